Context: an optimization exercise on an open-source flow, tuned for small area, a short achievable clock period and few clock cycles. The choices shown serve that exercise and are no tape-out recipe. At most, simulation tests tie the RTL to the original design; equivalence was not proved. The runs stand in the order in which they began. Some may have run side by side, so a run need not build on the results above it, and the first need not be the original design. The series may have gaps, and a smaller design here may also do less where the tests do not look. Function not checked in runs 3 to 5: the RTL went through the layout flow alone. Power and IR drop assume default switching activity.

<file path="flow/constraint.sdc">
create_clock -name core_clock -period 10.0 [get_ports {Clock}]
set_input_delay 2.0000 -clock core_clock [delete_from_list [all_inputs] [get_ports {Clock}]]
set_output_delay 2.0000 -clock core_clock [all_outputs]
set_load 0.01 [all_outputs]
</file>
<file path="flow/run.sh">
#!/bin/bash
# synth_recipe.tcl (not shown) runs the flow's synth.tcl, then flattens the netlist and writes it again
# the make line also repeats each setting of config.mk as NAME=value (left out here)
make -C /OpenROAD-flow-scripts/flow DESIGN_CONFIG=/design/flow/config.mk WORK_HOME=/design/flow/orfs CLKGATE_MAP_FILE= SYNTH_SCRIPT=/design/flow/synth_recipe.tcl finish
</file>
<file path="flow/design.v">
`timescale 1ns / 1ps
module add32(a, b, c);
input [31:0] a, b;
output [31:0] c;
assign c=a+b;
endmodule
`timescale 1ns / 1ps
module mux32_2_1(a0,a1,s,y
    );
	 input [31:0] a0,a1;
	 input s;
	 output [31:0] y;
	 reg [31:0] y;
	 always @ (*)
		begin
			case(s)
				1'b0: y=a0;
				1'b1: y=a1;
				default: y=32'hxxxxxxxx; 
			endcase
		end
endmodule
`timescale 1ns / 1ps
module mux32_4_1(a0,a1,a2,a3,s,y
    );
	 input [31:0] a0,a1,a2,a3;
	 input [1:0] s;
	 output [31:0] y;
	 reg [31:0] y;
	 always @ (*)
		begin
			case(s)
				2'b00: y=a0;
				2'b01: y=a1;
				2'b10: y=a2;
				2'b11: y=a3;
				default: y=2'bx; 
			endcase
		end
endmodule
`timescale 1ns / 1ps
module mux5_2_1(a0,a1,s,y
    );
	 input [4:0] a0,a1;
	 input s;
	 output [4:0] y;
	 reg [4:0] y;
	 always @ (*)
		begin
			case(s)
				1'b0: y=a0;
				1'b1: y=a1;
				default: y=1'bx; 
			endcase
		end
endmodule
`timescale 1ns / 1ps
module dff32(d,clk,clrn,q,write_en
    );
	 input [31:0] d;
	 input clk,clrn,write_en;
	 output [31:0] q;
    reg [31:0] q;
    always @ (negedge clrn or posedge clk)
	 if(clrn==0)
	     begin
		      q<=0;
		  end
    else if(write_en)
        begin		      
		      q<=d;
		  end	 
endmodule
`timescale 1ns / 1ps
module program_counter(
    clk,
    clrn,
    write_en,
    npc,
    pc
    );
	 input clk, clrn,write_en;
	 input [31:0] npc;		
	 output [31:0] pc;		
 	 dff32 program_counter(npc,clk,clrn,pc,write_en);   
endmodule
`timescale 1ns / 1ps
module instruction_fetch(pcsource,pc,bpc,jpc,pc4,npc
    );
	 input [1:0] pcsource;
	 input [31:0] pc, bpc, jpc;
	 output [31:0] pc4, npc;		 
	 add32 pc_plus4(pc,32'h4,pc4);
	 mux32_4_1 next_pc(pc4,bpc,jpc,32'h0,pcsource,npc);
endmodule
`timescale 1ns / 1ps
module instruction_register(if_pc4,if_inst,clk,clrn,id_pc4,id_inst,write_en,flush
                           );
input [31:0] if_pc4, if_inst;
input write_en, flush;
input clk, clrn;
output [31:0] id_pc4,id_inst;
reg [31:0] id_pc4,id_inst;
always @(posedge clk or negedge clrn)
    if(clrn == 0) begin
        id_pc4 <= 32'b0;
        id_inst <= 32'b0;
    end
    else if(flush)
    begin
        id_pc4 <= if_pc4;
        id_inst <= 32'b0;
    end
    else if(write_en)
    begin
        id_pc4 <= if_pc4;
        id_inst <= if_inst;
    end
endmodule
`timescale 1ns / 1ps
module Control_Unit(func,
                    op,wreg,sld,wmem,aluop,regrt,aluimm,
                    sext,pcsource,shift,wz,bne,rs_used,rt_used
                   );
input [5:0] func,op;		 
output wreg;  
output sld;  
output wmem;  
output regrt;  
output aluimm;
output sext;
output shift;
output wz;		 
output bne;		 
output rs_used, rt_used;	 
output [2:0] aluop;		 
output [1:0] pcsource;		 
reg [2:0] aluop;
wire i_add,i_and,i_or,i_xor,i_sll,i_srl;            
wire i_addi,i_andi,i_ori,i_xori;
wire i_lw,i_sw;		
wire i_beq,i_bne;		 
wire i_j;		 
and(i_add,~op[5],~op[4],~op[3],~op[2],~op[1],~op[0],~func[5],~func[4],~func[3],~func[2],~func[1],func[0]);		 
and(i_and,~op[5],~op[4],~op[3],~op[2],~op[1],op[0],~func[5],~func[4],~func[3],~func[2],~func[1],func[0]);		 
and(i_or,~op[5],~op[4],~op[3],~op[2],~op[1],op[0],~func[5],~func[4],~func[3],~func[2],func[1],~func[0]);		 
and(i_xor,~op[5],~op[4],~op[3],~op[2],~op[1],op[0],~func[5],~func[4],~func[3],func[2],~func[1],~func[0]);		 
and(i_srl,~op[5],~op[4],~op[3],~op[2],op[1],~op[0],~func[5],~func[4],~func[3],~func[2],func[1],~func[0]);		 
and(i_sll,~op[5],~op[4],~op[3],~op[2],op[1],~op[0],~func[5],~func[4],~func[3],~func[2],func[1],func[0]);		 
and(i_addi,~op[5],~op[4],~op[3],op[2],~op[1],op[0]);		 
and(i_andi,~op[5],~op[4],op[3],~op[2],~op[1],op[0]);		 
and(i_ori,~op[5],~op[4],op[3],~op[2],op[1],~op[0]);		 
and(i_xori,~op[5],~op[4],op[3],op[2],~op[1],~op[0]);		 
and(i_lw,~op[5],~op[4],op[3],op[2],~op[1],op[0]);		 
and(i_sw,~op[5],~op[4],op[3],op[2],op[1],~op[0]);		 
and(i_beq,~op[5],~op[4],op[3],op[2],op[1],op[0]);		 
and(i_bne,~op[5],op[4],~op[3],~op[2],~op[1],~op[0]);		 
and(i_j,~op[5],op[4],~op[3],~op[2],op[1],~op[0]);		 
assign wreg=i_add|i_and|i_or|i_xor|i_sll|i_srl|i_addi|i_andi|i_ori|i_xori|i_lw;		
assign regrt=i_addi|i_andi|i_ori|i_xori|i_lw;     
assign sld=i_lw;   
assign shift=i_sll|i_srl; 
assign aluimm=i_addi|i_andi|i_ori|i_xori|i_lw|i_sw; 
assign sext=i_addi|i_lw|i_sw|i_beq|i_bne; 
assign wmem=i_sw; 
assign wz=i_beq|i_bne;
assign bne=i_bne;
assign rs_used=i_add|i_and|i_or|i_xor|i_addi|i_andi|i_ori|i_xori|i_lw|i_sw|i_beq|i_bne;
assign rt_used=i_add|i_and|i_or|i_xor|i_sll|i_srl|i_sw|i_beq|i_bne;
assign pcsource={i_j,1'b0};
always @(*)
    if (i_and|i_andi) aluop=3'b001;
    else if (i_or|i_ori) aluop=3'b010;
    else if (i_xor|i_xori) aluop=3'b011;
    else if (i_srl) aluop=3'b100;
    else if (i_sll) aluop=3'b101;
    else if (i_beq|i_bne) aluop=3'b110;
    else aluop=3'b000;
endmodule
`timescale 1ns / 1ps
module Regfile(rna,rnb,d,wn,we,clk,clrn,qa,qb
    );
	 input [4:0] rna,rnb,wn;
    input [31:0] d;
	 input we,clk,clrn;
	 output [31:0] qa,qb;
	 reg [31:0] register [1:31];
	 assign qa=(rna==0)?0:((we&&(wn==rna))?d:register[rna]);
	 assign qb=(rnb==0)?0:((we&&(wn==rnb))?d:register[rnb]);
	 always @(posedge clk or negedge clrn)
	     if(clrn==0)
		  begin:init
		  integer i;
		  for(i=1;i<32;i=i+1)
		      register[i]<=0;
			register[5'h01]<=32'h00000001;
			register[5'h02]<=32'h00000002;
			register[5'h03]<=32'h00000003;
			register[5'h04]<=32'h00000004;
			register[5'h05]<=32'h00000005;
			register[5'h06]<=32'h00000006;
			register[5'h07]<=32'h00000007;
			register[5'h08]<=32'h00000008;		  
		  end
		  else if((wn!=0)&&we)
		     register[wn]<=d;
endmodule
`timescale 1ns / 1ps
module ForwardDecoder(
	input [3:0] depen,
	input shift,
	output [1:0] EXE_A_CTRL,
	output [1:0] EXE_B_CTRL
	 );
	 assign EXE_A_CTRL[1] = ~shift & (depen[3] | depen[1]);
	 assign EXE_A_CTRL[0] = shift | (~depen[3] & depen[1]);
	 assign EXE_B_CTRL[1] = depen[2] | depen[0];
	 assign EXE_B_CTRL[0] = ~depen[2] & depen[0];
endmodule
`timescale 1ns / 1ps
module instruction_decode(
				clk,
				clrn,
				pc4,
				inst,
              	wb_data_in,
				wb_wreg,
                wb_rn,
                depen,
				bpc,
				jpc,
				pcsource,
				sld,
				wmem,
				aluop,
				b_ctrl,
				a,
				b,
				imm,
				a_ctrl,
				id_wreg,
				id_rd,
				id_wz,
				id_bne,
				aluimm,
				rs,
				rt,
				rs_used,
				rt_used
    );
	 input [31:0] pc4,inst,wb_data_in;
	 input clk,clrn;
	 input wb_wreg;		 
	 input [4:0] wb_rn;		 
	 input [3:0] depen;
	 output [31:0] bpc,jpc,a,b,imm;		 
	 output [2:0] aluop;		 
	 output [1:0] pcsource;		
	 output [4:0] id_rd;
	 output sld,wmem,id_wreg;
	 output [1:0] a_ctrl,b_ctrl;
	 output id_wz, id_bne, aluimm;
	 output [4:0] rs,rt;
	 output rs_used, rt_used;
	 wire shift;
	 wire [5:0] op,func;
	 wire [4:0] rd;
	 wire [31:0] qa,qb,br_offset;
	 wire [15:0] ext16;
	 wire regrt,sext,e;
	 assign func=inst[25:20];  
	 assign op=inst[31:26];
	 assign rs=inst[9:5];
	 assign rt=inst[4:0];
	 assign rd=inst[14:10];
	 Control_Unit cu(
	 .func(func),
	 .op(op),
	 .wreg(id_wreg),
	 .sld(sld),
	 .wmem(wmem),
	 .aluop(aluop),
	 .regrt(regrt),
	 .aluimm(aluimm),
	 .sext(sext),
	 .pcsource(pcsource),
	 .shift(shift),
	 .wz(id_wz),
	 .bne(id_bne),
	 .rs_used(rs_used),
	 .rt_used(rt_used)
	 );
	 Regfile rf (rs,rt,wb_data_in,wb_rn,wb_wreg,clk,clrn,qa,qb);
	 mux5_2_1 des_reg_num (rd,rt,regrt,id_rd);
	ForwardDecoder	 forward_decoder(
	.depen(depen),
	.shift(shift),
	.EXE_A_CTRL(a_ctrl),
	.EXE_B_CTRL(b_ctrl)
	);
	 assign a=qa;
	 assign b=qb;
	 assign e=sext&inst[25];
	 assign ext16={16{e}};
	 assign imm={ext16,inst[25:10]};		 
	 assign br_offset={imm[29:0],2'b00};
	 add32 br_addr (pc4,br_offset,bpc);		 
	 assign jpc={pc4[31:28],inst[25:0],2'b00};		 
endmodule
`timescale 1ns / 1ps
module DataHazardDepen(
           input [4:0] ID_rs1,
           input [4:0] ID_rs2,
           input ID_rs1ISReg,
           input ID_rs2ISReg,
           input [4:0]EXE_rd,
           input EXE_wreg,
           input EXE_sld,
           input[4:0] MEM_rd,
           input MEM_Wreg,
           output [3:0] DEPEN,
           output LOAD_DEPEN
       );
wire EXE_ADEPEN,EXE_BDEPEN;
wire MEM_ADEPEN,MEM_BDEPEN;
wire LOAD_A_DEPEN,LOAD_B_DEPEN;
wire EXE_w, MEM_w;
assign EXE_w = EXE_wreg && (EXE_rd != 5'b0);
assign MEM_w = MEM_Wreg && (MEM_rd != 5'b0);
assign LOAD_A_DEPEN = (ID_rs1 == EXE_rd) && EXE_w && EXE_sld && ID_rs1ISReg;
assign LOAD_B_DEPEN = (ID_rs2 == EXE_rd) && EXE_w && EXE_sld && ID_rs2ISReg;
assign EXE_ADEPEN = (ID_rs1 == EXE_rd) && EXE_w && ID_rs1ISReg;
assign EXE_BDEPEN = (ID_rs2 == EXE_rd) && EXE_w && ID_rs2ISReg;
assign MEM_ADEPEN = (ID_rs1 == MEM_rd) && MEM_w && ID_rs1ISReg;
assign MEM_BDEPEN = (ID_rs2 == MEM_rd) && MEM_w && ID_rs2ISReg;
assign DEPEN =  {EXE_ADEPEN ,EXE_BDEPEN , MEM_ADEPEN ,MEM_BDEPEN};
assign LOAD_DEPEN = ~(LOAD_A_DEPEN || LOAD_B_DEPEN);
endmodule
`timescale 1ns / 1ps
module id_exe_register(clk,clrn,
		id_aluop,
		id_a,
		id_b,
		id_imm,
		id_rd,
		id_a_ctrl,
		id_b_ctrl,
		id_wz,
		id_bne,
		id_aluimm,
		id_bpc,
		id_wreg,
		id_m2reg,
		id_wmem,
		write_en,
		flush,
		exe_aluop,
		exe_a,
		exe_b,
		exe_imm,
		exe_rd,
		exe_a_ctrl,
		exe_b_ctrl,
		exe_wz,
		exe_bne,
		exe_aluimm,
		exe_bpc,
		exe_wreg,
		exe_m2reg,
		exe_wmem
    );
	 input [31:0] id_a,id_b,id_imm,id_bpc;
	 input [4:0] id_rd;
	 input [2:0] id_aluop;
	 input id_wreg,id_m2reg,id_wmem,id_wz,id_bne,id_aluimm;
	 input [1:0] id_b_ctrl,id_a_ctrl;
	 input clk,clrn,write_en,flush;
	 output [31:0] exe_a,exe_b,exe_imm,exe_bpc;
	 reg [31:0] exe_a,exe_b,exe_imm,exe_bpc;
	 output [4:0] exe_rd;
	 reg  [4:0] exe_rd;
	 output [2:0] exe_aluop;
	 reg [2:0] exe_aluop;
	 output exe_wreg,exe_m2reg,exe_wmem,exe_wz,exe_bne,exe_aluimm;
	reg exe_wreg,exe_m2reg,exe_wmem,exe_wz,exe_bne,exe_aluimm;
	output [1:0] exe_b_ctrl,exe_a_ctrl;
	reg [1:0] exe_b_ctrl,exe_a_ctrl;
		always @(posedge clk or negedge clrn)
		if(clrn == 0)
			begin
				exe_aluop <= 3'b0;
				exe_a <= 32'b0;
				exe_b <= 32'b0;
				exe_imm <= 32'b0;
				exe_bpc <= 32'b0;
				exe_rd <= 5'b0;
				exe_a_ctrl<= 2'b0;
				exe_b_ctrl<= 2'b0;
				exe_bne <= 0;
				exe_aluimm <= 0;
				exe_wz<= 0;
				exe_wreg <= 0;
				exe_m2reg<= 0;
				exe_wmem <= 0;
			end
		else
			begin
				exe_aluop <= id_aluop;
				exe_a <= id_a;
				exe_b <= id_b;
				exe_imm <= id_imm;
				exe_bpc <= id_bpc;
				exe_rd <= id_rd;
				exe_a_ctrl<= id_a_ctrl;
				exe_b_ctrl<= id_b_ctrl;
				exe_bne <= id_bne;
				exe_aluimm <= id_aluimm;
				if(write_en && !flush)
				begin
					exe_wz<=id_wz;
                    exe_wreg <= id_wreg;
                    exe_m2reg<= id_m2reg;
                    exe_wmem <= id_wmem;
				end
				else
				begin
					exe_wz<=0;
                    exe_wreg <= 0;
                    exe_m2reg<= 0;
                    exe_wmem <= 0;
				end
			end
			endmodule
`timescale 1ns / 1ps
module alu(alua,alub,aluop,alu_output,z
    );
	 input [31:0] alua,alub;
	 input [2:0] aluop;
	 output [31:0] alu_output;
	 output z;
    assign alu_output = (aluop == 3'b000) ? alua + alub :
	               (aluop == 3'b001) ? alua & alub :
	               (aluop == 3'b010) ? alua | alub :
	               (aluop == 3'b011) ? alua ^ alub :
	               (aluop == 3'b100) ? alub >> alua :
	               (aluop == 3'b101) ? alub << alua :
	               (aluop == 3'b110) ? alua - alub :					
	    				32'hxxxxxxxx;	
	 assign z = ~|alu_output;
	 always@(alua or alub)
	 begin
	 end
endmodule
`timescale 1ns / 1ps
module execute(
	aluop,
	exe_a,
	exe_b,
	imm,
	aluimm,
	exe_data_forward,  
	mem_data_forward,  
	a_ctrl,
	b_ctrl,
	exe_output,
	store_data,
	zero_flag
    );
	 input [31:0] exe_a,exe_b,imm;
	 input [2:0] aluop;
	 input aluimm;
	 input [1:0]b_ctrl,a_ctrl;
	 input [31:0] exe_data_forward,mem_data_forward;
	 output [31:0] exe_output;		 
	 output [31:0] store_data;
	 output zero_flag;
	 wire [31:0] alu_in_a,alu_in_b,shift_num;
	 assign shift_num={27'b0,imm[9:5]};
	 mux32_4_1 alu_ina (exe_a,shift_num,exe_data_forward,mem_data_forward,  a_ctrl,alu_in_a);
	 mux32_4_1 fwd_b (exe_b,exe_b,exe_data_forward,mem_data_forward,  b_ctrl,store_data);
	 mux32_2_1 alu_inb (store_data,imm,aluimm,alu_in_b);
 	 alu al_unit (alu_in_a,alu_in_b,aluop,exe_output,zero_flag);
endmodule
`timescale 1ns / 1ps
module exe_mem_register(clk,clrn,
                        exe_wreg,exe_m2reg,exe_wmem,exe_alu,exe_b,exe_rn,
                        mem_wreg,mem_m2reg,mem_wmem,mem_alu,mem_b,mem_rn
                       );
input [31:0] exe_alu,exe_b;		
input [4:0] exe_rn;
input exe_wreg,exe_m2reg,exe_wmem;
input clk,clrn;
output  [31:0] mem_alu,mem_b;
reg  [31:0] mem_alu,mem_b;
output [4:0] mem_rn;
reg  [4:0] mem_rn;
output mem_wreg,mem_m2reg,mem_wmem;		 
reg mem_wreg,mem_m2reg,mem_wmem;
always @(posedge clk or negedge clrn)
    if(clrn == 0) begin
        mem_alu <=32'b0;
        mem_b <=32'b0;
        mem_rn <= 5'b0;
        mem_wreg <= 0;
        mem_m2reg <=0;
        mem_wmem <=0;
    end
    else begin
        mem_alu <=exe_alu;
        mem_b <=exe_b;
        mem_rn <=exe_rn;
        mem_wreg <=exe_wreg;
        mem_m2reg <=exe_m2reg;
        mem_wmem <=exe_wmem;
    end
endmodule
`timescale 1ns / 1ps
module mem_wb_register(
				mem_wreg,
				mem_m2reg,
				mem_mo,
				mem_alu,
				mem_rn,
				clk,clrn,
                 wb_wreg,
				 wb_m2reg,
				 wb_mo,
				 wb_alu,
				 wb_rn
    );
	 input [31:0] mem_alu,mem_mo;
	 input [4:0] mem_rn;
	 input mem_wreg,mem_m2reg;
	 input clk,clrn;
	 output [31:0] wb_alu,wb_mo;
	 reg [31:0] wb_alu,wb_mo;
	 output [4:0] wb_rn;
	 reg [4:0] wb_rn;
	 output wb_wreg,wb_m2reg;
		reg wb_wreg,wb_m2reg;
	 always @(posedge clk or negedge clrn)
		if(clrn == 0)
			begin
			wb_alu <= 32'b0;
				wb_mo <= 32'b0;
				wb_rn <= 4'b0;
				wb_wreg<= 0;
				wb_m2reg <= 0;
			end
		else
			begin
				wb_alu <= mem_alu;
				wb_mo <= mem_mo;
				wb_rn <= mem_rn;
				wb_wreg<= mem_wreg;
				wb_m2reg <= mem_m2reg;
			end
endmodule
`timescale 1ns / 1ps
module write_back(resut_alu,mem_output,sld,wb_data_output
    );
	 input [31:0] resut_alu;
	 input [31:0] mem_output;
	 input sld;
	 output [31:0] wb_data_output;
	 mux32_2_1 wb_stage (resut_alu, mem_output, sld, wb_data_output);
endmodule
`timescale 1ns / 1ps
module PPCPU(Clock, reset, PC, inst, dmem_we, dmem_addr, dmem_wdata, dmem_rdata,
    rf_we, rf_wn, rf_wd
    );
	 input Clock, reset;
	 output [31:0] PC;		 
	 input [31:0] inst;		 
	 output dmem_we;		 
	 output [4:0] dmem_addr;	 
	 output [31:0] dmem_wdata;	 
	 input [31:0] dmem_rdata;	 
	 output rf_we;			 
	 output [4:0] rf_wn;
	 output [31:0] rf_wd;
	 wire [31:0] ID_Inst;
	 wire [31:0] EXE_Alu, MEM_Alu, WB_Alu;
	 wire [3:0] DEPEN;
	 wire LOAD_DEPEN;
	 wire [31:0]new_pc;
	 wire [1:0] id_pcsource, pcsource;
	 wire [31:0] branch_pc, jump_pc4, if_pc4, id_pc4, exe_bpc; 
	 wire [31:0] wb_data;
	 wire id_m2reg, exe_m2reg, mem_m2reg, wb_m2reg;
	 wire id_wmem, exe_wmem, mem_wmem;
	 wire [2:0] id_aluc, exe_aluop;
	 wire[1:0] id_b_ctrl, exe_b_ctrl;
	 wire [31:0] id_a, exe_a;
	 wire [31:0] id_b, exe_b, mem_b, exe_sd;
	 wire [31:0] id_imm, exe_imm;
	 wire[1:0] id_a_ctrl, exe_a_ctrl;
	 wire exe_z;
 	 wire id_wz, exe_wz, id_bne, exe_bne, id_aluimm, exe_aluimm;
	 wire id_wreg, exe_wreg, mem_wreg, wb_wreg;
	 wire [4:0] id_rn, exe_rn, mem_rn, wb_rn;
	 wire [4:0] id_rs, id_rt;
	 wire id_rs_used, id_rt_used;
	 wire [31:0] wb_mo;
	 wire exe_taken, id_jump, pc_we;
	 assign exe_taken = exe_wz & (exe_bne ^ exe_z);
	 assign id_jump = id_pcsource[1];
	 assign pcsource = exe_taken ? 2'b01 : (id_jump ? 2'b10 : 2'b00);
	 assign pc_we = LOAD_DEPEN | exe_taken;
	 program_counter PCR (
	 .clk(Clock),
      .clrn(reset),
      .npc(new_pc),
      .pc(PC),
      .write_en(pc_we)
	 );
	 instruction_fetch IF_STAGE (
	    .pcsource(pcsource),
	    .pc(PC),
	    .jpc(jump_pc4),
	    .bpc(exe_bpc),
	    .pc4(if_pc4),
	    .npc(new_pc)
	 );
	 instruction_register IR(
	 .if_pc4(if_pc4),
	 .if_inst(inst),
	 .clk(Clock),
	 .clrn(reset),
	 .id_inst(ID_Inst),
	 .id_pc4(id_pc4),
	 .write_en(LOAD_DEPEN),
	 .flush(exe_taken | id_jump)
	 );
	 instruction_decode ID_STAGE (
	  .clk(Clock),
	  .clrn(reset),
	  .pc4(id_pc4),
	  .inst(ID_Inst),
	  .wb_data_in(wb_data),
	  .wb_wreg(wb_wreg),
	  .wb_rn(wb_rn),
       .depen(DEPEN),
	  .bpc(branch_pc),
	  .jpc(jump_pc4),
	  .pcsource(id_pcsource),
       .sld(id_m2reg),
       .wmem(id_wmem),
       .aluop(id_aluc),
       .b_ctrl(id_b_ctrl),
       .a(id_a),
       .b(id_b),
       .imm(id_imm),
       .a_ctrl(id_a_ctrl),
	   .id_wz(id_wz),
	   .id_bne(id_bne),
	   .aluimm(id_aluimm),
       .id_rd(id_rn),
       .id_wreg(id_wreg),
       .rs(id_rs),
       .rt(id_rt),
       .rs_used(id_rs_used),
       .rt_used(id_rt_used)
       );
	  DataHazardDepen hazaed (
	 		.ID_rs1(id_rs),
	 		.ID_rs2(id_rt),
	 		.ID_rs1ISReg(id_rs_used),
	 		.ID_rs2ISReg(id_rt_used),
	 		.EXE_rd(exe_rn),
	 		.EXE_wreg(exe_wreg),
	 		.EXE_sld(exe_m2reg),
	 		.MEM_rd(mem_rn),
	  		.MEM_Wreg(mem_wreg),
	 		.DEPEN(DEPEN),
	 		.LOAD_DEPEN(LOAD_DEPEN)
	 );
	 id_exe_register ID_EXE (
		 	.clk(Clock), .clrn(reset),
            .id_aluop (id_aluc),
            .id_a(id_a),
            .id_b(id_b),
            .id_imm(id_imm),
            .id_rd(id_rn),
            .id_a_ctrl(id_a_ctrl),
            .id_b_ctrl(id_b_ctrl),
            .id_wz(id_wz),
            .id_bne(id_bne),
            .id_aluimm(id_aluimm),
            .id_bpc(branch_pc),
            .id_wreg(id_wreg),
            .id_m2reg(id_m2reg),
            .id_wmem(id_wmem),
            .write_en(LOAD_DEPEN),
            .flush(exe_taken),
             .exe_aluop(exe_aluop),
             .exe_a(exe_a),
             .exe_b(exe_b),
             .exe_imm(exe_imm),
             .exe_rd(exe_rn),
             .exe_a_ctrl(exe_a_ctrl),
             .exe_b_ctrl(exe_b_ctrl),
             .exe_wz(exe_wz),
             .exe_bne(exe_bne),
             .exe_aluimm(exe_aluimm),
             .exe_bpc(exe_bpc),
             .exe_wreg(exe_wreg),
             .exe_m2reg(exe_m2reg),
             .exe_wmem(exe_wmem)
             );
	 execute EXE_STAGE (
		 .aluop(exe_aluop),
		 .exe_a(exe_a),
		 .exe_b(exe_b),
		 .imm(exe_imm),
		 .aluimm(exe_aluimm),
		 .exe_data_forward(MEM_Alu),
		 .mem_data_forward(wb_data),
		 .a_ctrl(exe_a_ctrl),
		 .b_ctrl(exe_b_ctrl),
		 .exe_output(EXE_Alu),
		 .store_data(exe_sd),
		 .zero_flag(exe_z));
	 exe_mem_register EXE_MEM (
		.clk(Clock),
	 	.clrn(reset), 
		.exe_wreg(exe_wreg),
		.exe_m2reg(exe_m2reg),
		.exe_wmem(exe_wmem),
		.exe_alu(EXE_Alu),
		.exe_b(exe_sd),
		.exe_rn(exe_rn), 
		.mem_wreg(mem_wreg),
		.mem_m2reg(mem_m2reg),
		.mem_wmem(mem_wmem),
		.mem_alu(MEM_Alu),
		.mem_b(mem_b),
		.mem_rn(mem_rn));
	 assign dmem_we = mem_wmem;
	 assign dmem_addr = MEM_Alu[4:0];
	 assign dmem_wdata = mem_b;
	 mem_wb_register MEM_WB (
		mem_wreg,
		mem_m2reg, 
		dmem_rdata,
		MEM_Alu,
		mem_rn,
		Clock,
		reset,
		wb_wreg,
		wb_m2reg,
		wb_mo,
		WB_Alu, 
		wb_rn);
	 write_back WB_STAGE (
		 .resut_alu(WB_Alu),
		 .mem_output(wb_mo),
		 .sld(wb_m2reg),
		 .wb_data_output(wb_data)
		 );
	 assign rf_we = wb_wreg;
	 assign rf_wn = wb_rn;
	 assign rf_wd = wb_data;
endmodule
</file>
<file path="flow/config.mk">
export PLATFORM = sky130hd
export DESIGN_NAME = PPCPU
export DESIGN_NICKNAME = PPCPU
export VERILOG_FILES = /design/flow/design.v
export SDC_FILE = /design/flow/constraint.sdc
export NUM_CORES = 4
export LEC_CHECK = 0
export CAP_MARGIN = 20
export CELL_PAD_IN_SITES_DETAIL_PLACEMENT = 1
export CELL_PAD_IN_SITES_GLOBAL_PLACEMENT = 2
export CORE_MARGIN = 2
export CORE_UTILIZATION = 35
export SLEW_MARGIN = 20
</file>
==> results.json, run 1 <==
{
  "status": "timing/DRC/antenna clean",
  "synth_cells": 8162,
  "clk_pin_slew_ns": 0.06,
  "rsz0062_at_grt": "false",
  "ys_types": 93,
  "finalCritPeriodShare_pct": 89.6,
  "worst_pin_slew_ns": 1.35,
  "cap_violations": 0,
  "wl_per_cell_um": 40.8,
  "cp.arrival_ns": 9.66,
  "cts_buffers": 166,
  "cts_tree": "built",
  "dpl.hpwl_um": 286000,
  "cp_top_family": "compound AO/OA/AOI/OAI gates",
  "netSwitchingPower_w": 0.00646,
  "maxSlewHeadroom_pct": 9.47,
  "cp_num_buf_inv": 4,
  "grt_max_degree": 173,
  "grt_usage_pct": 41.4,
  "comb_power_share_pct": 24.3,
  "slew_viol_final": 0,
  "ys_warn_count": 12,
  "via_per_inst": 6.75,
  "drtPass1Iterations": 7,
  "dp.cells": 10677,
  "final_cells": 10982,
  "num_rows": 167,
  "cts_max_level": 4,
  "portBuffers": 173,
  "crit_type": "register to register",
  "largest_reg_flops": 992,
  "final_cell_mix": "1338 x dfrtp_1, 857 x nor2_1, 822 x a21oi_1",
  "grt_overflow": 0,
  "crit_path_max_incr_delay_ns": 0.87,
  "die-area_um2": 213000,
  "power.density_nw_per_um2": 210,
  "required_ns": 10.71,
  "ys_async_sr_fraction_pct": 100,
  "setup_viol": 0,
  "fin_nets": 8252,
  "leakagePower_nw": 35.8,
  "p_sw_share_pct": 36.3,
  "grt_pass1_wl_um": 614000,
  "drt-total-wl_um": 448000,
  "die-height_um": 461,
  "ys_ff_latch": 1362,
  "critPathCaptureType": "register",
  "irDropWorstVdd_v": 0.000191,
  "cts_sinks": 1362,
  "crit_slowest_cell": "dfrtp_4",
  "syn_avg_cell_area_um2": 8.96,
  "synth_area_um2": 73100,
  "initialDrtViolationCount": 9897,
  "ioPinCount": 174,
  "grt_pass1_vias": 72629,
  "root_buffer": "clkbuf_16",
  "clk_latency_ns": 0.86,
  "globalplace.congestion": 0.978,
  "p_seq_share_pct": 39.3,
  "clock_power_share_pct": 36.4,
  "cp_max_fo": 36,
  "start_kind": "register",
  "drive_gt1_share_pct": 10.7,
  "yosysSeqAreaShare_pct": 46.6,
  "cp_cell_sequence": "mux2i_4, buf_4, inv_1, mux4_2, inv_1, ha_1, o31a_1, o41a_1, o211ai_1, a311oi_2, or3b_2, a211oi_1, o311ai_0, nor4_1, a311oi_1, o22ai_1, nand2b_1, nor3_2, o21bai_4, buf_4, mux2_1",
  "ctsResizeCount": 0,
  "hold_class": "register to register",
  "ys.flop_type": "dfrtp_1",
  "clockBufferDepth": 3,
  "layout_min_cycle_time_ns": 8.96,
  "initial_core_util_pct": 35.3,
  "antenna_found_initial": 17,
  "largest_register": "ID_STAGE.rf.register",
  "synth_edf_count": 0,
  "ctsHoldBuffers": 0,
  "die_w_um": 461,
  "finalSetupTns_ns": 0,
  "postCtsSetupRepairBufs": 0,
  "skew_ns": 0.0499,
  "drc_errors": 0,
  "final_common_cell": "dfrtp_1",
  "syn2layout_area_growth_pct": 15.8,
  "internal_power_w": 0.0113,
  "core_um2": 207000,
  "max_freq_mhz": 112,
  "vias": 74093,
  "hold_viol": 0,
  "ant_nets": 0
}
## path summary, 6_finish.rpt
path,to,cells past startpoint,slack [ns],from
min in group asynchronous,EXE_MEM.mem_alu[20],1,1.06,reset
max in group asynchronous,IR.id_inst[5],3,6.41,reset
min,MEM_WB.wb_m2reg,0,0.35,EXE_MEM.mem_m2reg
min reg2reg,MEM_WB.wb_m2reg,0,0.35,EXE_MEM.mem_m2reg
max reg2reg,PCR.program_counter.q[23],21,1.04,MEM_WB.wb_m2reg
max,PCR.program_counter.q[23],21,1.04,MEM_WB.wb_m2reg
## per-stage QoR
stage / instance area (µm²) / power (W) / hold slack (ns) / util [%] / setup WS, ns
after global placement: 78900 / 0.0112 / 0.340 / 38.0 / 1.29
after CTS: 84700 / 0.0177 / 0.351 / 40.8 / 1.24
final: 84700 / 0.0178 / 0.349 / 40.9 / 1.04
after detailed placement: 78900 / 0.0113 / 0.340 / 38.1 / 1.28
after floorplan: 73100 / 0.00904 / 0.331 / - / 2.44
after global routing: 84700 / 0.0184 / 0.368 / 40.9 / 0.769
## per-layer routing
metal | wire (µm) | up-vias | global-route usage [%]
li1 | - | 29927 | -
met1 | 190000 | 38697 | 57.4
met2 | 185000 | 4380 | 59.1
met3 | 46200 | 1081 | 10.9
met4 | 26200 | 8 | 20.5
met5 | 345 | - | 0.873
## synth_stat cells, types with 22 or more instances
library cell  instances  area [µm²]
nand4_1             150         938
nand3_1             186         931
a221oi_1            288        2520
dfrtp_1            1349       33800
a222oi_1             64         641
a22o_1              219        1920
a31oi_1              28         175
xnor2_1              84         736
xor2_1               46         403
or2_2                40         250
nand2b_1             33         206
mux2_2               50         563
a32oi_1              29         254
ha_1                126        1580
a211oi_1             37         278
o211ai_1             47         353
buf_1                56         210
nor3_1              125         626
clkbuf_1            667        2500
mux2_1               29         327
o31ai_1              50         375
o22ai_1             105         657
nor4_1               34         213
nor3b_1              34         255
nor2_1              931        3490
a22oi_1             442        3320
nor2b_1              22         138
a21oi_1             822        4110
mux2i_1              96         961
or4_1                36         270
inv_1               159         597
nand2_1             742        2790
o21ai_0             681        3410
nand4b_1             28         245
## logic make-up after synthesis
kind of cell	count (synthesis)	share of synthesized area, %
simple gates	2436	14.9
flops	1362	46.6
xor+xnor	130	1.56
compound gates	2995	26.9
fa+ha+maj	130	2.25
buf+inv	921	4.88
mux	188	2.90
## layout make-up
class | count | area, µm²
Antenna cell | 7 | 17.5
Clock buffer | 232 | 4700
Clock inverter | 66 | 1020
Fill cell | 23476 | 123000
Inverter | 167 | 627
Multi-Input combinational cell | 5879 | 36500
Sequential cell | 1362 | 34100
Tap cell | 2788 | 3490
Timing Repair Buffer | 481 | 4180
## power by group through the flow
stage	clock network, W	logic, W	registers [W]
2_1_floorplan	0	0.00235	0.00668
3_3_place_gp	0	0.00413	0.00707
3_5_place_dp	0	0.00419	0.00707
4_1_cts	0.00653	0.00421	0.00698
5_1_grt	0.00674	0.00457	0.00707
6_report	0.00647	0.00432	0.00700
Testbench counts, summed over its fixed seeds: cycles 34,662.
==> run 2: changes to the inputs <==
==> flow/design.v (replaced) <==
`timescale 1ns / 1ps
module PPCPU(Clock, reset, PC, inst, dmem_we, dmem_addr, dmem_wdata, dmem_rdata,
    rf_we, rf_wn, rf_wd
    );
	input Clock, reset;
	output [31:0] PC;		 
	input [31:0] inst;		 
	output dmem_we;			 
	output [4:0] dmem_addr;		 
	output [31:0] dmem_wdata;	 
	input [31:0] dmem_rdata;	 
	output rf_we;			 
	output [4:0] rf_wn;
	output [31:0] rf_wd;
	reg [7:0] pc;			 
	reg d_v;			 
	reg [31:0] d_inst;
	reg [7:0] d_alt;		 
	reg d_pt;			 
	reg e_wreg, e_store, e_beq, e_bne;	 
	reg e_load, e_pt;
	reg [31:0] e_a, e_b;
	reg [4:0] e_k5, e_rd;
	reg [7:0] e_alt;
	reg e_add, e_and, e_or, e_xor, e_srl, e_sll, e_pass;
	reg e_fa_r, e_fa_m, e_fa_w, e_fb_r, e_fb_m, e_fb_w;
	reg m_wreg, m_store, m_load;	 
	reg [31:0] m_res;
	reg [4:0] m_addr, m_rd;
	reg w_we;			 
	reg [31:0] w_wd;
	reg [4:0] w_rd;
	reg [31:0] rf [1:31];		 
	reg [31:1] rv;			 
	wire [5:0] f_op = inst[31:26];
	wire f_j  = (f_op == 6'b010010);
	wire f_bt = ((f_op == 6'b001111) | (f_op == 6'b010000)) & inst[25];
	wire [7:0] pc1 = pc + 8'd1;
	wire [7:0] f_btgt = pc1 + inst[17:10];
	wire f_rtype = (f_op == 6'b000000) | (f_op == 6'b000001);
	wire f_shift = (f_op == 6'b000010);
	wire f_itype = (f_op == 6'b000101) | (f_op == 6'b001001) | (f_op == 6'b001010) |
	               (f_op == 6'b001100) | (f_op == 6'b001101);
	wire f_msb   = (f_op == 6'b001110) | (f_op == 6'b001111) | (f_op == 6'b010000);
	wire f_urs = f_rtype | f_itype | f_msb;
	wire f_urt = f_rtype | f_shift | f_msb;
	wire d_load = d_v & (d_inst[31:26] == 6'b001101) & (d_inst[4:0] != 5'd0);
	wire f_stall = d_load & ((f_urs & (inst[9:5] == d_inst[4:0])) |
	                         (f_urt & (inst[4:0] == d_inst[4:0])));
	wire ex_redirect;
	always @(posedge Clock or negedge reset)
		if (!reset) begin
			pc <= 8'd0;
			d_v <= 1'b0;
		end else begin
			if (ex_redirect) pc <= e_alt;
			else if (!f_stall) pc <= f_j ? inst[7:0] : (f_bt ? f_btgt : pc1);
			d_v <= ~ex_redirect & ~f_stall & ~f_j;
		end
	always @(posedge Clock) begin
		d_inst <= inst;
		d_alt <= f_bt ? pc1 : f_btgt;
		d_pt <= f_bt;
	end
	assign PC = {22'b0, pc, 2'b00};
	wire [5:0] op = d_inst[31:26];
	wire [5:0] func = d_inst[25:20];
	wire [4:0] rs = d_inst[9:5];
	wire [4:0] rt = d_inst[4:0];
	wire [4:0] rd = d_inst[14:10];
	wire i_add  = (op == 6'b000000) & (func == 6'b000001);
	wire i_and  = (op == 6'b000001) & (func == 6'b000001);
	wire i_or   = (op == 6'b000001) & (func == 6'b000010);
	wire i_xor  = (op == 6'b000001) & (func == 6'b000100);
	wire i_srl  = (op == 6'b000010) & (func == 6'b000010);
	wire i_sll  = (op == 6'b000010) & (func == 6'b000011);
	wire i_addi = (op == 6'b000101);
	wire i_andi = (op == 6'b001001);
	wire i_ori  = (op == 6'b001010);
	wire i_xori = (op == 6'b001100);
	wire i_lw   = (op == 6'b001101);
	wire i_sw   = (op == 6'b001110);
	wire i_beq  = (op == 6'b001111);
	wire i_bne  = (op == 6'b010000);
	wire r_type = i_add | i_and | i_or | i_xor | i_srl | i_sll;
	wire i_alui = i_addi | i_andi | i_ori | i_xori;
	wire [4:0] dest = r_type ? rd : rt;
	wire wreg = (r_type | i_alui | i_lw) & (dest != 5'd0);
	wire use_rs = i_add | i_and | i_or | i_xor | i_alui | i_lw | i_sw | i_beq | i_bne;
	wire use_rt = r_type | i_sw | i_beq | i_bne;	 
	wire [31:0] immv = {{16{i_addi & d_inst[25]}}, d_inst[25:10]};
	wire [31:0] qa, qb;
	rf_read RA (.a(rs), .rv(rv), .rf_flat(rf_flat), .we(w_we), .wn(w_rd), .wd(w_wd), .q(qa));
	rf_read RB (.a(rt), .rv(rv), .rf_flat(rf_flat), .we(w_we), .wn(w_rd), .wd(w_wd), .q(qb));
	wire fa_m = use_rs & e_wreg & (rs == e_rd);
	wire fa_w = use_rs & m_wreg & (rs == m_rd) & ~fa_m;
	wire fb_m = use_rt & e_wreg & (rt == e_rd);
	wire fb_w = use_rt & m_wreg & (rt == m_rd) & ~fb_m;
	wire d_ok = d_v & ~ex_redirect;
	always @(posedge Clock or negedge reset)
		if (!reset) begin
			e_wreg <= 1'b0;
			e_store <= 1'b0;
			e_beq <= 1'b0;
			e_bne <= 1'b0;
		end else begin
			e_wreg <= d_ok & wreg;
			e_store <= d_ok & i_sw;
			e_beq <= d_ok & i_beq;
			e_bne <= d_ok & i_bne;
		end
	always @(posedge Clock) begin
		e_load <= i_lw;
		e_pt <= d_pt;
		e_a <= qa;
		e_b <= i_alui ? immv : qb;
		e_k5 <= (i_srl | i_sll) ? d_inst[19:15] : d_inst[14:10];
		e_rd <= dest;
		e_alt <= d_alt;
		e_add <= i_add | i_addi;
		e_and <= i_and | i_andi;
		e_or <= i_or | i_ori;
		e_xor <= i_xor | i_xori;
		e_srl <= i_srl;
		e_sll <= i_sll;
		e_pass <= i_sw;
		e_fa_r <= ~fa_m & ~fa_w;
		e_fa_m <= fa_m;
		e_fa_w <= fa_w;
		e_fb_r <= ~fb_m & ~fb_w;
		e_fb_m <= fb_m;
		e_fb_w <= fb_w;
	end
	wire [31:0] A = ({32{e_fa_r}} & e_a) | ({32{e_fa_m}} & m_res) | ({32{e_fa_w}} & w_wd);
	wire [31:0] B = ({32{e_fb_r}} & e_b) | ({32{e_fb_m}} & m_res) | ({32{e_fb_w}} & w_wd);
	wire [31:0] sum = A + B;
	wire [31:0] shr = B >> e_k5;
	wire [31:0] shl = B << e_k5;
	wire [31:0] res = ({32{e_add}} & sum) | ({32{e_and}} & (A & B)) |
	                  ({32{e_or}} & (A | B)) | ({32{e_xor}} & (A ^ B)) |
	                  ({32{e_srl}} & shr) | ({32{e_sll}} & shl) | ({32{e_pass}} & B);
	wire eq = (A == B);
	wire taken = (e_beq & eq) | (e_bne & ~eq);
	assign ex_redirect = (e_beq | e_bne) & (taken ^ e_pt);
	wire [4:0] addr = A[4:0] + e_k5;
	always @(posedge Clock or negedge reset)
		if (!reset) begin
			m_wreg <= 1'b0;
			m_store <= 1'b0;
		end else begin
			m_wreg <= e_wreg;
			m_store <= e_store;
		end
	always @(posedge Clock) begin
		m_load <= e_load;
		m_res <= res;
		m_addr <= addr;
		m_rd <= e_rd;
	end
	assign dmem_we = m_store;
	assign dmem_addr = m_addr;
	assign dmem_wdata = m_res;
	always @(posedge Clock or negedge reset)
		if (!reset) w_we <= 1'b0;
		else w_we <= m_wreg;
	always @(posedge Clock) begin
		w_wd <= m_load ? dmem_rdata : m_res;
		w_rd <= m_rd;
	end
	assign rf_we = w_we;
	assign rf_wn = w_rd;
	assign rf_wd = w_wd;
	wire [32*32-1:0] rf_flat;
	assign rf_flat[31:0] = 32'b0;
	genvar g;
	generate
		for (g = 1; g < 32; g = g + 1) begin : regs
			assign rf_flat[32*g+31:32*g] = rf[g];
			always @(posedge Clock)
				if (w_we && w_rd == g) rf[g] <= w_wd;
		end
	endgenerate
	always @(posedge Clock or negedge reset)
		if (!reset) rv <= 31'b0;
		else if (w_we) rv[w_rd] <= 1'b1;
endmodule
module rf_read(a, rv, rf_flat, we, wn, wd, q);
	input [4:0] a;
	input [31:1] rv;
	input [32*32-1:0] rf_flat;
	input we;
	input [4:0] wn;
	input [31:0] wd;
	output [31:0] q;
	reg [31:0] sel;
	reg v;
	integer i;
	always @(*) begin
		sel = 32'b0;
		v = 1'b0;
		for (i = 1; i < 32; i = i + 1)
			if (a == i) begin
				sel = rf_flat[32*i +: 32];
				v = rv[i];
			end
	end
	wire [31:0] init = (a != 5'd0 && a <= 5'd8) ? {27'b0, a} : 32'b0;
	wire wt = we && (wn == a) && (a != 5'd0);
	assign q = wt ? wd : (v ? sel : init);
endmodule
==> results.json, run 2 <==
{
  "status": "timing/DRC/antenna clean",
  "max_freq_mhz": 182,
  "r2r-start": "d_inst[3]",
  "cts_max_level": 4,
  "crit_type": "register to register",
  "start_kind": "register",
  "synth_common_cells": "992 x edfxtp_1, 529 x nand2_1, 410 x nor2_1",
  "synth_area_um2": 63200,
  "ctsHoldBuffers": 0,
  "rr_endpoint": "e_b[1]",
  "vias": 59633,
  "hold_viol": 0,
  "final_common_cell": "edfxtp_1",
  "crit_path_max_incr_delay_ns": 1.06,
  "crit_slowest_cell": "a2111oi_0",
  "antenna_found_initial": 41,
  "cp.arrival_ns": 6.23,
  "grt_pass1_wl_um": 532000,
  "cp_max_fo": 32,
  "dpl.hpwl_um": 284000,
  "synth_edf_count": 992,
  "layout_min_cycle_time_ns": 5.49,
  "finalSetupTns_ns": 0,
  "wl_per_cell_um": 48.1,
  "die-area_um2": 184000,
  "via_per_inst": 7.08,
  "yosysMostFrequentCell": "edfxtp_1",
  "clockBufferDepth": 3,
  "grt_usage_pct": 42.6,
  "grt_max_degree": 74,
  "core_um2": 179000,
  "syn2layout_area_growth_pct": 16.4,
  "die-height_um": 429,
  "irDropWorstVdd_v": 0.000135,
  "drive_gt1_share_pct": 14.0,
  "leakagePower_nw": 24.6,
  "critPathCaptureType": "register",
  "clk_latency_ns": 0.83,
  "largest_register": "rf",
  "fin_nets": 6077,
  "portBuffers": 149,
  "drtPass1Iterations": 7,
  "drc_errors": 0,
  "ys_warn_count": 3,
  "synth_top_area_cell": "edfxtp_1",
  "setup_viol": 0,
  "drt-total-wl_um": 405000,
  "grt_overflow": 0,
  "num_rows": 155,
  "worst_pin_slew_ns": 1.27,
  "ys_types": 111,
  "final_cell_mix": "992 x edfxtp_1, 529 x nand2_1, 381 x a22oi_1",
  "ys.flop_type": "edfxtp_1",
  "globalplace.congestion": 0.976,
  "yosysSeqAreaShare_pct": 55.9,
  "postCtsSetupRepairBufs": 0,
  "ctsResizeCount": 0,
  "required_ns": 10.75,
  "synth_top_area_share_pct": 47.2,
  "maxSlewHeadroom_pct": 14.8,
  "hold_end": "e_alt[0]",
  "initialDrtViolationCount": 10799,
  "power.density_nw_per_um2": 186,
  "syn_avg_cell_area_um2": 11.0,
  "ys_async_sr_fraction_pct": 3.74,
  "min_path_cells": 0,
  "rsz0062_at_grt": "false",
  "root_buffer": "clkbuf_16",
  "ys_ff_latch": 1257,
  "clk_pin_slew_ns": 0.06,
  "cp_cell_sequence": "buf_4, or3b_1, buf_4, nor2_2, buf_4, a22oi_1, nand3_1, o221ai_1, a2111oi_0, a211oi_1, nor3_1",
  "slew_viol_final": 0,
  "cts_tree": "built",
  "r2r_cells": 11,
  "grt_pass1_vias": 57115,
  "initial_core_util_pct": 35.3,
  "synthTopCellsByArea": "edfxtp_1 47%, dfxtp_1 6.9%, a22oi_1 4.5%, nand2_1 3.1%, o21ai_0 3.0%",
  "synth_cells": 5725,
  "ant_nets": 0,
  "ioPinCount": 174,
  "skew_ns": 0.0334,
  "die_w_um": 429,
  "hp-start": "d_alt[0]",
  "cap_violations": 0,
  "cts_buffers": 152,
  "finalCritPeriodShare_pct": 54.9,
  "path_common_cell": "buf_4",
  "r2r_slack_ns": 4.51,
  "hold_class": "register to register",
  "cts_sinks": 1257,
  "holdWs_ns": 0.324,
  "largest_reg_flops": 992
}
==> run 2: cell count changes after synthesis, moves of 93 or more <==
cell,before,now
a21oi_1,822,349
a221oi_1,288,119
a22o_1,219,41
buf_2,11,129
clkbuf_1,667,192
dfrtp_1,1349,47
dfxtp_1,0,218
edfxtp_1,0,992
nand2_1,742,529
nand4_1,150,57
nor2_1,931,410
o21ai_0,681,380
==> run 2: worst max path at each step <==
stage,startpoint,to,slack (ns),depth (start not counted)
floorplan,inst[10],pc[6],5.95,10
global placement,w_wd[3],pc[7],4.83,12
detailed placement,w_wd[10],pc[7],4.87,11
CTS,w_wd[10],pc[7],4.85,11
global route,e_fb_r,m_res[24],4.54,14
finish,d_inst[3],e_b[1],4.51,11
==> run 2: cell families (layout without fill, tap and decap cells) <==
logic type | count (synthesis) | count (layout) | share of synthesized area [%]
mux | 219 | 219 | 3.78
buf+inv | 536 | 834 | 3.96
other cells | 1 | 40 | 0.00594
simple gates | 1503 | 1503 | 11.1
xor+xnor | 81 | 81 | 1.12
flops | 1257 | 1257 | 55.9
compound gates | 2036 | 2036 | 22.2
fa+ha+maj | 92 | 92 | 1.85
==> run 2: layout make-up <==
type / instances / area [µm²]
diodes: 16 / 40.0
clock buffers: 184 / 4050
clock inverters: 96 / 968
fillers: 19153 / 105000
inverters: 109 / 409
multi-input cells: 3955 / 25900
flip-flops and latches: 1257 / 35400
well taps: 2355 / 2950
repair buffers: 445 / 3750
==> run 2: stage by stage <==
stage	area [µm²]	util, %	std cells	total power [W]	setup WS, ns
after floorplan	63200	-	5748	0.00695	5.95
after global placement	68400	38.2	8116	0.00793	4.83
after detailed placement	68400	38.3	8117	0.00793	4.87
after CTS	73400	41.1	8397	0.0136	4.85
after global routing	73500	41.1	8402	0.0139	4.54
final	73500	41.1	8417	0.0136	4.51
==> run 2: power breakdown <==
| group | switching (W) | leakage, nW | internal (W) | total (W) |
|---|---|---|---|---|
| logic | 0.00137 | 11.4 | 0.000617 | 0.00199 |
| clock network | 0.00248 | 2.45 | 0.00327 | 0.00575 |
| registers | 0.000162 | 10.8 | 0.00575 | 0.00591 |
| total | 0.00401 | 24.6 | 0.00963 | 0.0136 |
==> run 2: critical path: cells and delay by family (launching register included) <==
kind	cells	cell delay (ns)
DFF	1	0.68
buffers and inverters	3	1.36
and+or+nand+nor	4	1.58
AOI/OAI and AO/OA	4	1.63
==> run 2: metal layers <==
metal / wire (µm) / GRT usage (%) / up-vias / part of all wire (%)
met4: 25200 / 22.7 / 12 / 6.2
li1: - / - / 22887 / -
met3: 50400 / 12.3 / 986 / 12
met2: 167000 / 60.5 / 4810 / 41
met5: 80 / 0 / - / 0.020
met1: 163000 / 58.3 / 30938 / 40
Testbench counts for the RTL of run 2, summed over its fixed seeds: cycles 33,338.
==> run 3: changes to the inputs <==
--- a/flow/design.v
+++ b/flow/design.v
@@ -134,14 +134,18 @@
 	wire [31:0] A = ({32{e_fa_r}} & e_a) | ({32{e_fa_m}} & m_res) | ({32{e_fa_w}} & w_wd);
 	wire [31:0] B = ({32{e_fb_r}} & e_b) | ({32{e_fb_m}} & m_res) | ({32{e_fb_w}} & w_wd);
-	wire [31:0] sum = A + B;
-	wire [31:0] shr = B >> e_k5;
-	wire [31:0] shl = B << e_k5;
+	wire [31:0] sum;
+	add32 ADD (.a(A), .b(B), .s(sum));
+	wire [31:0] sh = (e_sll ? rev32(B) : B) >> e_k5;
 	wire [31:0] res = ({32{e_add}} & sum) | ({32{e_and}} & (A & B)) |
 	                  ({32{e_or}} & (A | B)) | ({32{e_xor}} & (A ^ B)) |
-	                  ({32{e_srl}} & shr) | ({32{e_sll}} & shl) | ({32{e_pass}} & B);
+	                  ({32{e_srl}} & sh) | ({32{e_sll}} & rev32(sh)) | ({32{e_pass}} & B);
 	wire eq = (A == B);
 	wire taken = (e_beq & eq) | (e_bne & ~eq);
 	assign ex_redirect = (e_beq | e_bne) & (taken ^ e_pt);
 	wire [4:0] addr = A[4:0] + e_k5;
+	function [31:0] rev32(input [31:0] x);
+		integer i;
+		for (i = 0; i < 32; i = i + 1) rev32[i] = x[31 - i];
+	endfunction
 	always @(posedge Clock or negedge reset)
 		if (!reset) begin
@@ -173,10 +177,15 @@
 	wire [32*32-1:0] rf_flat;
 	assign rf_flat[31:0] = 32'b0;
-	genvar g;
+	wire [31:0] wsel = 32'b1 << w_rd;
+	genvar g, b;
 	generate
 		for (g = 1; g < 32; g = g + 1) begin : regs
+			wire we_g = w_we & wsel[g];
+			wire [31:0] nxt;
+			for (b = 0; b < 32; b = b + 1) begin : bits
+				c_ao22 h (.a1(we_g), .a2(w_wd[b]), .b1(~we_g), .b2(rf[g][b]), .x(nxt[b]));
+			end
 			assign rf_flat[32*g+31:32*g] = rf[g];
-			always @(posedge Clock)
-				if (w_we && w_rd == g) rf[g] <= w_wd;
+			always @(posedge Clock) rf[g] <= nxt;
 		end
 	endgenerate
@@ -193,18 +202,60 @@
 	input [31:0] wd;
 	output [31:0] q;
-	reg [31:0] sel;
-	reg v;
-	integer i;
+	wire wt = we && (wn == a) && (a != 5'd0);
+	wire [31:0] dec = 32'b1 << a;
+	wire [31:1] s = dec[31:1] & rv & {31{~wt}};	 
+	wire [8:1] z = dec[8:1] & ~rv[8:1] & {8{~wt}};	 
+	wire [3:0] init = {z[8], z[4] | z[5] | z[6] | z[7],
+	                   z[2] | z[3] | z[6] | z[7], z[1] | z[3] | z[5] | z[7]};
+	genvar b, k;
+	generate
+		for (b = 0; b < 32; b = b + 1) begin : bits
+			wire [10:0] y;
+			for (k = 0; k < 10; k = k + 1) begin : t
+				c_a222oi c (.a1(s[3*k+1]), .a2(rf_flat[32*(3*k+1)+b]),
+				            .b1(s[3*k+2]), .b2(rf_flat[32*(3*k+2)+b]),
+				            .c1(s[3*k+3]), .c2(rf_flat[32*(3*k+3)+b]), .y(y[k]));
+			end
+			c_a22oi c10 (.a1(s[31]), .a2(rf_flat[32*31+b]), .b1(wt), .b2(wd[b]), .y(y[10]));
+			if (b < 4) begin : lo
+				assign q[b] = ~(&y) | init[b];
+			end else begin : hi
+				assign q[b] = ~(&y);
+			end
+		end
+	endgenerate
+endmodule
+module add32(a, b, s);
+	input [31:0] a, b;
+	output [31:0] s;
+	wire [31:0] g0 = a & b, p0 = a ^ b;
+	reg [31:0] g, p;
+	integer l, i, j;
 	always @(*) begin
-		sel = 32'b0;
-		v = 1'b0;
-		for (i = 1; i < 32; i = i + 1)
-			if (a == i) begin
-				sel = rf_flat[32*i +: 32];
-				v = rv[i];
-			end
-	end
-	wire [31:0] init = (a != 5'd0 && a <= 5'd8) ? {27'b0, a} : 32'b0;
-	wire wt = we && (wn == a) && (a != 5'd0);
-	assign q = wt ? wd : (v ? sel : init);
-endmodule
+		g = g0;
+		p = p0;
+		for (l = 0; l < 5; l = l + 1)
+			for (i = 0; i < 32; i = i + 1)
+				if ((i >> l) & 1) begin
+					j = ((i >> l) << l) - 1;
+					g[i] = g[i] | (p[i] & g[j]);
+					p[i] = p[i] & p[j];
+				end
+	end
+	assign s = p0 ^ {g[30:0], 1'b0};
+endmodule
+module c_a222oi(a1, a2, b1, b2, c1, c2, y);
+	input a1, a2, b1, b2, c1, c2;
+	output y;
+	assign y = ~((a1 & a2) | (b1 & b2) | (c1 & c2));
+endmodule
+module c_a22oi(a1, a2, b1, b2, y);
+	input a1, a2, b1, b2;
+	output y;
+	assign y = ~((a1 & a2) | (b1 & b2));
+endmodule
+module c_ao22(a1, a2, b1, b2, x);
+	input a1, a2, b1, b2;
+	output x;
+	assign x = (a1 & a2) | (b1 & b2);
+endmodule
--- a/flow/config.mk
+++ b/flow/config.mk
@@ -6,4 +6,5 @@
 export NUM_CORES = 4
 export LEC_CHECK = 0
+export ABC_CLOCK_PERIOD_IN_PS = 3000
 export CAP_MARGIN = 20
 export CELL_PAD_IN_SITES_DETAIL_PLACEMENT = 1
@@ -11,3 +12,5 @@
 export CORE_MARGIN = 2
 export CORE_UTILIZATION = 35
+export SETUP_SLACK_MARGIN = 5
 export SLEW_MARGIN = 20
+export SYNTH_HIERARCHICAL = 1
==> results.json, run 3 <==
{
  "required_ns": 10.68,
  "clk_latency_ns": 0.81,
  "syn2layout_area_growth_pct": 19.5,
  "ys_async_sr_fraction_pct": 3.74,
  "synthTopCellsByArea": "dfxtp_1 44%, a22o_1 16%, a222oi_1 13%, ha_1 2.7%, nand4_1 2.3%",
  "multiInputGateArea_um2": 28500,
  "ioPinCount": 174,
  "hold_viol": 0,
  "leakagePower_nw": 25.5,
  "skew_ns": 0.0313,
  "worst_pin_slew_ns": 1.19,
  "irDropWorstVdd_v": 0.000193,
  "initialDrtViolationCount": 9858,
  "cp_max_fo": 32,
  "final_common_cell": "dfxtp_1",
  "synth_edf_count": 0,
  "initial_core_util_pct": 35.2,
  "power.density_nw_per_um2": 178,
  "drt-total-wl_um": 303000,
  "cts_buffers": 150,
  "synth_cells": 4853,
  "hold_class": "register to register",
  "ctsHoldBuffers": 0,
  "drive_gt1_share_pct": 14.6,
  "maxSlewHeadroom_pct": 20.5,
  "ys_ff_latch": 1257,
  "ys.flop_type": "dfxtp_1",
  "num_rows": 145,
  "grt_usage_pct": 36.6,
  "core_um2": 156000,
  "cts_tree": "built",
  "yosysSeqAreaShare_pct": 46.3,
  "crit_type": "register to register",
  "synth_top_area_share_pct": 44.2,
  "clk_pin_slew_ns": 0.06,
  "ys_types": 99,
  "critPathCaptureType": "register",
  "root_buffer": "clkbuf_16",
  "portBuffers": 149,
  "power.total_w": 0.0116,
  "largest_reg_flops": 992,
  "die-area_um2": 160000,
  "fin_nets": 5473,
  "cts_max_level": 4,
  "start_kind": "register",
  "cap_violations": 0,
  "grt_overflow": 0,
  "synth_top_area_cell": "dfxtp_1",
  "setup_viol": 0,
  "drtPass1Iterations": 11,
  "antenna_found_initial": 18,
  "final_cell_mix": "1170 x dfxtp_1, 997 x a22o_1, 704 x a222oi_1",
  "max_freq_mhz": 201,
  "hp-start": "d_alt[4]",
  "via_per_inst": 7.12,
  "slew_viol_final": 0,
  "synth_area_um2": 54800,
  "dpl.hpwl_um": 198000,
  "register_area_um2": 25500,
  "syn_avg_cell_area_um2": 11.3,
  "grt_pass1_vias": 50340,
  "rsz0062_at_grt": "true",
  "status": "timing/DRC/antenna clean",
  "clockBufferDepth": 3,
  "grt_pass1_wl_um": 418000,
  "grt_max_degree": 64,
  "dp.cells": 7174,
  "cts_sinks": 1257,
  "ys_warn_count": 10,
  "finalSetupTns_ns": 0,
  "r2r-start": "d_inst[0]",
  "layout_min_cycle_time_ns": 4.97,
  "fillers": 16695,
  "ant_nets": 0,
  "finalCritPeriodShare_pct": 49.7,
  "wl_per_cell_um": 40.6,
  "vias": 53150,
  "synth_common_cells": "1210 x dfxtp_1, 997 x a22o_1, 704 x a222oi_1",
  "drc_errors": 0,
  "startpoint": "d_inst[0]",
  "die-height_um": 400,
  "final_cells": 7462,
  "die_w_um": 400,
  "globalplace.congestion": 0.952,
  "cp.arrival_ns": 5.64,
  "yosysMostFrequentCell": "dfxtp_1",
  "largest_register": "rf"
}
[run 3: critical path, stage by stage (launching register included)]
cell,delay [ns]
dfxtp_2,0.62
nor3_2,0.16
a221oi_1,0.28
and3_4,0.61
buf_6,0.48
nor3_2,0.11
buf_4,0.33
a222oi_1,0.66
nand4_1,0.37
nor3_1,0.51
o41ai_1,0.25
mux2_2,0.31
[run 3: logic make-up after synthesis]
| logic type | after synthesis | share of synthesized area [%] |
|---|---|---|
| AO/OA/AOI/OAI | 2136 | 35.1 |
| XOR/XNOR | 88 | 1.41 |
| adder cells (fa/ha/maj) | 126 | 2.97 |
| buffers and inverters | 284 | 2.50 |
| flip-flops | 1257 | 46.3 |
| multiplexers | 205 | 4.48 |
| other | 1 | 0.00684 |
| AND/OR/NAND/NOR | 756 | 7.19 |
[run 3: path summary, 6_finish.rpt]
check | end | slack [ns] | cells past startpoint
max | e_b[2] | 5.03 | 11
min | e_alt[4] | 0.33 | 0
max reg2reg | e_b[2] | 5.03 | 11
min reg2reg | e_alt[4] | 0.33 | 0
max in group asynchronous | rv[16] | 8.14 | 2
min in group asynchronous | pc[3] | 1.33 | 2
[run 3: metal layers]
layer	up-vias	part of all wire (%)	global-route usage [%]
met4	2	4.7	15.6
met5	-	0.0043	0
met1	27453	42	50.9
li1	21929	-	-
met2	3259	42	53.4
met3	507	11	9.39
[run 3: power breakdown]
| group | switching [W] | internal [W] |
|---|---|---|
| Clock | 0.00234 | 0.00340 |
| Combinational | 0.000389 | 0.000299 |
| Sequential | 0.000102 | 0.00511 |
[run 3: layout make-up]
type	count	area share, %
diodes	5	0.0191
clock buffers	226	6.86
clock inverters	43	0.915
inverters	144	0.825
multi-input cells	3335	43.5
flip-flops and latches	1257	38.9
well taps	2058	3.93
repair buffers	394	5.08
[run 3: per-stage QoR]
stage                     utilization, %  cell area (µm²)  setup slack, ns  hold WS [ns]
after floorplan                        -            54900             5.89         0.310
after global placement              38.7            60300             4.72         0.310
after detailed placement            38.7            60300             4.65         0.316
after CTS                           42.0            65400             5.00         0.330
after global routing                42.0            65500             4.88         0.335
final                               42.0            65500             5.03         0.328
[run 3: modules after synthesis, one instance, submodules excluded]
module | cell area [µm²] | copies in the design | flops+latches
PPCPU | 34900 | 1 | 1257
add32 | 1450 | 1 | 0
c_a222oi | 10.0 | 640 | 0
c_a22oi | 12.5 | 64 | 0
c_ao22 | 8.76 | 992 | 0
rf_read | 1310 | 2 | 0
[run 3: timing repair]
action	in CTS	in global routing
pin swaps	3	9
setup buffers	3	11
gates resized for setup	2	11
endpoints found under the setup margin	21	51
hold endpoints to repair	0	0
==> run 4: changes to the inputs <==
==> flow/flow/run.sh (new file) <==
#!/bin/bash
set -euo pipefail
bash standard.sh SETUP_SLACK_MARGIN=6.5 finish > standard_make.log 2>&1
==> flow/standard.sh (new file) <==
#!/bin/bash
# synth_recipe.tcl (not shown) runs the flow's synth.tcl, then flattens the netlist and writes it again
# the make line also repeats each setting of config.mk as NAME=value (left out here)
make -C /OpenROAD-flow-scripts/flow DESIGN_CONFIG=/design/flow/config.mk WORK_HOME=/design/flow/orfs CLKGATE_MAP_FILE= SYNTH_SCRIPT=/design/flow/synth_recipe.tcl "${@:-finish}"
--- a/flow/config.mk
+++ b/flow/config.mk
@@ -12,5 +12,4 @@
 export CORE_MARGIN = 2
 export CORE_UTILIZATION = 35
-export SETUP_SLACK_MARGIN = 5
 export SLEW_MARGIN = 20
 export SYNTH_HIERARCHICAL = 1
removed: flow/run.sh
==> results.json, run 4 <==
{
  "status": "timing/DRC/antenna clean",
  "grt_max_degree": 64,
  "final_cell_mix": "1127 x dfxtp_1, 996 x a22o_1, 704 x a222oi_1",
  "irDropWorstVdd_v": 0.000179,
  "synth_top_area_share_pct": 44.2,
  "clockBufferDepth": 3,
  "synth_cells": 4853,
  "drc_errors": 0,
  "yosysSeqAreaShare_pct": 46.3,
  "cp_max_fo": 7,
  "fin_nets": 5781,
  "synthAdderAreaFrac_pct": 2.97,
  "drtPass1Iterations": 11,
  "num_rows": 145,
  "clk_pin_slew_ns": 0.06,
  "synth_common_cells": "1210 x dfxtp_1, 997 x a22o_1, 704 x a222oi_1",
  "globalplace.congestion": 0.941,
  "met2_usage_pct": 55.9,
  "wl_per_cell_um": 42.0,
  "grt_pass1_wl_um": 437000,
  "multiInputGateArea_um2": 30200,
  "fillers": 16355,
  "vias": 55422,
  "critPathCaptureType": "register",
  "dp.cells": 7161,
  "largest_register": "rf",
  "slew_viol_final": 0,
  "synth_top_family_by_area": "compound AO/OA/AOI/OAI gates",
  "syn_avg_cell_area_um2": 11.3,
  "setup_viol": 0,
  "dpl.hpwl_um": 194000,
  "syn2layout_area_growth_pct": 29.7,
  "finalCritPeriodShare_pct": 42.0,
  "ys_warn_count": 10,
  "grt_busiest_layer": "met2",
  "holdWs_ns": 0.324,
  "grt_util_met1_pct": 52.4,
  "power.density_nw_per_um2": 162,
  "p_seq_share_pct": 44.9,
  "grt_overflow": 0,
  "rsz0062_at_grt": "true",
  "ioPinCount": 174,
  "final_common_cell": "dfxtp_1",
  "antenna_found_initial": 21,
  "crit_type": "register to register",
  "portBuffers": 149,
  "finalSetupTns_ns": 0,
  "yosysMostFrequentCell": "dfxtp_1",
  "ys_async_sr_fraction_pct": 3.74,
  "root_buffer": "clkbuf_16",
  "clk_latency_ns": 0.81,
  "via_per_inst": 7.13,
  "netSwitchingPower_w": 0.00293,
  "die_w_um": 400,
  "required_ns": 10.67,
  "die-height_um": 400,
  "ctsHoldBuffers": 0,
  "internal_power_w": 0.00861,
  "comb_power_share_pct": 7.4,
  "core_um2": 156000,
  "grt_usage_pct": 38.7,
  "drive_gt1_share_pct": 24.7,
  "ys_types": 99,
  "register_area_um2": 25600,
  "ys_ff_latch": 1257,
  "worst_pin_slew_ns": 1.33,
  "yosys.area_share.simple_pct": 7.19,
  "maxSlewHeadroom_pct": 11.6,
  "hold_viol": 0,
  "cp.arrival_ns": 4.86,
  "synth_edf_count": 0,
  "initial_core_util_pct": 35.2,
  "synth_compound_area_share_pct": 35.1,
  "cts_buffers": 148,
  "synth_area_um2": 54800,
  "clock_power_share_pct": 47.7,
  "ys.flop_type": "dfxtp_1",
  "met3_usage_pct": 12.2,
  "die-area_um2": 160000,
  "cts_max_level": 4,
  "layout_min_cycle_time_ns": 4.20,
  "skew_ns": 0.0346,
  "cts_tree": "built",
  "p_sw_share_pct": 25.4,
  "cap_violations": 0,
  "leakagePower_nw": 27.8,
  "max_freq_mhz": 238,
  "synth.area.mux_share_pct": 4.48,
  "grt_pass1_vias": 52162,
  "drt-total-wl_um": 327000,
  "yosys.area_share.xor_xnor_pct": 1.41,
  "largest_reg_flops": 992,
  "hold_class": "register to register",
  "cts_sinks": 1257,
  "final_cells": 7771,
  "start_kind": "register",
  "synth_top_area_cell": "dfxtp_1",
  "ant_nets": 0,
  "synthTopCellsByArea": "dfxtp_1 44%, a22o_1 16%, a222oi_1 13%, ha_1 2.7%, nand4_1 2.3%",
  "initialDrtViolationCount": 10349
}
[run 4: metal layers]
layer	up-vias	part of all wire, %
li1	22568	-
met1	28755	41
met2	3539	42
met3	552	12
met4	8	4.9
met5	-	0.017
[run 4: worst paths after layout]
check                      depth (start not counted)  slack [ns]       end    from
setup / recovery                                  18        5.80  m_res[9]  e_fb_r
setup reg to reg                                  18        5.80  m_res[9]  e_fb_r
min in group asynchronous                          2        1.33     rv[1]   reset
hold / removal                                     0        0.32    m_load  e_load
max in group asynchronous                          2        8.14     pc[5]   reset
hold reg to reg                                    0        0.32    m_load  e_load
[run 4: per-stage QoR]
step,worst slack (ns),power [W],instance area (µm²),util (%)
detailed placement,4.81,0.00601,60400,38.8
finish,5.80,0.0115,71100,45.6
floorplan,6.19,0.00574,55200,-
CTS,5.95,0.0116,69300,44.4
global placement,4.87,0.00601,60400,38.8
global route,5.75,0.0119,71100,45.6
[run 4: critical path: stages, from the launching register on]
cell	delay, ns
dfxtp_4	0.39
buf_12	0.16
a222oi_1	0.34
buf_4	0.20
inv_4	0.04
ha_4	0.15
fa_2	0.39
a211oi_4	0.31
buf_4	0.18
o21ai_2	0.08
a21oi_2	0.21
o21ai_2	0.10
fa_2	0.37
xor2_1	0.17
a221oi_1	0.24
o21ai_1	0.17
a31oi_1	0.18
o21ai_0	0.11
a221o_1	0.29
[run 4: layout make-up]
class,count,area share [%]
flip-flops and latches,1257,36.1
multi-input cells,3337,42.5
well taps,2058,3.62
diodes,12,0.0422
repair buffers,702,10.2
inverters,144,0.797
clock inverters,52,0.792
clock buffers,209,6.02
[run 4: kinds of logic after synthesis]
logic type / Yosys count
flip-flops: 1257
AND/OR/NAND/NOR: 756
AO/OA/AOI/OAI: 2136
other: 1
adder cells (fa/ha/maj): 126
buffers and inverters: 284
XOR/XNOR: 88
multiplexers: 205
[run 4: modules after synthesis, one instance, submodules excluded]
module | copies in the design | area, µm² | flip-flops and latches
c_a222oi | 640 | 10.0 | 0
c_ao22 | 992 | 8.76 | 0
c_a22oi | 64 | 12.5 | 0
add32 | 1 | 1450 | 0
rf_read | 2 | 1310 | 0
PPCPU | 1 | 34900 | 1257
[run 4: power groups by stage]
stage	Combinational (W)	Sequential, W	Clock [W]
after floorplan	0.000461	0.00528	0
after global placement	0.000690	0.00532	0
after detailed placement	0.000694	0.00532	0
after CTS	0.000811	0.00518	0.00557
after global routing	0.000919	0.00519	0.00577
final	0.000859	0.00518	0.00550
[run 4: what timing repair did]
action                     CTS  global route
cloned                      16            12
pin swaps                  117           160
setup endpoints to repair  286           190
resized for setup          641           192
setup buffers              226            83
==> run 5: changes to the inputs <==
--- a/flow/design.v
+++ b/flow/design.v
@@ -18,4 +18,6 @@
 	reg [7:0] d_alt;		 
 	reg d_pt;			 
+	reg d_fa1, d_fa2, d_faw;	 
+	reg d_fb1, d_fb2, d_fbw;	 
 	reg e_wreg, e_store, e_beq, e_bne;	 
 	reg e_load, e_pt;
@@ -24,5 +26,4 @@
 	reg [7:0] e_alt;
 	reg e_add, e_and, e_or, e_xor, e_srl, e_sll, e_pass;
-	reg e_fa_r, e_fa_m, e_fa_w, e_fb_r, e_fb_m, e_fb_w;
 	reg m_wreg, m_store, m_load;	 
 	reg [31:0] m_res;
@@ -58,8 +59,16 @@
 			d_v <= ~ex_redirect & ~f_stall & ~f_j;
 		end
+	wire id_w;
+	wire [4:0] id_dest;
 	always @(posedge Clock) begin
 		d_inst <= inst;
 		d_alt <= f_bt ? pc1 : f_btgt;
 		d_pt <= f_bt;
+		d_fa1 <= id_w & (inst[9:5] == id_dest);
+		d_fa2 <= e_wreg & (inst[9:5] == e_rd);
+		d_faw <= m_wreg & (inst[9:5] == m_rd);
+		d_fb1 <= id_w & (inst[4:0] == id_dest);
+		d_fb2 <= e_wreg & (inst[4:0] == e_rd);
+		d_fbw <= m_wreg & (inst[4:0] == m_rd);
 	end
 	assign PC = {22'b0, pc, 2'b00};
@@ -87,14 +96,14 @@
 	wire [4:0] dest = r_type ? rd : rt;
 	wire wreg = (r_type | i_alui | i_lw) & (dest != 5'd0);
-	wire use_rs = i_add | i_and | i_or | i_xor | i_alui | i_lw | i_sw | i_beq | i_bne;
-	wire use_rt = r_type | i_sw | i_beq | i_bne;	 
 	wire [31:0] immv = {{16{i_addi & d_inst[25]}}, d_inst[25:10]};
-	wire [31:0] qa, qb;
-	rf_read RA (.a(rs), .rv(rv), .rf_flat(rf_flat), .we(w_we), .wn(w_rd), .wd(w_wd), .q(qa));
-	rf_read RB (.a(rt), .rv(rv), .rf_flat(rf_flat), .we(w_we), .wn(w_rd), .wd(w_wd), .q(qb));
-	wire fa_m = use_rs & e_wreg & (rs == e_rd);
-	wire fa_w = use_rs & m_wreg & (rs == m_rd) & ~fa_m;
-	wire fb_m = use_rt & e_wreg & (rt == e_rd);
-	wire fb_w = use_rt & m_wreg & (rt == m_rd) & ~fb_m;
+	assign id_w = d_v & wreg;
+	assign id_dest = dest;
+	wire [31:0] res;
+	wire [31:0] wd_next = m_load ? dmem_rdata : m_res;
+	wire [31:0] opa, opb;
+	rf_read RA (.a(rs), .rv(rv), .rf_flat(rf_flat), .fw(d_faw), .wd(w_wd),
+	            .f1(d_fa1), .r1(res), .f2(d_fa2), .r2(wd_next), .fx(1'b0), .rx(32'b0), .q(opa));
+	rf_read RB (.a(rt), .rv(rv), .rf_flat(rf_flat), .fw(d_fbw), .wd(w_wd),
+	            .f1(d_fb1), .r1(res), .f2(d_fb2), .r2(wd_next), .fx(i_alui), .rx(immv), .q(opb));
 	wire d_ok = d_v & ~ex_redirect;
 	always @(posedge Clock or negedge reset)
@@ -113,6 +122,6 @@
 		e_load <= i_lw;
 		e_pt <= d_pt;
-		e_a <= qa;
-		e_b <= i_alui ? immv : qb;
+		e_a <= opa;
+		e_b <= opb;
 		e_k5 <= (i_srl | i_sll) ? d_inst[19:15] : d_inst[14:10];
 		e_rd <= dest;
@@ -125,19 +134,20 @@
 		e_sll <= i_sll;
 		e_pass <= i_sw;
-		e_fa_r <= ~fa_m & ~fa_w;
-		e_fa_m <= fa_m;
-		e_fa_w <= fa_w;
-		e_fb_r <= ~fb_m & ~fb_w;
-		e_fb_m <= fb_m;
-		e_fb_w <= fb_w;
-	end
-	wire [31:0] A = ({32{e_fa_r}} & e_a) | ({32{e_fa_m}} & m_res) | ({32{e_fa_w}} & w_wd);
-	wire [31:0] B = ({32{e_fb_r}} & e_b) | ({32{e_fb_m}} & m_res) | ({32{e_fb_w}} & w_wd);
-	wire [31:0] sum;
-	add32 ADD (.a(A), .b(B), .s(sum));
+	end
+	wire [31:0] A = e_a;
+	wire [31:0] B = e_b;
+	wire [31:0] g, p, c;
+	add_pg PG (.a(A), .b(B), .g(g), .p(p));
+	add_prefix PF (.g(g), .p(p), .c(c));
+	wire [31:0] sum = p ^ {c[30:0], 1'b0};
 	wire [31:0] sh = (e_sll ? rev32(B) : B) >> e_k5;
-	wire [31:0] res = ({32{e_add}} & sum) | ({32{e_and}} & (A & B)) |
-	                  ({32{e_or}} & (A | B)) | ({32{e_xor}} & (A ^ B)) |
-	                  ({32{e_srl}} & sh) | ({32{e_sll}} & rev32(sh)) | ({32{e_pass}} & B);
+	wire [31:0] other = ({32{e_and}} & g) | ({32{e_or}} & (A | B)) | ({32{e_xor}} & p) |
+	                    ({32{e_srl}} & sh) | ({32{e_sll}} & rev32(sh)) | ({32{e_pass}} & B);
+	genvar gi;
+	generate
+		for (gi = 0; gi < 32; gi = gi + 1) begin : rmux
+			c_a21o r (.a1(e_add), .a2(sum[gi]), .b1(other[gi]), .x(res[gi]));
+		end
+	endgenerate
 	wire eq = (A == B);
 	wire taken = (e_beq & eq) | (e_bne & ~eq);
@@ -169,5 +179,5 @@
 		else w_we <= m_wreg;
 	always @(posedge Clock) begin
-		w_wd <= m_load ? dmem_rdata : m_res;
+		w_wd <= wd_next;
 		w_rd <= m_rd;
 	end
@@ -178,14 +188,14 @@
 	assign rf_flat[31:0] = 32'b0;
 	wire [31:0] wsel = 32'b1 << w_rd;
-	genvar g, b;
+	genvar g2, b2;
 	generate
-		for (g = 1; g < 32; g = g + 1) begin : regs
-			wire we_g = w_we & wsel[g];
+		for (g2 = 1; g2 < 32; g2 = g2 + 1) begin : regs
+			wire we_g = w_we & wsel[g2];
 			wire [31:0] nxt;
-			for (b = 0; b < 32; b = b + 1) begin : bits
-				c_ao22 h (.a1(we_g), .a2(w_wd[b]), .b1(~we_g), .b2(rf[g][b]), .x(nxt[b]));
+			for (b2 = 0; b2 < 32; b2 = b2 + 1) begin : bits
+				c_ao22 h (.a1(we_g), .a2(w_wd[b2]), .b1(~we_g), .b2(rf[g2][b2]), .x(nxt[b2]));
 			end
-			assign rf_flat[32*g+31:32*g] = rf[g];
-			always @(posedge Clock) rf[g] <= nxt;
+			assign rf_flat[32*g2+31:32*g2] = rf[g2];
+			always @(posedge Clock) rf[g2] <= nxt;
 		end
 	endgenerate
@@ -194,16 +204,21 @@
 		else if (w_we) rv[w_rd] <= 1'b1;
 endmodule
-module rf_read(a, rv, rf_flat, we, wn, wd, q);
+module rf_read(a, rv, rf_flat, fw, wd, f1, r1, f2, r2, fx, rx, q);
 	input [4:0] a;
 	input [31:1] rv;
 	input [32*32-1:0] rf_flat;
-	input we;
-	input [4:0] wn;
+	input fw;
 	input [31:0] wd;
+	input f1, f2, fx;
+	input [31:0] r1, r2, rx;
 	output [31:0] q;
-	wire wt = we && (wn == a) && (a != 5'd0);
+	wire kx = fx;
+	wire k1 = ~fx & f1;
+	wire k2 = ~fx & ~f1 & f2;
+	wire kw = ~fx & ~f1 & ~f2 & fw;
+	wire kr = ~fx & ~f1 & ~f2 & ~fw;
 	wire [31:0] dec = 32'b1 << a;
-	wire [31:1] s = dec[31:1] & rv & {31{~wt}};	 
-	wire [8:1] z = dec[8:1] & ~rv[8:1] & {8{~wt}};	 
+	wire [31:1] s = dec[31:1] & rv & {31{kr}};	 
+	wire [8:1] z = dec[8:1] & ~rv[8:1] & {8{kr}};	 
 	wire [3:0] init = {z[8], z[4] | z[5] | z[6] | z[7],
 	                   z[2] | z[3] | z[6] | z[7], z[1] | z[3] | z[5] | z[7]};
@@ -211,5 +226,5 @@
 	generate
 		for (b = 0; b < 32; b = b + 1) begin : bits
-			wire [10:0] y;
+			wire [11:0] y;
 			for (k = 0; k < 10; k = k + 1) begin : t
 				c_a222oi c (.a1(s[3*k+1]), .a2(rf_flat[32*(3*k+1)+b]),
@@ -217,31 +232,40 @@
 				            .c1(s[3*k+3]), .c2(rf_flat[32*(3*k+3)+b]), .y(y[k]));
 			end
-			c_a22oi c10 (.a1(s[31]), .a2(rf_flat[32*31+b]), .b1(wt), .b2(wd[b]), .y(y[10]));
+			c_a222oi c10 (.a1(s[31]), .a2(rf_flat[32*31+b]), .b1(kw), .b2(wd[b]),
+			              .c1(k2), .c2(r2[b]), .y(y[10]));
+			c_nand2 c11 (.a(kx), .b(rx[b]), .y(y[11]));
+			wire tree;
 			if (b < 4) begin : lo
-				assign q[b] = ~(&y) | init[b];
+				assign tree = ~(&y) | init[b];
 			end else begin : hi
-				assign q[b] = ~(&y);
+				assign tree = ~(&y);
 			end
+			c_a21o cl (.a1(k1), .a2(r1[b]), .b1(tree), .x(q[b]));
 		end
 	endgenerate
 endmodule
-module add32(a, b, s);
+module add_pg(a, b, g, p);
 	input [31:0] a, b;
-	output [31:0] s;
-	wire [31:0] g0 = a & b, p0 = a ^ b;
-	reg [31:0] g, p;
+	output [31:0] g, p;
+	assign g = a & b;
+	assign p = a ^ b;
+endmodule
+module add_prefix(g, p, c);
+	input [31:0] g, p;
+	output [31:0] c;		 
+	reg [31:0] gg, pp;
 	integer l, i, j;
 	always @(*) begin
-		g = g0;
-		p = p0;
+		gg = g;
+		pp = p;
 		for (l = 0; l < 5; l = l + 1)
 			for (i = 0; i < 32; i = i + 1)
 				if ((i >> l) & 1) begin
 					j = ((i >> l) << l) - 1;
-					g[i] = g[i] | (p[i] & g[j]);
-					p[i] = p[i] & p[j];
+					gg[i] = gg[i] | (pp[i] & gg[j]);
+					pp[i] = pp[i] & pp[j];
 				end
 	end
-	assign s = p0 ^ {g[30:0], 1'b0};
+	assign c = gg;
 endmodule
 module c_a222oi(a1, a2, b1, b2, c1, c2, y);
@@ -250,8 +274,13 @@
 	assign y = ~((a1 & a2) | (b1 & b2) | (c1 & c2));
 endmodule
-module c_a22oi(a1, a2, b1, b2, y);
-	input a1, a2, b1, b2;
+module c_nand2(a, b, y);
+	input a, b;
 	output y;
-	assign y = ~((a1 & a2) | (b1 & b2));
+	assign y = ~(a & b);
+endmodule
+module c_a21o(a1, a2, b1, x);
+	input a1, a2, b1;
+	output x;
+	assign x = (a1 & a2) | b1;
 endmodule
 module c_ao22(a1, a2, b1, b2, x);
==> flow/flow/run.sh (replaced) <==
#!/bin/bash
set -euo pipefail
bash standard.sh SETUP_SLACK_MARGIN=6.6 \
  "BUFFER_PORTS_ARGS=-buffer_cell sky130_fd_sc_hd__buf_2" \
  "CTS_ARGS=-sink_clustering_enable -repair_clock_nets -buf_list sky130_fd_sc_hd__clkbuf_8 -dont_use_dummy_load" \
  finish > standard_make.log 2>&1
--- a/flow/config.mk
+++ b/flow/config.mk
@@ -11,5 +11,5 @@
 export CELL_PAD_IN_SITES_GLOBAL_PLACEMENT = 2
 export CORE_MARGIN = 2
-export CORE_UTILIZATION = 35
+export CORE_UTILIZATION = 60
 export SLEW_MARGIN = 20
 export SYNTH_HIERARCHICAL = 1
==> results.json, run 5 <==
{
  "status": "did not finish",
  "lastStage": "3_1_place_gp_skip_io",
  "error_line": "[ERROR GPL-0301] Utilization 102.646 % exceeds 100%.",
  "initial_core_util_pct": 60.7,
  "ys_warn_count": 10,
  "syn_avg_cell_area_um2": 11.2,
  "synth_area_um2": 53900,
  "die_w_um": 304,
  "synth_cells": 4800,
  "die-height_um": 304,
  "num_rows": 109
}
==> run 6: changes to the inputs <==
--- a/flow/design.v
+++ b/flow/design.v
@@ -18,6 +18,7 @@
 	reg [7:0] d_alt;		 
 	reg d_pt;			 
-	reg d_fa1, d_fa2, d_faw;	 
-	reg d_fb1, d_fb2, d_fbw;	 
+	reg d_ka1, d_ka2, d_kaw, d_kb1, d_kb2, d_kbw, d_kbx;
+	reg [31:1] d_sela, d_selb;
+	reg [3:0] d_inita, d_initb;
 	reg e_wreg, e_store, e_beq, e_bne;	 
 	reg e_load, e_pt;
@@ -36,5 +37,6 @@
 	wire [5:0] f_op = inst[31:26];
 	wire f_j  = (f_op == 6'b010010);
-	wire f_bt = ((f_op == 6'b001111) | (f_op == 6'b010000)) & inst[25];
+	wire f_bt = ((f_op == 6'b001111) & (inst[9:5] == inst[4:0])) |
+	            ((f_op == 6'b010000) & (inst[9:5] != inst[4:0]));
 	wire [7:0] pc1 = pc + 8'd1;
 	wire [7:0] f_btgt = pc1 + inst[17:10];
@@ -61,15 +63,38 @@
 	wire id_w;
 	wire [4:0] id_dest;
+	wire f_alui = (f_op == 6'b000101) | (f_op == 6'b001001) | (f_op == 6'b001010) |
+	              (f_op == 6'b001100);
+	wire [31:0] wsel = 32'b1 << w_rd;
+	wire [31:1] rv_n = rv | ({31{w_we}} & wsel[31:1]);
+	wire fa1 = id_w & (inst[9:5] == id_dest);
+	wire fa2 = e_wreg & (inst[9:5] == e_rd);
+	wire faw = m_wreg & (inst[9:5] == m_rd);
+	wire fb1 = id_w & (inst[4:0] == id_dest);
+	wire fb2 = e_wreg & (inst[4:0] == e_rd);
+	wire fbw = m_wreg & (inst[4:0] == m_rd);
+	wire kar = ~fa1 & ~fa2 & ~faw;
+	wire kbr = ~f_alui & ~fb1 & ~fb2 & ~fbw;
+	wire [31:0] deca = 32'b1 << inst[9:5];
+	wire [31:0] decb = 32'b1 << inst[4:0];
 	always @(posedge Clock) begin
 		d_inst <= inst;
 		d_alt <= f_bt ? pc1 : f_btgt;
 		d_pt <= f_bt;
-		d_fa1 <= id_w & (inst[9:5] == id_dest);
-		d_fa2 <= e_wreg & (inst[9:5] == e_rd);
-		d_faw <= m_wreg & (inst[9:5] == m_rd);
-		d_fb1 <= id_w & (inst[4:0] == id_dest);
-		d_fb2 <= e_wreg & (inst[4:0] == e_rd);
-		d_fbw <= m_wreg & (inst[4:0] == m_rd);
+		d_ka1 <= fa1;
+		d_ka2 <= ~fa1 & fa2;
+		d_kaw <= ~fa1 & ~fa2 & faw;
+		d_kbx <= f_alui;
+		d_kb1 <= ~f_alui & fb1;
+		d_kb2 <= ~f_alui & ~fb1 & fb2;
+		d_kbw <= ~f_alui & ~fb1 & ~fb2 & fbw;
+		d_sela <= deca[31:1] & rv_n & {31{kar}};
+		d_selb <= decb[31:1] & rv_n & {31{kbr}};
+		d_inita <= initv(deca[8:1] & ~rv_n[8:1] & {8{kar}});
+		d_initb <= initv(decb[8:1] & ~rv_n[8:1] & {8{kbr}});
 	end
+	function [3:0] initv(input [8:1] z);
+		initv = {z[8], z[4] | z[5] | z[6] | z[7], z[2] | z[3] | z[6] | z[7],
+		         z[1] | z[3] | z[5] | z[7]};
+	endfunction
 	assign PC = {22'b0, pc, 2'b00};
 	wire [5:0] op = d_inst[31:26];
@@ -102,8 +127,8 @@
 	wire [31:0] wd_next = m_load ? dmem_rdata : m_res;
 	wire [31:0] opa, opb;
-	rf_read RA (.a(rs), .rv(rv), .rf_flat(rf_flat), .fw(d_faw), .wd(w_wd),
-	            .f1(d_fa1), .r1(res), .f2(d_fa2), .r2(wd_next), .fx(1'b0), .rx(32'b0), .q(opa));
-	rf_read RB (.a(rt), .rv(rv), .rf_flat(rf_flat), .fw(d_fbw), .wd(w_wd),
-	            .f1(d_fb1), .r1(res), .f2(d_fb2), .r2(wd_next), .fx(i_alui), .rx(immv), .q(opb));
+	rf_read #(.HASX(0)) RA (.sel(d_sela), .init(d_inita), .rf_flat(rf_flat), .kw(d_kaw), .wd(w_wd),
+	            .k1(d_ka1), .r1(res), .k2(d_ka2), .r2(wd_next), .kx(1'b0), .rx(32'b0), .q(opa));
+	rf_read #(.HASX(1)) RB (.sel(d_selb), .init(d_initb), .rf_flat(rf_flat), .kw(d_kbw), .wd(w_wd),
+	            .k1(d_kb1), .r1(res), .k2(d_kb2), .r2(wd_next), .kx(d_kbx), .rx(immv), .q(opb));
 	wire d_ok = d_v & ~ex_redirect;
 	always @(posedge Clock or negedge reset)
@@ -187,5 +212,4 @@
 	wire [32*32-1:0] rf_flat;
 	assign rf_flat[31:0] = 32'b0;
-	wire [31:0] wsel = 32'b1 << w_rd;
 	genvar g2, b2;
 	generate
@@ -204,42 +228,40 @@
 		else if (w_we) rv[w_rd] <= 1'b1;
 endmodule
-module rf_read(a, rv, rf_flat, fw, wd, f1, r1, f2, r2, fx, rx, q);
-	input [4:0] a;
-	input [31:1] rv;
+module rf_read(sel, init, rf_flat, kw, wd, k1, r1, k2, r2, kx, rx, q);
+	parameter HASX = 1;
+	input [31:1] sel;
+	input [3:0] init;
 	input [32*32-1:0] rf_flat;
-	input fw;
-	input [31:0] wd;
-	input f1, f2, fx;
-	input [31:0] r1, r2, rx;
+	input kw, k1, k2, kx;
+	input [31:0] wd, r1, r2, rx;
 	output [31:0] q;
-	wire kx = fx;
-	wire k1 = ~fx & f1;
-	wire k2 = ~fx & ~f1 & f2;
-	wire kw = ~fx & ~f1 & ~f2 & fw;
-	wire kr = ~fx & ~f1 & ~f2 & ~fw;
-	wire [31:0] dec = 32'b1 << a;
-	wire [31:1] s = dec[31:1] & rv & {31{kr}};	 
-	wire [8:1] z = dec[8:1] & ~rv[8:1] & {8{kr}};	 
-	wire [3:0] init = {z[8], z[4] | z[5] | z[6] | z[7],
-	                   z[2] | z[3] | z[6] | z[7], z[1] | z[3] | z[5] | z[7]};
 	genvar b, k;
 	generate
 		for (b = 0; b < 32; b = b + 1) begin : bits
 			wire [11:0] y;
+			wire [2:0] n;
 			for (k = 0; k < 10; k = k + 1) begin : t
-				c_a222oi c (.a1(s[3*k+1]), .a2(rf_flat[32*(3*k+1)+b]),
-				            .b1(s[3*k+2]), .b2(rf_flat[32*(3*k+2)+b]),
-				            .c1(s[3*k+3]), .c2(rf_flat[32*(3*k+3)+b]), .y(y[k]));
+				c_a222oi c (.a1(sel[3*k+1]), .a2(rf_flat[32*(3*k+1)+b]),
+				            .b1(sel[3*k+2]), .b2(rf_flat[32*(3*k+2)+b]),
+				            .c1(sel[3*k+3]), .c2(rf_flat[32*(3*k+3)+b]), .y(y[k]));
 			end
-			c_a222oi c10 (.a1(s[31]), .a2(rf_flat[32*31+b]), .b1(kw), .b2(wd[b]),
+			c_a222oi c10 (.a1(sel[31]), .a2(rf_flat[32*31+b]), .b1(kw), .b2(wd[b]),
 			              .c1(k2), .c2(r2[b]), .y(y[10]));
-			c_nand2 c11 (.a(kx), .b(rx[b]), .y(y[11]));
-			wire tree;
-			if (b < 4) begin : lo
-				assign tree = ~(&y) | init[b];
-			end else begin : hi
-				assign tree = ~(&y);
+			c_nand4 n0 (.a(y[0]), .b(y[1]), .c(y[2]), .d(y[3]), .y(n[0]));
+			c_nand4 n1 (.a(y[4]), .b(y[5]), .c(y[6]), .d(y[7]), .y(n[1]));
+			if (HASX && b < 4) begin : xl
+				c_a21oi c11 (.a1(kx), .a2(rx[b]), .b1(init[b]), .y(y[11]));
+				c_nand4 n2 (.a(y[8]), .b(y[9]), .c(y[10]), .d(y[11]), .y(n[2]));
+			end else if (HASX) begin : xh
+				c_nand2 c11 (.a(kx), .b(rx[b]), .y(y[11]));
+				c_nand4 n2 (.a(y[8]), .b(y[9]), .c(y[10]), .d(y[11]), .y(n[2]));
+			end else if (b < 4) begin : ol
+				c_inv c11 (.a(init[b]), .y(y[11]));
+				c_nand4 n2 (.a(y[8]), .b(y[9]), .c(y[10]), .d(y[11]), .y(n[2]));
+			end else begin : oh
+				assign y[11] = 1'b1;
+				c_nand3 n2 (.a(y[8]), .b(y[9]), .c(y[10]), .y(n[2]));
 			end
-			c_a21o cl (.a1(k1), .a2(r1[b]), .b1(tree), .x(q[b]));
+			c_a2111o cl (.a1(k1), .a2(r1[b]), .b1(n[0]), .c1(n[1]), .d1(n[2]), .x(q[b]));
 		end
 	endgenerate
@@ -274,4 +296,29 @@
 	assign y = ~((a1 & a2) | (b1 & b2) | (c1 & c2));
 endmodule
+module c_nand4(a, b, c, d, y);
+	input a, b, c, d;
+	output y;
+	assign y = ~(a & b & c & d);
+endmodule
+module c_nand3(a, b, c, y);
+	input a, b, c;
+	output y;
+	assign y = ~(a & b & c);
+endmodule
+module c_a21oi(a1, a2, b1, y);
+	input a1, a2, b1;
+	output y;
+	assign y = ~((a1 & a2) | b1);
+endmodule
+module c_inv(a, y);
+	input a;
+	output y;
+	assign y = ~a;
+endmodule
+module c_a2111o(a1, a2, b1, c1, d1, x);
+	input a1, a2, b1, c1, d1;
+	output x;
+	assign x = (a1 & a2) | b1 | c1 | d1;
+endmodule
 module c_nand2(a, b, y);
 	input a, b;
==> flow/flow/run.sh (replaced) <==
#!/bin/bash
set -euo pipefail
bash standard.sh SETUP_SLACK_MARGIN=6.6 \
  "BUFFER_PORTS_ARGS=-buffer_cell sky130_fd_sc_hd__buf_2" \
  finish > standard_make.log 2>&1
--- a/flow/config.mk
+++ b/flow/config.mk
@@ -8,8 +8,10 @@
 export ABC_CLOCK_PERIOD_IN_PS = 3000
 export CAP_MARGIN = 20
-export CELL_PAD_IN_SITES_DETAIL_PLACEMENT = 1
-export CELL_PAD_IN_SITES_GLOBAL_PLACEMENT = 2
+export CELL_PAD_IN_SITES_DETAIL_PLACEMENT = 0
+export CELL_PAD_IN_SITES_GLOBAL_PLACEMENT = 1
 export CORE_MARGIN = 2
-export CORE_UTILIZATION = 60
+export CORE_UTILIZATION = 55
+export CTS_CLUSTER_DIAMETER = 100
+export CTS_CLUSTER_SIZE = 30
 export SLEW_MARGIN = 20
 export SYNTH_HIERARCHICAL = 1
==> results.json, run 6 <==
{
  "drive_gt1_share_pct": 14.4,
  "status": "timing/DRC/antenna clean",
  "cts_tree": "built",
  "comb_power_share_pct": 8.0,
  "dp.cells": 6249,
  "syn_avg_cell_area_um2": 11.5,
  "largest_register": "rf",
  "grt_pass1_vias": 48045,
  "initialDrtViolationCount": 12963,
  "grt_max_degree": 48,
  "grt_pass1_wl_um": 361000,
  "layout_setup_ws_ns": 6.53,
  "dpl.hpwl_um": 155000,
  "clk_pin_slew_ns": 0.11,
  "internal_power_w": 0.00662,
  "cts_buffers": 51,
  "power.density_nw_per_um2": 145,
  "cp_max_fo": 5,
  "syn2layout_area_growth_pct": 12.7,
  "required_ns": 8.00,
  "cap_violations": 0,
  "dp_slack_ns": 5.56,
  "p_sw_share_pct": 25.3,
  "clk_latency_ns": 0.77,
  "final_common_cell": "dfxtp_1",
  "cts_max_level": 2,
  "num_rows": 115,
  "largest_reg_flops": 992,
  "wl_per_cell_um": 40.8,
  "fillers": 8133,
  "layout_min_cycle_time_ns": 3.47,
  "fin_nets": 5269,
  "clockBufferDepth": 3,
  "core_um2": 98100,
  "critPathCaptureType": "output pin",
  "hold_class": "register to register",
  "synth_cells": 4723,
  "antenna_found_initial": 30,
  "final_cell_mix": "1202 x dfxtp_1, 992 x a22o_1, 704 x a222oi_1",
  "die-area_um2": 101000,
  "initial_core_util_pct": 55.3,
  "netSwitchingPower_w": 0.00225,
  "synth_area_um2": 54200,
  "max_freq_mhz": 288,
  "ys_warn_count": 10,
  "clock_power_share_pct": 30.6,
  "p_seq_share_pct": 61.5,
  "crit_type": "register to output pin",
  "via_per_inst": 8.25,
  "grt_overflow": 0,
  "drt-total-wl_um": 263000,
  "irDropWorstVdd_v": 0.000155,
  "rsz0062_at_grt": "true",
  "worst_pin_slew_ns": 1.26,
  "cts_sinks": 1323,
  "final_cells": 6437,
  "ioPinCount": 174,
  "root_buffer": "clkbuf_16",
  "start_kind": "register",
  "drc_errors": 0,
  "finalSetupTns_ns": 0,
  "slew_viol_final": 0,
  "die-height_um": 318,
  "maxSlewHeadroom_pct": 16.2,
  "drtPass1Iterations": 15,
  "portBuffers": 149,
  "vias": 53115,
  "finalCritPeriodShare_pct": 34.7,
  "die_w_um": 318,
  "ant_nets": 0,
  "globalplace.congestion": 1.00,
  "cp.arrival_ns": 1.47,
  "grt_usage_pct": 48.9,
  "hold_viol": 0,
  "leakagePower_nw": 23.9,
  "skew_ns": 0.0655,
  "setup_viol": 0
}
-- run 6: layout make-up --
type / instances / area (µm²) / share of cell area [%]
repair buffers: 418 / 3710 / 6.07
flip-flops and latches: 1323 / 26900 / 44.0
clock buffers: 63 / 1340 / 2.20
multi-input cells: 3182 / 26900 / 44.0
inverters: 136 / 523 / 0.856
diodes: 20 / 50.0 / 0.0819
clock inverters: 8 / 97.6 / 0.160
well taps: 1287 / 1610 / 2.63
-- run 6: power groups by stage --
stage | Sequential [W] | Clock [W] | Combinational [W]
after global placement | 0.00557 | 0 | 0.000625
final | 0.00546 | 0.00271 | 0.000706
after global routing | 0.00546 | 0.00287 | 0.000753
after floorplan | 0.00556 | 0 | 0.000432
after detailed placement | 0.00558 | 0 | 0.000627
after CTS | 0.00545 | 0.00269 | 0.000653
-- run 6: layer usage --
layer,global-route usage [%],part of all wire [%]
met2,68.5,40
met4,34.2,8.7
met1,60.5,35
met3,20.8,16
met5,0.946,0.10
-- run 6: repair_timing --
action / in CTS / in global routing
cloned: 18 / 3
gates resized for setup: 155 / 67
hold buffers: 0 / 0
endpoints found under the setup margin: 144 / 106
setup buffers: 50 / 26
pin swaps: 3 / 17
-- run 6: worst max-delay path, cell delays in order, from the launching register on --
cell	delay (ns)
dfxtp_4	0.43
buf_12	0.18
buf_6	0.12
-- run 6: path summary, 6_finish.rpt --
| path | startpoint | endpoint | slack (ns) | cells past startpoint |
|---|---|---|---|---|
| max | w_wd[8] | rf_wd[8] | 6.53 | 2 |
| min | e_load | m_load | 0.33 | 0 |
| max reg2reg | w_we | d_sela[15] | 6.62 | 9 |
| min reg2reg | e_load | m_load | 0.33 | 0 |
| max in group asynchronous | reset | rv[22] | 8.13 | 2 |
| min in group asynchronous | reset | pc[1] | 1.36 | 2 |
-- run 6: through the flow --
stage               hold slack [ns]  area (µm²)  power, W  util, %
floorplan                     0.310       54500   0.00599        -
global placement              0.311       57600   0.00620     58.7
CTS                           0.333       60600   0.00879     61.7
finish                        0.333       61100   0.00887     62.3
global route                  0.337       61100   0.00909     62.2
detailed placement            0.312       57600   0.00620     58.7
Testbench counts for the RTL of run 6, summed over its fixed seeds: cycles 31,810.
==> run 7: changes to the inputs <==
--- a/flow/config.mk
+++ b/flow/config.mk
@@ -11,7 +11,7 @@
 export CELL_PAD_IN_SITES_GLOBAL_PLACEMENT = 1
 export CORE_MARGIN = 2
-export CORE_UTILIZATION = 55
-export CTS_CLUSTER_DIAMETER = 100
-export CTS_CLUSTER_SIZE = 30
+export CORE_UTILIZATION = 40
+export CTS_CLUSTER_DIAMETER = 80
+export CTS_CLUSTER_SIZE = 20
 export SLEW_MARGIN = 20
 export SYNTH_HIERARCHICAL = 1
==> results.json, run 7 <==
{
  "crit_slowest_cell": "nand4bb_1",
  "rsz0062_at_grt": "true",
  "path_common_cell": "nor3_1",
  "drc_errors": 0,
  "setup_viol": 0,
  "maxSlewHeadroom_pct": 13.1,
  "die-height_um": 372,
  "grt_max_degree": 48,
  "largest_reg_flops": 992,
  "syn_avg_cell_area_um2": 11.5,
  "leakagePower_nw": 24.1,
  "cp_cell_sequence": "buf_4, o221ai_1, o22ai_1, o21ai_0, nor3_1, a21oi_2, nand4bb_1, nor3_1",
  "r2r_cells": 10,
  "globalplace.congestion": 0.929,
  "grt_busiest_layer": "met2",
  "grt_usage_pct": 40.2,
  "syn2layout_area_growth_pct": 14.5,
  "vias": 52316,
  "clockBufferDepth": 3,
  "initial_core_util_pct": 40.2,
  "ioPinCount": 174,
  "power.density_nw_per_um2": 156,
  "hold_class": "register to register",
  "grt_util_met1_pct": 53.6,
  "cp_num_buf_inv": 1,
  "skew_ns": 0.0500,
  "die_w_um": 372,
  "synth_area_um2": 54200,
  "core_um2": 135000,
  "irDropWorstVdd_v": 0.000134,
  "required_ns": 10.63,
  "largest_register": "rf",
  "max_freq_mhz": 291,
  "final_cell_mix": "1176 x dfxtp_1, 992 x a22o_1, 704 x a222oi_1",
  "antenna_found_initial": 28,
  "drive_gt1_share_pct": 15.4,
  "root_buffer": "clkbuf_16",
  "cts_max_level": 3,
  "via_per_inst": 7.55,
  "die-area_um2": 139000,
  "rr_endpoint": "e_b[17]",
  "layout_min_cycle_time_ns": 3.43,
  "synth_cells": 4723,
  "dpl.hpwl_um": 169000,
  "finalSetupTns_ns": 0,
  "grt_pass1_wl_um": 394000,
  "cp_top_family": "simple AND/OR/NAND/NOR gates",
  "num_rows": 135,
  "hold_end": "m_load",
  "critPathCaptureType": "register",
  "r2r-start": "e_b[3]",
  "fin_nets": 5268,
  "r2r_slack_ns": 6.58,
  "ant_nets": 0,
  "cts_tree": "built",
  "min_path_cells": 0,
  "cts_sinks": 1323,
  "drt-total-wl_um": 290000,
  "cap_violations": 0,
  "clk_latency_ns": 0.74,
  "portBuffers": 149,
  "holdWs_ns": 0.330,
  "cp.arrival_ns": 4.06,
  "met3_usage_pct": 12.3,
  "grt_pass1_vias": 48582,
  "hp-start": "e_load",
  "ctsHoldBuffers": 0,
  "initialDrtViolationCount": 11825,
  "start_kind": "input pin",
  "final_common_cell": "dfxtp_1",
  "slew_viol_final": 0,
  "ys_warn_count": 10,
  "cp_max_fo": 21,
  "crit_type": "input pin to register",
  "grt_overflow": 0,
  "worst_pin_slew_ns": 1.30,
  "clk_pin_slew_ns": 0.09,
  "wl_per_cell_um": 41.9,
  "drtPass1Iterations": 12,
  "hold_viol": 0,
  "crit_path_max_incr_delay_ns": 0.49,
  "finalCritPeriodShare_pct": 34.3,
  "met2_usage_pct": 58.6,
  "cts_buffers": 80,
  "status": "timing/DRC/antenna clean"
}
-- run 7: worst max-delay path by stage --
stage | startpoint | endpoint | slack, ns | depth (start not counted)
2_1_floorplan | inst[10] | pc[6] | 6.16 | 11
3_3_place_gp | inst[5] | pc[7] | 5.47 | 11
3_5_place_dp | inst[5] | pc[7] | 5.50 | 11
4_1_cts | w_wd[10] | rf_wd[10] | 6.37 | 1
5_1_grt | d_inst[21] | d_sela[2] | 6.45 | 9
6_report | inst[7] | d_sela[2] | 6.57 | 8
-- run 7: stage by stage --
stage | area, µm² | total power [W] | worst slack [ns] | util (%) | cells
finish | 62100 | 0.00967 | 6.57 | 46.0 | 6925
global route | 62100 | 0.00993 | 6.45 | 46.0 | 6920
CTS | 61700 | 0.00963 | 6.37 | 45.7 | 6897
detailed placement | 58200 | 0.00621 | 5.50 | 43.2 | 6733
global placement | 58200 | 0.00621 | 5.47 | 43.2 | 6733
floorplan | 54500 | 0.00599 | 6.16 | - | 4746
-- run 7: cell type report --
class                      instances  area [µm²]
fill                           12555       72900
sequential                      1323       26900
multi-input combinational       3182       26900
timing repair buffer             388        3210
tap                             1781        2230
clock buffer                      98        2140
inverter                         136         514
clock inverter                    12         146
antenna                            5        12.5
-- run 7: worst register-to-register path, stage by stage, from the launching register on --
cell and delay (ns):
dfxtp_1 0.62, ha_4 0.30, a21o_1 0.19, a31o_4 0.23, a31oi_4 0.26, o31ai_4 0.16
buf_4 0.19, a21o_2 0.22, xor2_1 0.14, a21o_2 0.33, a2111o_1 0.62
-- run 7: metal layers --
| metal | routed length [µm] | vias up | share of wire, % |
|---|---|---|---|
| met2 | 122000 | 4177 | 42 |
| met1 | 113000 | 26011 | 39 |
| met3 | 38800 | 794 | 13 |
| met4 | 16200 | 28 | 5.6 |
| met5 | 194 | - | 0.067 |
| li1 | - | 21306 | - |
-- run 7: what timing repair did --
| action | in CTS | in global routing |
|---|---|---|
| endpoints found under the setup margin | 175 | 76 |
| cloned | 12 | 1 |
| pin swaps | 3 | 17 |
| resized for setup | 121 | 48 |
| buffers inserted | 42 | 22 |
-- run 7: where the power goes --
part,switching [W],internal [W]
sequential,0.0000890,0.00536
combinational,0.000424,0.000294
clock,0.00195,0.00156
==> run 8: changes to the inputs <==
--- a/flow/design.v
+++ b/flow/design.v
@@ -51,5 +51,5 @@
 	wire f_stall = d_load & ((f_urs & (inst[9:5] == d_inst[4:0])) |
 	                         (f_urt & (inst[4:0] == d_inst[4:0])));
-	wire ex_redirect;
+	wire ex_redirect, id_redirect;
 	always @(posedge Clock or negedge reset)
 		if (!reset) begin
@@ -58,6 +58,7 @@
 		end else begin
 			if (ex_redirect) pc <= e_alt;
+			else if (id_redirect) pc <= d_alt;
 			else if (!f_stall) pc <= f_j ? inst[7:0] : (f_bt ? f_btgt : pc1);
-			d_v <= ~ex_redirect & ~f_stall & ~f_j;
+			d_v <= ~ex_redirect & ~id_redirect & ~f_stall & ~f_j;
 		end
 	wire id_w;
@@ -132,4 +133,9 @@
 	            .k1(d_kb1), .r1(res), .k2(d_kb2), .r2(wd_next), .kx(d_kbx), .rx(immv), .q(opb));
 	wire d_ok = d_v & ~ex_redirect;
+	wire [31:0] pz, aob;
+	wire id_chk = d_ok & (i_beq | i_bne) & e_add &
+	              ((rt == 5'd0) & d_ka1 | (rs == 5'd0) & d_kb1);
+	wire ex_zero = &(pz ~^ {aob[30:0], 1'b0});
+	assign id_redirect = id_chk & ((i_beq ~^ ex_zero) ^ d_pt);
 	always @(posedge Clock or negedge reset)
 		if (!reset) begin
@@ -141,6 +147,6 @@
 			e_wreg <= d_ok & wreg;
 			e_store <= d_ok & i_sw;
-			e_beq <= d_ok & i_beq;
-			e_bne <= d_ok & i_bne;
+			e_beq <= d_ok & i_beq & ~id_chk;
+			e_bne <= d_ok & i_bne & ~id_chk;
 		end
 	always @(posedge Clock) begin
@@ -167,5 +173,7 @@
 	wire [31:0] sum = p ^ {c[30:0], 1'b0};
 	wire [31:0] sh = (e_sll ? rev32(B) : B) >> e_k5;
-	wire [31:0] other = ({32{e_and}} & g) | ({32{e_or}} & (A | B)) | ({32{e_xor}} & p) |
+	assign pz = p;
+	assign aob = A | B;
+	wire [31:0] other = ({32{e_and}} & g) | ({32{e_or}} & aob) | ({32{e_xor}} & p) |
 	                    ({32{e_srl}} & sh) | ({32{e_sll}} & rev32(sh)) | ({32{e_pass}} & B);
 	genvar gi;
--- a/flow/config.mk
+++ b/flow/config.mk
@@ -11,7 +11,7 @@
 export CELL_PAD_IN_SITES_GLOBAL_PLACEMENT = 1
 export CORE_MARGIN = 2
-export CORE_UTILIZATION = 40
-export CTS_CLUSTER_DIAMETER = 80
-export CTS_CLUSTER_SIZE = 20
+export CORE_UTILIZATION = 55
+export CTS_CLUSTER_DIAMETER = 100
+export CTS_CLUSTER_SIZE = 25
 export SLEW_MARGIN = 20
 export SYNTH_HIERARCHICAL = 1
==> results.json, run 8 <==
{
  "core_um2": 100000,
  "grt_pass1_vias": 49693,
  "vias": 54603,
  "grt_pass1_wl_um": 368000,
  "cts_tree": "built",
  "grt_max_degree": 48,
  "grt_usage_pct": 49.0,
  "portBuffers": 149,
  "final_common_cell": "dfxtp_1",
  "synth_cells": 4897,
  "critPathCaptureType": "output pin",
  "worst_pin_slew_ns": 1.23,
  "status": "timing/DRC/antenna clean",
  "slew_viol_final": 0,
  "irDropWorstVdd_v": 0.000164,
  "power.density_nw_per_um2": 146,
  "die-area_um2": 103000,
  "max_freq_mhz": 292,
  "synth_area_um2": 55400,
  "dp.cells": 6428,
  "largest_register": "rf",
  "holdWs_ns": 0.333,
  "power.total_w": 0.00910,
  "cts_max_level": 2,
  "num_rows": 116,
  "drtPass1Iterations": 15,
  "cts_sinks": 1328,
  "clk_latency_ns": 0.78,
  "clk_pin_slew_ns": 0.10,
  "r2r_cells": 10,
  "grt_overflow": 0,
  "layout_min_cycle_time_ns": 3.42,
  "cp_num_buf_inv": 2,
  "syn2layout_area_growth_pct": 12.5,
  "cp.arrival_ns": 1.42,
  "root_buffer": "clkbuf_16",
  "final_cell_mix": "1227 x dfxtp_1, 996 x a22o_1, 704 x a222oi_1",
  "hold_class": "register to register",
  "final_cells": 6584,
  "drc_errors": 0,
  "layout_setup_ws_ns": 6.58,
  "start_kind": "register",
  "hold_viol": 0,
  "setup_viol": 0,
  "ioPinCount": 174,
  "cts_buffers": 59,
  "cp_top_family": "flip-flops",
  "maxSlewHeadroom_pct": 17.6,
  "crit_type": "register to output pin",
  "cap_violations": 0,
  "initial_core_util_pct": 55.4,
  "finalSetupTns_ns": 0,
  "largest_reg_flops": 992,
  "clockBufferDepth": 3,
  "die_w_um": 321,
  "drt-total-wl_um": 266000,
  "min_path_cells": 0,
  "cp_max_fo": 8,
  "ant_nets": 0,
  "crit_slowest_cell": "dfxtp_4",
  "initialDrtViolationCount": 13483,
  "cp_cell_sequence": "buf_6, buf_2",
  "wl_per_cell_um": 40.4,
  "dp_slack_ns": 5.19,
  "dpl.hpwl_um": 163000,
  "leakagePower_nw": 24.1,
  "skew_ns": 0.0660,
  "syn_avg_cell_area_um2": 11.3,
  "rsz0062_at_grt": "true",
  "cp_num_cells": 2,
  "crit_path_max_incr_delay_ns": 0.38,
  "required_ns": 8.00,
  "finalCritPeriodShare_pct": 34.2,
  "globalplace.congestion": 1.02,
  "antenna_found_initial": 14,
  "drive_gt1_share_pct": 14.2,
  "ys_warn_count": 10,
  "fin_nets": 5430,
  "die-height_um": 321,
  "via_per_inst": 8.29
}
## run 8: worst register-to-register path, delay by kind of cell, from the launching register on
| family | cells | cell delay, ns |
|---|---|---|
| compound gates | 5 | 1.46 |
| simple gates | 2 | 0.28 |
| buf+inv | 1 | 0.30 |
| flops | 1 | 0.40 |
| mux | 2 | 0.81 |
## run 8: worst paths after layout
kind	slack (ns)	from	end
worst max-delay path	6.58	w_rd[0]	rf_wn[0]
worst min-delay path	0.33	e_load	m_load
worst max register to register	6.58	e_sll	e_b[18]
worst min register to register	0.33	e_load	m_load
max in group asynchronous	8.14	reset	e_bne
min in group asynchronous	1.36	reset	pc[4]
## run 8: layout make-up
| class | instances | area [µm²] |
|---|---|---|
| Tap cell | 1298 | 1620 |
| Fill cell | 8196 | 37700 |
| Sequential cell | 1328 | 27000 |
| Timing Repair Buffer | 419 | 3450 |
| Inverter | 143 | 557 |
| Clock inverter | 4 | 56.3 |
| Clock buffer | 67 | 1530 |
| Multi-Input combinational cell | 3323 | 28100 |
| Antenna cell | 2 | 5.00 |
## run 8: stage by stage
stage / util (%) / instance area (µm²)
floorplan: - / 55700
global route: 62.3 / 62300
CTS: 61.7 / 61700
detailed placement: 58.8 / 58800
global placement: 58.8 / 58800
finish: 62.3 / 62300
## run 8: power by group
group          internal [W]  total [W]  leakage [nW]  switching (W)
combinational      0.000322   0.000765          12.4       0.000442
sequential          0.00538    0.00548          11.0      0.0000929
clock               0.00109    0.00286         0.772        0.00177
## run 8: metal layers
| metal | part of all wire [%] | global-route usage (%) | vias to the layer above |
|---|---|---|---|
| met3 | 18 | 23.6 | 1150 |
| met4 | 7.1 | 26.4 | 16 |
| met5 | 0.12 | 1.61 | - |
| met1 | 35 | 61.2 | 26408 |
| met2 | 40 | 69.2 | 5081 |
| li1 | - | - | 21948 |
## run 8: what timing repair did
action	CTS	global route
pin swaps	10	45
setup endpoints to repair	215	163
hold buffers	0	0
buffers inserted	38	31
gates resized for setup	174	96
cloned	14	0
Testbench counts for the RTL of run 8, summed over its fixed seeds: cycles 30,912.
==> run 9: changes to the inputs <==
==> flow/flow/run.sh (replaced) <==
#!/bin/bash
set -euo pipefail
bash standard.sh SETUP_SLACK_MARGIN=6.5 \
  "BUFFER_PORTS_ARGS=-buffer_cell sky130_fd_sc_hd__buf_2" \
  finish > standard_make.log 2>&1
==> results.json, run 9 <==
{
  "status": "timing/DRC/antenna clean",
  "drtPass1Iterations": 17,
  "globalplace.congestion": 1.03,
  "grt_util_met1_pct": 62.4,
  "cts_sinks": 1328,
  "cts_buffers": 59,
  "r2r_cells": 9,
  "irDropWorstVdd_v": 0.000134,
  "met2_usage_pct": 70.4,
  "crit_path_max_incr_delay_ns": 0.69,
  "cts_tree": "built",
  "core_um2": 100000,
  "syn2layout_area_growth_pct": 12.6,
  "grt_max_degree": 48,
  "finalSetupTns_ns": 0,
  "fillers": 8317,
  "crit_slowest_cell": "dfxtp_1",
  "r2r-start": "e_b[28]",
  "max_freq_mhz": 276,
  "met3_usage_pct": 22.8,
  "via_per_inst": 8.41,
  "portBuffers": 149,
  "skew_ns": 0.0679,
  "dpl-instance-area_um2": 58700,
  "die-area_um2": 103000,
  "rr_endpoint": "e_b[30]",
  "synth_area_um2": 55400,
  "hold_end": "m_load",
  "synth_cells": 4897,
  "syn_avg_cell_area_um2": 11.3,
  "grt_pass1_vias": 50681,
  "initialDrtViolationCount": 13592,
  "clockBufferDepth": 3,
  "setup_viol": 0,
  "clk_pin_slew_ns": 0.10,
  "final_common_cell": "dfxtp_1",
  "critPathCaptureType": "register",
  "leakagePower_nw": 23.9,
  "final_cell_mix": "1201 x dfxtp_1, 996 x a22o_1, 704 x a222oi_1",
  "die-height_um": 321,
  "largest_register": "rf",
  "maxSlewHeadroom_pct": 10.1,
  "min_path_cells": 0,
  "cp_num_buf_inv": 0,
  "power.density_nw_per_um2": 146,
  "crit_type": "register to register",
  "cp_top_family": "compound AO/OA/AOI/OAI gates",
  "register_area_um2": 27000,
  "grt_usage_pct": 50.2,
  "hold_class": "register to register",
  "fin_util_pct": 62.3,
  "cp_max_fo": 7,
  "grt_busiest_layer": "met2",
  "fin_nets": 5408,
  "wl_per_cell_um": 41.4,
  "start_kind": "register",
  "drc_errors": 0,
  "vias": 55257,
  "multiInputGateArea_um2": 28000,
  "rsz0062_at_grt": "true",
  "root_buffer": "clkbuf_16",
  "ant_nets": 0,
  "ioPinCount": 174,
  "power.total_w": 0.00909,
  "slew_viol_final": 0,
  "r2r_slack_ns": 6.38,
  "drive_gt1_share_pct": 14.3,
  "path_common_cell": "a21o_1",
  "dpl.hpwl_um": 159000,
  "finalCritPeriodShare_pct": 36.2,
  "drt-total-wl_um": 272000,
  "layout_min_cycle_time_ns": 3.62,
  "clk_latency_ns": 0.77,
  "cp_cell_sequence": "mux4_2, mux2i_2, mux2_2, mux2i_1, nor2_1, a21oi_1, a21o_1, a21o_1, a2111o_1",
  "grt_overflow": 0,
  "stdcell_area_um2": 62300,
  "hp-start": "e_load",
  "required_ns": 10.61,
  "cap_violations": 0,
  "initial_core_util_pct": 55.4,
  "worst_pin_slew_ns": 1.35,
  "antenna_found_initial": 25,
  "largest_reg_flops": 992,
  "ys_warn_count": 10,
  "hold_viol": 0,
  "grt_pass1_wl_um": 377000,
  "cp.arrival_ns": 4.23,
  "cts_max_level": 2,
  "num_rows": 116,
  "die_w_um": 321
}
==> run 9: cell types whose count changed in the layout (fill, tap and decap cells not counted), moves of 10 or more <==
cell / change
dfxtp_2: +14
buf_2: +10
dfxtp_4: +12
dfxtp_1: -26
inv_1: -11
buf_4: -41
nand2_2: +11
diode_2: +10
==> run 9: area by class of cell <==
type                            instances  share of cell area [%]
Antenna cell                           12                  0.0482
Clock buffer                           69                    2.46
Clock inverter                          2                  0.0963
Inverter                              143                   0.897
Multi-Input combinational cell       3323                    44.9
Sequential cell                      1328                    43.3
Tap cell                             1298                    2.61
Timing Repair Buffer                  395                    5.64
Timing Repair inverter                  2                  0.0161
==> run 9: worst max path at each step <==
stage	startpoint	endpoint	slack, ns	cells past startpoint
floorplan	inst[10]	pc[6]	6.18	10
finish	e_b[28]	e_b[30]	6.38	9
detailed placement	inst[3]	pc[5]	5.29	9
global route	e_a[6]	pc[4]	6.47	10
global placement	inst[3]	pc[5]	5.27	9
CTS	w_wd[29]	rf_wd[29]	6.50	2
==> run 9: what timing repair did <==
| action | CTS | global route |
|---|---|---|
| buffers inserted | 17 | 32 |
| gates resized for setup | 172 | 90 |
| hold buffers | 0 | 0 |
| gates cloned | 21 | 5 |
| pin swaps | 9 | 23 |
| setup endpoints to repair | 249 | 151 |
==> run 9: metal layers <==
| metal | vias up | wire length (µm) |
|---|---|---|
| met4 | 24 | 21500 |
| met1 | 26596 | 94600 |
| met2 | 5373 | 109000 |
| met5 | - | 187 |
| met3 | 1352 | 47000 |
| li1 | 21912 | - |
==> run 9: where the power goes <==
| group | leakage, nW | switching, W | internal (W) | total [W] |
|---|---|---|---|---|
| clock network | 0.773 | 0.00178 | 0.00110 | 0.00287 |
| logic | 12.1 | 0.000421 | 0.000306 | 0.000727 |
| registers | 11.0 | 0.000107 | 0.00538 | 0.00549 |
| total | 23.9 | 0.00231 | 0.00678 | 0.00909 |
==> run 9: metrics by stage <==
step	hold WS [ns]	cells	setup slack [ns]
floorplan	0.310	4920	6.18
CTS	0.339	6523	6.50
global placement	0.315	6414	5.27
detailed placement	0.322	6414	5.29
finish	0.343	6572	6.38
global route	0.343	6567	6.47
==> run 10: changes to the inputs <==
--- a/flow/design.v
+++ b/flow/design.v
@@ -51,5 +51,5 @@
 	wire f_stall = d_load & ((f_urs & (inst[9:5] == d_inst[4:0])) |
 	                         (f_urt & (inst[4:0] == d_inst[4:0])));
-	wire ex_redirect, id_redirect;
+	wire ex_redirect;
 	always @(posedge Clock or negedge reset)
 		if (!reset) begin
@@ -58,7 +58,6 @@
 		end else begin
 			if (ex_redirect) pc <= e_alt;
-			else if (id_redirect) pc <= d_alt;
 			else if (!f_stall) pc <= f_j ? inst[7:0] : (f_bt ? f_btgt : pc1);
-			d_v <= ~ex_redirect & ~id_redirect & ~f_stall & ~f_j;
+			d_v <= ~ex_redirect & ~f_stall & ~f_j;
 		end
 	wire id_w;
@@ -133,9 +132,4 @@
 	            .k1(d_kb1), .r1(res), .k2(d_kb2), .r2(wd_next), .kx(d_kbx), .rx(immv), .q(opb));
 	wire d_ok = d_v & ~ex_redirect;
-	wire [31:0] pz, aob;
-	wire id_chk = d_ok & (i_beq | i_bne) & e_add &
-	              ((rt == 5'd0) & d_ka1 | (rs == 5'd0) & d_kb1);
-	wire ex_zero = &(pz ~^ {aob[30:0], 1'b0});
-	assign id_redirect = id_chk & ((i_beq ~^ ex_zero) ^ d_pt);
 	always @(posedge Clock or negedge reset)
 		if (!reset) begin
@@ -147,6 +141,6 @@
 			e_wreg <= d_ok & wreg;
 			e_store <= d_ok & i_sw;
-			e_beq <= d_ok & i_beq & ~id_chk;
-			e_bne <= d_ok & i_bne & ~id_chk;
+			e_beq <= d_ok & i_beq;
+			e_bne <= d_ok & i_bne;
 		end
 	always @(posedge Clock) begin
@@ -173,7 +167,5 @@
 	wire [31:0] sum = p ^ {c[30:0], 1'b0};
 	wire [31:0] sh = (e_sll ? rev32(B) : B) >> e_k5;
-	assign pz = p;
-	assign aob = A | B;
-	wire [31:0] other = ({32{e_and}} & g) | ({32{e_or}} & aob) | ({32{e_xor}} & p) |
+	wire [31:0] other = ({32{e_and}} & g) | ({32{e_or}} & (A | B)) | ({32{e_xor}} & p) |
 	                    ({32{e_srl}} & sh) | ({32{e_sll}} & rev32(sh)) | ({32{e_pass}} & B);
 	genvar gi;
==> results.json, run 10 <==
{
  "die-area_um2": 101000,
  "clk_pin_slew_ns": 0.10,
  "root_buffer": "clkbuf_16",
  "antenna_found_initial": 37,
  "max_freq_mhz": 282,
  "internal_power_w": 0.00673,
  "clockBufferDepth": 3,
  "synth_area_um2": 54200,
  "drt-total-wl_um": 261000,
  "maxSlewHeadroom_pct": 14.4,
  "worst_pin_slew_ns": 1.28,
  "cts_tree": "built",
  "min_path_cells": 0,
  "num_rows": 115,
  "power.density_nw_per_um2": 149,
  "fin_nets": 5206,
  "required_ns": 8.00,
  "clock_power_share_pct": 31.8,
  "ctsHoldBuffers": 0,
  "initialDrtViolationCount": 11940,
  "grt_pass1_vias": 49045,
  "drive_gt1_share_pct": 12.8,
  "grt_overflow": 0,
  "register_area_um2": 26800,
  "r2r-start": "e_b[3]",
  "grt_pass1_wl_um": 363000,
  "multiInputGateArea_um2": 26800,
  "syn_avg_cell_area_um2": 11.5,
  "die-height_um": 318,
  "cap_violations": 0,
  "via_per_inst": 8.32,
  "portBuffers": 149,
  "start_kind": "register",
  "critPathCaptureType": "output pin",
  "setup_viol": 0,
  "drc_errors": 0,
  "largest_register": "rf",
  "syn2layout_area_growth_pct": 11.2,
  "layout_min_cycle_time_ns": 3.54,
  "rsz0062_at_grt": "true",
  "hold_viol": 0,
  "cp.arrival_ns": 1.54,
  "r2r_cells": 12,
  "startpoint": "w_wd[10]",
  "synth_cells": 4723,
  "skew_ns": 0.0497,
  "core_um2": 98100,
  "grt_usage_pct": 48.9,
  "r2r_slack_ns": 6.53,
  "largest_reg_flops": 992,
  "final_cell_mix": "1219 x dfxtp_1, 992 x a22o_1, 704 x a222oi_1",
  "irDropWorstVdd_v": 0.000163,
  "status": "timing/DRC/antenna clean",
  "leakagePower_nw": 23.5,
  "finalSetupTns_ns": 0,
  "slew_viol_final": 0,
  "hold_class": "register to register",
  "initial_core_util_pct": 55.3,
  "netSwitchingPower_w": 0.00226,
  "p_sw_share_pct": 25.1,
  "drtPass1Iterations": 13,
  "grt_max_degree": 48,
  "wl_per_cell_um": 41.0,
  "clk_latency_ns": 0.76,
  "rr_endpoint": "e_a[26]",
  "vias": 52960,
  "comb_power_share_pct": 7.3,
  "ant_nets": 0,
  "fillers": 8273,
  "p_seq_share_pct": 60.8,
  "finalCritPeriodShare_pct": 35.4,
  "cts_sinks": 1323,
  "ys_warn_count": 10,
  "globalplace.congestion": 1.00,
  "crit_type": "register to output pin",
  "hold_end": "e_alt[5]",
  "final_common_cell": "dfxtp_1",
  "die_w_um": 318,
  "cts_max_level": 2,
  "hp-start": "d_alt[5]",
  "dpl.hpwl_um": 156000,
  "ioPinCount": 174,
  "cts_buffers": 59,
  "cp_max_fo": 35,
  "holdWs_ns": 0.338
}
==> run 10: area by class of cell <==
class	instances	area share (%)
Multi-Input combinational cell	3182	44.4
Timing Repair inverter	1	0.00830
Tap cell	1287	2.67
Inverter	136	0.871
Clock inverter	4	0.0954
Antenna cell	14	0.0581
Timing Repair Buffer	346	4.82
Clock buffer	72	2.56
Sequential cell	1323	44.5
==> run 10: critical path: stages, from the launching register on <==
cell and delay (ns):
dfxtp_2 0.35, buf_12 0.23, buf_2 0.19
==> run 10: worst max-delay path by stage <==
| stage | endpoint | slack [ns] | cells past startpoint |
|---|---|---|---|
| global placement | pc[7] | 5.60 | 11 |
| global route | e_b[1] | 6.42 | 10 |
| finish | rf_wd[10] | 6.46 | 2 |
| floorplan | pc[6] | 6.16 | 11 |
| detailed placement | pc[6] | 5.55 | 9 |
| CTS | rf_wd[10] | 6.34 | 2 |
==> run 10: power by group through the flow <==
stage | sequential, W | clock (W) | combinational, W
2_1_floorplan | 0.00556 | 0 | 0.000431
3_3_place_gp | 0.00558 | 0 | 0.000618
3_5_place_dp | 0.00558 | 0 | 0.000623
4_1_cts | 0.00546 | 0.00284 | 0.000636
5_1_grt | 0.00547 | 0.00300 | 0.000708
6_report | 0.00547 | 0.00286 | 0.000660
==> run 10: routing by layer <==
layer  global-route usage (%)  part of all wire (%)  vias up
li1                         -                     -    21164
met1                     61.0                    35    25591
met2                     67.5                    39     5008
met3                     21.7                    17     1153
met4                     33.5                   8.4       44
met5                    0.189                  0.12        -
==> run 10: repair_timing <==
item	in CTS	in global routing
pin swaps	1	4
gates resized for setup	94	42
buffers inserted	14	2
setup endpoints to repair	75	108
gates cloned	15	1
==> run 10: per-stage QoR <==
stage | worst slack (ns) | util (%) | power (W) | instances | instance area (µm²)
final | 6.46 | 61.5 | 0.00899 | 6365 | 60300
after global routing | 6.42 | 61.4 | 0.00918 | 6353 | 60300
after CTS | 6.34 | 61.2 | 0.00893 | 6347 | 60100
after detailed placement | 5.55 | 58.7 | 0.00620 | 6242 | 57600
after global placement | 5.60 | 58.7 | 0.00620 | 6242 | 57600
after floorplan | 6.16 | - | 0.00599 | 4746 | 54500
Testbench counts for the RTL of run 10, summed over its fixed seeds: cycles 31,810.

-- static timing again, ports no longer ideal --
The flow's constraints put no driver on any port. The routed layouts listed below were extracted and timed again, unchanged, in two steps.
Step 1 sets driving cells, clkbuf_16 on the clock port and buf_2 on the other inputs (assumed; they add their load-dependent delay and slew).
Step 2 also shifts input and output timing later by t, the mid clock arrival at the registers, as if the neighbouring blocks saw the same clock.
a / b / c = ideal ports / drivers / drivers and shift; a / b = the first two.
run | t (ns) | setup slack, ns | hold WS [ns] | clock arrival spread, ns | worst slew at a driven data input, ns
run 1 | 0.925 | 1.044 / 1.044 / 1.044 | 0.349 / 0.349 / 0.349 | 0.056 / 0.056 | 0.10
run 2 | 0.912 | 4.514 / 4.514 / 4.514 | 0.324 / 0.324 / 0.324 | 0.041 / 0.042 | 0.17
run 3 | 0.883 | 5.033 / 5.033 / 4.972 | 0.328 / 0.328 / 0.328 | 0.035 / 0.035 | 0.06
run 4 | 0.872 | 5.803 / 5.803 / 5.575 | 0.324 / 0.324 / 0.324 | 0.036 / 0.036 | 0.08
run 6 | 0.814 | 6.530 / 6.451 / 5.903 | 0.333 / 0.333 / 0.333 | 0.067 / 0.067 | 0.04
run 7 | 0.799 | 6.567 / 6.527 / 5.830 | 0.330 / 0.330 / 0.330 | 0.051 / 0.051 | 0.05
run 8 | 0.820 | 6.576 / 6.498 / 5.930 | 0.333 / 0.333 / 0.333 | 0.068 / 0.068 | 0.09
run 9 | 0.812 | 6.376 / 6.376 / 5.847 | 0.343 / 0.343 / 0.343 | 0.068 / 0.069 | 0.06
run 10 | 0.811 | 6.458 / 6.380 / 5.838 | 0.338 / 0.338 / 0.338 | 0.053 / 0.054 | 0.04
After both steps every run listed still meets setup and hold. The setup slack of run 7, which loses most, moves by -0.040 ns with the drivers and by -0.737 ns with both steps.
